This design comes from an exercise in tuning for small area on the open sky130 flow, not from production work. Only simulation tests tie the RTL to the original design; equivalence was not proved. Order is by start time. A run may have started before the one above it ended, and the first run may already hold edits. Not every run is shown, and edits may drop behaviour that the tests do not exercise. No activity file was given, so power comes from the tool's default toggle rates. The flow treats the clock pin as an ideal source, which a real chip does not have.

[flow/design.v]
`timescale 1ns / 1ps
module packet_data #(
    parameter data_width = 8,
    parameter depth = 64
)(
    input wire clk,
    input wire rst,
    input wire [data_width-1:0] s_axis_data,
    input wire s_axis_valid,
    output reg s_axis_ready,
    input wire s_axis_last,
    input wire [data_width + data_width-1 :0] packet_config,
    output reg [data_width-1 : 0] m_axis_data,
    output reg m_axis_valid,
    input wire m_axis_ready,
    output reg m_axis_last,
    output  full,
    output  empty
);
    reg [data_width-1:0] mem_1 [depth-1:0];
    reg [data_width-1:0] mem_2 [depth-1:0];
    reg mem_3 [depth-1:0];
    reg [data_width-1:0] wr_ptr;
    reg [data_width-1:0] rd_ptr;
    reg [data_width:0] wr_ptr2;
    assign full = (wr_ptr == depth)?1:0;
    assign empty = (wr_ptr == 0)?1:0;
    wire [data_width-1:0] k;
    wire [data_width-1:0] len;
    assign {k, len} = packet_config;
    integer i;
     always@(posedge clk) begin
       if(rst) begin
         s_axis_ready <= 0;
       end else begin
         s_axis_ready <= 1;
       end
     end
    always @(posedge clk or posedge rst) begin
        if (rst) begin
            wr_ptr <= 0;
            wr_ptr2 <= 0;
            for (i = 0; i < depth; i = i + 1) begin
                mem_1[i] <= 0;
                mem_2[i] <= 0;
                mem_3[i] <= 0;
            end
        end else begin
            if (s_axis_valid && s_axis_ready && ~full) begin
                mem_1[wr_ptr] <= s_axis_data;
                mem_3[wr_ptr] <= s_axis_last;
                if (wr_ptr > len-1-k) begin
                    mem_2[wr_ptr2] <= s_axis_data;
                    wr_ptr2 <= wr_ptr2 + 1;
                end else begin
                wr_ptr2 <= 0;
                end
                wr_ptr <= wr_ptr + 1;
            end
            if (s_axis_last) begin
                wr_ptr <= 0;
            end
        end
    end
    wire [data_width-1:0] rd_1 = (rd_ptr < depth) ? mem_1[rd_ptr] : 0;
    wire [data_width-1:0] rd_2 = (rd_ptr < depth) ? mem_2[rd_ptr] : 0;
    wire                  rd_3 = (rd_ptr < depth) ? mem_3[rd_ptr] : 1'b0;
    always @(posedge clk or posedge rst) begin
        if (rst) begin
            m_axis_data <= 0;
            m_axis_valid <= 0;
            m_axis_last <= 0;
            rd_ptr <= 0;
        end else begin
            if (m_axis_ready && ~empty) begin
                m_axis_valid <= 1;
                m_axis_data <= rd_1 + rd_2;
                m_axis_last <= rd_3;
                rd_ptr <= rd_ptr + 1;
                if (rd_ptr == len - 1) begin
                    rd_ptr <= 0;
            end else begin
                m_axis_valid <= 0;
                m_axis_data  <= 0;
            end
        end
    end
 end
endmodule
[flow/run.sh]
#!/bin/bash
# synth_recipe.tcl (not shown) runs the flow's synth.tcl, then flattens the netlist and writes it again
# the make line also repeats each setting of config.mk as NAME=value (left out here)
make -C /OpenROAD-flow-scripts/flow DESIGN_CONFIG=/design/flow/config.mk WORK_HOME=/design/flow/orfs CLKGATE_MAP_FILE= SYNTH_SCRIPT=/design/flow/synth_recipe.tcl finish
[flow/config.mk]
export PLATFORM = sky130hd
export DESIGN_NAME = packet_data
export DESIGN_NICKNAME = packet_data
export VERILOG_FILES = /design/flow/design.v
export SDC_FILE = /design/flow/constraint.sdc
export NUM_CORES = 4
export LEC_CHECK = 0
export CAP_MARGIN = 20
export CORE_MARGIN = 2
export CORE_UTILIZATION = 45
export PLACE_DENSITY = 0.6
export SLEW_MARGIN = 20
[flow/constraint.sdc]
create_clock -name core_clock -period 6.5 [get_ports {clk}]
set_input_delay 1.3000 -clock core_clock [delete_from_list [all_inputs] [get_ports {clk}]]
set_output_delay 1.3000 -clock core_clock [all_outputs]
set_load 0.01 [all_outputs]
==> impl_metrics.tcl, run 1 <==
set metrics [dict create \
    period_minus_slack_ns 6.090 \
    synth_fa_ha_area_frac 0.01144 \
    combPwrFrac 0.105 \
    post_dp_cell_area_sq_mm 0.05560 \
    leakage_uw 0.02896 \
    hold_buffers 0 \
    synthArstFlopShare 0.9991 \
    die_h_um 342.7 \
    track_usage 0.3511 \
    routed_wl_mm 206.9 \
    grt_overflow 0 \
    post-route-period-util 0.9369 \
    drtIter0Drc 5166 \
    wl_met1_mm 85.47 \
    seqPwrFrac 0.460 \
    synthesis.nets 4079 \
    drtAntennaViolNets 0 \
    yosys-top-cells-area "dfrtp_1 (54%), mux2_2 (24%), a22oi_1 (4.8%)" \
    rsz0062_at_grt "no" \
    die_x_um 342.7 \
    firstDrtPassIters 6 \
    cpPeakStageDelay_ns 0.77 \
    clkTransAtPathRegs_ns 0.06 \
    ioPinCount 42 \
    fin_worst_skew_ns 0.02800 \
    utilization 0.5215 \
    hold_violations 0 \
    synth_compound_area_frac 0.08975 \
    min-delay-path-class "flip-flop to flip-flop" \
    drc 0 \
    drv_slew 0 \
    cp.arrival_ns 6.73 \
    pwr-share-clk 0.435 \
    vias 38230 \
    vias_per_cell 6.633 \
    synth_seq_cells 1121 \
    cts_tree "yes" \
    startpoint_type "flip-flop" \
    row_count 124 \
    yosys.area_share.simple 0.08410 \
    grt_pass1_vias 36800 \
    h-tree-depth 3 \
    grt_pass1_wl_mm 289.2 \
    synth_edf_count 0 \
    crit_chain "inv_1, ha_1, buf_4, nand3b_1, nor2_2, a22o_1, a221oi_1, nand4_1, or4_1, o21ai_0, inv_1, ha_1, a21o_1, a21oi_1, o21bai_1, a21oi_1, o21ai_0, or3b_2, o211ai_1" \
    drive_above_1_share 0.4066 \
    die_area_sq_mm 0.1175 \
    p_sw_frac 0.2682 \
    power.switching_uw 4143 \
    synth.distinct_cells 81 \
    post_cts_resized 0 \
    setup_violations 0 \
    tightest_slew_ns 1.258 \
    syn_inst 4004 \
    drv_cap 0 \
    wl_met2_mm 85.61 \
    grt_start_max_net_pins 177 \
    synth_top_family_by_area "multiplexers" \
    hpwl_mm 140.8 \
    seq_area_frac_synth 0.5433 \
    synth_area_sq_mm 0.05163 \
    worst_path_max_delay_cell "o21ai_0" \
    start_util 0.4527 \
    cp_max_fo 17 \
    internal_power_uw 11300 \
    syn_avg_cell_area_sq_um 12.89 \
    yosysWarningCount 4 \
    synthXorXnorAreaFrac 0.006204 \
    power.density_mw_per_mm2 259.7 \
    clkLatencyLatePin_ns 0.73 \
    clockBufferDepth 3 \
    layout.nets 4225 \
    cts_setup_buffers 0 \
    wl_per_cell_um 35.90 \
    final_area_sq_mm 0.05947 \
    max_freq_mhz 164.2 \
    path_class "flip-flop to flip-flop" \
    path_delay_family "compound AO/OA/AOI/OAI gates" \
    port_buffers 41 \
    cts_root_buf "clkbuf_16" \
    outcome "timing/DRC/antenna clean" \
    max_slew_margin 0.1604 \
    fin_setup_tns_ns 0 \
    routed.top_layer "met5" \
    cts.sink_count 1121 \
    critical_path_buf_inv_count 3 \
    required_ns 7.14 \
    synth_largest_area_cell "dfrtp_1" \
    cts_buffers 117 \
    peakVddDrop_v 0.0002214 \
    synth_top_area_frac 0.5429 \
    synthMuxAreaShare 0.2393 \
    core_region_area_sq_mm 0.1140 \
    setup.worst_path.end_class "flip-flop" \
    synth_flop_cell "dfrtp_1" \
    area_delta_synth_final_pct 15.20 \
    met3WireLength_mm 25.92 \
    antenna_found_initial 11 \
    gp_congestion 0.9871 \
]
[registers in the layout (all words and copies together), names as in the netlist]
| signal | count |
|---|---|
| mem_1 | 512 |
| mem_2 | 512 |
| mem_3 | 64 |
| m_axis_data | 8 |
| rd_ptr | 8 |
| wr_ptr | 8 |
| wr_ptr2 | 6 |
| m_axis_last | 1 |
| m_axis_valid | 1 |
| s_axis_ready | 1 |
[cell usage in the layout, fill, tap and decap left out, drive strengths merged, types with 38 or more instances in the layout]
cell type and instances:
inv 38, clkbuf 190, nand2 132, a22oi 333, a22o 64, nand3 155
buf 279, nand4 94, and3 53, ha 44, nor2 207, dfrtp 1120
nor3 38, mux2 1091, a221oi 59
[power by group through the flow]
stage / sequential [uW] / combinational [uW] / clock [uW]
2_1_floorplan: 7220 / 862 / 0
3_3_place_gp: 7230 / 1560 / 0
3_5_place_dp: 7230 / 1570 / 0
4_1_cts: 7100 / 1580 / 6760
5_1_grt: 7110 / 1690 / 7050
6_report: 7110 / 1620 / 6730
[worst paths after layout]
kind | cells past startpoint | end | slack (ns) | start
worst max-delay path | 19 | m_axis_data[7] | 0.41 | rd_ptr[0]
worst min-delay path | 1 | m_axis_valid | 0.48 | m_axis_valid
worst max register to register | 19 | m_axis_data[7] | 0.41 | rd_ptr[0]
worst min register to register | 1 | m_axis_valid | 0.48 | m_axis_valid
max in group asynchronous | 4 | mem_2[5][3] | 3.85 | rst
min in group asynchronous | 2 | mem_1[46][5] | 1.12 | rst
[metrics by stage]
step | setup WS, ns | cells | hold WS [ns] | power (uW)
after CTS | 0.6756 | 5753 | 0.4889 | 15440
after global routing | 0.2093 | 5755 | 0.5097 | 15850
after detailed placement | 0.02724 | 5541 | 0.4757 | 8801
after global placement | 0.04749 | 5541 | 0.4636 | 8788
after floorplan | -13.73 | 4004 | 0.4646 | 8082
final | 0.4098 | 5764 | 0.4806 | 15450
[worst register-to-register path, stage by stage, from the launching register on]
cell	delay, ns
dfrtp_1	0.51
inv_1	0.13
ha_1	0.21
buf_4	0.20
nand3b_1	0.40
nor2_2	0.08
a22o_1	0.23
a221oi_1	0.63
nand4_1	0.29
or4_1	0.62
o21ai_0	0.39
inv_1	0.09
ha_1	0.29
a21o_1	0.12
a21oi_1	0.10
o21bai_1	0.16
a21oi_1	0.12
o21ai_0	0.77
or3b_2	0.51
o211ai_1	0.16
[area by class of cell]
type | count | area (sq um)
Antenna cell | 9 | 22.52
Tap cell | 1512 | 1892
Clock inverter | 22 | 227.7
Timing Repair Buffer | 311 | 3049
Clock buffer | 190 | 3573
Sequential cell | 1121 | 28050
Multi-Input combinational cell | 2561 | 22510
Fill cell | 9876 | 54560
Inverter | 38 | 146.4
[synthesized netlist by cell type (all sizes together) (7+ instances only)]
library cell     n
clkbuf         238
buf             46
nand3b          13
and3            53
xnor2           17
nand2          132
a22oi          333
o21ai           23
dfrtp         1120
nand2b           7
xor2            17
o31ai            9
nor4            20
a222oi          11
nand3          155
and3b            7
nor3b            7
a221oi          59
a22o            64
nor2           207
a21o             8
nand4           94
a2111oi         14
nor3            38
nor2b           18
inv             38
a21oi           25
a31oi           12
ha              44
mux2          1091
[routing by layer]
metal | vias to the layer above | global-route usage
met5 | - | 0
met4 | 10 | 0.1549
met3 | 508 | 0.1195
met2 | 2247 | 0.4909
li1 | 15250 | -
met1 | 20220 | 0.4928
[logic make-up after synthesis]
logic type,after synthesis
simple gates,782
compound gates,603
buf+inv,322
fa+ha+maj,46
mux,1095
xor+xnor,35
flops,1121
==> inputs of run 2 (changes only) <==
==> flow/design.v (replaced) <==
`timescale 1ns / 1ps
module packet_data #(
    parameter data_width = 8,
    parameter depth = 64
)(
    input wire clk,
    input wire rst,
    input wire [data_width-1:0] s_axis_data,
    input wire s_axis_valid,
    output reg s_axis_ready,
    input wire s_axis_last,
    input wire [data_width + data_width-1 :0] packet_config,
    output reg [data_width-1 : 0] m_axis_data,
    output reg m_axis_valid,
    input wire m_axis_ready,
    output reg m_axis_last,
    output  full,
    output  empty
);
    reg [7:0] mem_1 [0:63];
    reg [7:0] mem_2 [0:62];
    reg       mem_3 [0:63];
    reg [6:0] wr_ptr;    
    reg [5:0] wr_ptr2;   
    reg [7:0] rd_ptr;
    reg [6:0] hwm1;      
    reg [5:0] hwm2;      
    assign full  = wr_ptr[6];
    assign empty = (wr_ptr == 7'd0);
    wire [7:0] k   = packet_config[15:8];
    wire [7:0] len = packet_config[7:0];
    always @(posedge clk) begin
        if (rst) s_axis_ready <= 1'b0;
        else     s_axis_ready <= 1'b1;
    end
    wire wr   = s_axis_valid & s_axis_ready & ~full;
    wire tail = (len > k) && ({2'b0, wr_ptr} + {1'b0, k} >= {1'b0, len});
    wire wr2  = wr & tail;
    always @(posedge clk) begin
        if (wr) begin
            mem_1[wr_ptr[5:0]] <= s_axis_data;
            mem_3[wr_ptr[5:0]] <= s_axis_last;
        end
        if (wr2)
            mem_2[wr_ptr2] <= s_axis_data;
    end
    always @(posedge clk or posedge rst) begin
        if (rst) begin
            wr_ptr  <= 7'd0;
            wr_ptr2 <= 6'd0;
            hwm1    <= 7'd0;
            hwm2    <= 6'd0;
        end else begin
            if (wr) begin
                if (wr_ptr == hwm1) hwm1 <= hwm1 + 7'd1;
                if (tail) begin
                    wr_ptr2 <= wr_ptr2 + 6'd1;
                    if (wr_ptr2 == hwm2) hwm2 <= hwm2 + 6'd1;
                end else begin
                    wr_ptr2 <= 6'd0;
                end
                wr_ptr <= wr_ptr + 7'd1;
            end
            if (s_axis_last)
                wr_ptr <= 7'd0;
        end
    end
    wire v1 = ({1'b0, rd_ptr} < {2'b0, hwm1});
    wire v2 = ({1'b0, rd_ptr} < {3'b0, hwm2});
    wire [5:0] ra = rd_ptr[5:0];
    reg [7:0] or_1, or_2;
    reg       or_3;
    integer i;
    always @* begin
        or_1 = 8'd0;
        or_2 = 8'd0;
        or_3 = 1'b0;
        for (i = 0; i < 64; i = i + 1) begin
            if (ra == i) begin
                or_1 = or_1 | mem_1[i];
                or_3 = or_3 | mem_3[i];
                if (i < 63) or_2 = or_2 | mem_2[i];
            end
        end
    end
    wire [7:0] rd_1 = v1 ? or_1 : 8'd0;
    wire [7:0] rd_2 = v2 ? or_2 : 8'd0;
    wire       rd_3 = v1 & or_3;
    wire [8:0] rd_inc = {1'b0, rd_ptr} + 9'd1;
    wire       hit    = (rd_inc == {1'b0, len});
    always @(posedge clk or posedge rst) begin
        if (rst) begin
            m_axis_data  <= 8'd0;
            m_axis_valid <= 1'b0;
            m_axis_last  <= 1'b0;
            rd_ptr       <= 8'd0;
        end else if (m_axis_ready && !empty) begin
            m_axis_last  <= rd_3;
            m_axis_valid <= hit;
            m_axis_data  <= hit ? rd_1 + rd_2 : 8'd0;
            rd_ptr       <= hit ? 8'd0 : rd_inc[7:0];
        end
    end
endmodule
==> run 2 against run 1 <==
Against the previous run: synthesized area is 15% lower; cell count is 24% lower; hold slack gained 0.0022 ns; maximum frequency down 0.30%; critical path depth decreased by 2; highest routed layer unchanged.
==> impl_metrics.tcl, run 2 <==
set metrics [dict create \
    fin_setup_tns_ns 0 \
    vias 30180 \
    multi_input_area_sq_mm 0.009978 \
    layout.nets 3086 \
    seqPwrFrac 0.478 \
    cts.sink_count 1125 \
    max_slew_margin 0.1287 \
    synthXorXnorAreaFrac 0.009828 \
    rr_startpoint "rd_ptr[0]" \
    largest_reg_flops 512 \
    cts_buffers 110 \
    clkLatencyLatePin_ns 0.71 \
    cp_max_fo 12 \
    clockBufferDepth 3 \
    leakage_uw 0.01703 \
    synthTopCellsByCount "edfxtp_1 (1080), a22oi_1 (482), nand2_1 (209), nor2_1 (169), clkbuf_1 (105)" \
    power.density_mw_per_mm2 332.0 \
    fillers 7882 \
    hp-start "m_axis_data[0]" \
    tightest_slew_ns 1.303 \
    drv_cap 0 \
    gp_congestion 1.052 \
    hpwl_mm 124.6 \
    cts_setup_buffers 0 \
    instances_no_fill 4373 \
    drive_above_1_share 0.1686 \
    setup_violations 0 \
    power.switching_uw 4779 \
    syn_inst 2766 \
    synth_flop_cell "edfxtp_1" \
    wl_per_cell_um 41.78 \
    required_ns 7.04 \
    post-route-period-util 0.9398 \
    synth.distinct_cells 70 \
    vias_per_cell 6.902 \
    utilization 0.5264 \
    drtAntennaViolNets 0 \
    die_x_um 315.5 \
    max_freq_mhz 163.7 \
    wl_met2_mm 75.62 \
    start_util 0.4529 \
    synth_area_sq_mm 0.04367 \
    yosysWarningCount 1 \
    synthArstFlopShare 0.03911 \
    grt_overflow 0 \
    routed.top_layer "met5" \
    synthMuxAreaShare 0.001519 \
    synth_largest_area_cell "edfxtp_1" \
    fin_worst_skew_ns 0.04253 \
    pwr-share-clk 0.365 \
    rsz0062_at_grt "no" \
    grt_pass1_vias 27760 \
    yosys.area_share.simple 0.08691 \
    setup.worst_path.start "rd_ptr[0]" \
    p_sw_frac 0.2836 \
    core_region_area_sq_mm 0.09642 \
    setup.worst_path.end_class "flip-flop" \
    synth_compound_area_frac 0.1019 \
    hold_violations 0 \
    die_area_sq_mm 0.09955 \
    routed_wl_mm 182.7 \
    track_usage 0.3651 \
    synthesis.nets 2847 \
    cts_root_buf "clkbuf_16" \
    grt_start_max_net_pins 78 \
    wl_met1_mm 68.01 \
    antenna_found_initial 12 \
    period_minus_slack_ns 6.108 \
    internal_power_uw 12070 \
    drv_slew 0 \
    synth_seq_cells 1125 \
    synth_top_family_by_area "compound AO/OA/AOI/OAI gates" \
    synth_top_area_frac 0.7427 \
    drc 0 \
    area_delta_synth_final_pct 16.24 \
    min-delay-path-class "flip-flop to flip-flop" \
    final_common_cell "edfxtp_1" \
    die_h_um 315.5 \
    post_cts_resized 0 \
    synth_fa_ha_area_frac 0.01524 \
    hold_buffers 0 \
    startpoint_type "flip-flop" \
    syn_avg_cell_area_sq_um 15.79 \
    synth_most_common_cell "edfxtp_1" \
    synth_edf_count 1080 \
    yosys-top-cells-area "edfxtp_1 (74%), a22oi_1 (8.3%), dfrtp_1 (2.5%)" \
    grt_pass1_wl_mm 243.4 \
    seq_area_frac_synth 0.7684 \
    path_class "flip-flop to flip-flop" \
    firstDrtPassIters 6 \
    drtIter0Drc 5965 \
    combPwrFrac 0.157 \
    outcome "timing/DRC/antenna clean" \
    ioPinCount 42 \
    port_buffers 41 \
    peakVddDrop_v 0.0002480 \
    cts_tree "yes" \
    final_cell_mix "edfxtp_1 (1080), a22oi_1 (482), buf_4 (216)" \
    cp.arrival_ns 6.65 \
    dp.cells 4169 \
    regArea_sq_mm 0.03355 \
    met3WireLength_mm 30.26 \
    clkTransAtPathRegs_ns 0.06 \
    row_count 114 \
    h-tree-depth 3 \
]
-- run 2: cell count changes after synthesis, moves of 77 or more --
| cell | delta |
|---|---|
| mux2_2 | -1081 |
| nand2_1 | +77 |
| a22oi_1 | +149 |
| edfxtp_1 | +1080 |
| dfrtp_1 | -1076 |
| clkbuf_1 | -131 |
-- run 2: logic make-up (layout without fill, tap and decap cells) --
logic type / Yosys count / in the layout
multiplexers: 6 / 6
buffers and inverters: 176 / 506
AND/OR/NAND/NOR: 761 / 761
adder cells (fa/ha/maj): 52 / 52
AO/OA/AOI/OAI: 597 / 597
other: 0 / 1
XOR/XNOR: 49 / 49
flip-flops: 1125 / 1125
-- run 2: routing by layer --
metal | track usage | vias up
met5 | 0 | -
met4 | 0.1476 | 24
met3 | 0.1477 | 458
met2 | 0.5088 | 2810
met1 | 0.5094 | 15320
li1 | - | 11570
-- run 2: critical path, stage by stage, from the launching register on --
cell	delay, ns
dfrtp_1	0.51
ha_1	0.48
or3b_2	0.58
nor2_2	0.89
buf_4	0.45
a22oi_1	0.28
nand4_1	0.18
nor3_1	0.11
and4_1	0.28
nor2_1	0.14
ha_1	0.28
a21oi_1	0.24
o21ai_0	0.18
o41a_1	0.40
o211a_1	0.16
mux2_4	0.27
o311ai_0	0.34
o211ai_1	0.14
-- run 2: path summary, 6_finish.rpt --
kind / end / slack, ns / cells past startpoint
max: m_axis_data[7] / 0.39 / 17
min: m_axis_data[0] / 0.48 / 2
max reg2reg: m_axis_data[7] / 0.39 / 17
min reg2reg: m_axis_data[0] / 0.48 / 2
max in group asynchronous: wr_ptr2[1] / 4.95 / 3
min in group asynchronous: rd_ptr[0] / 1.10 / 3
-- run 2: power by group through the flow --
stage               combinational (uW)  sequential, uW  clock, uW
global route                      2670            8070       6420
finish                            2650            8060       6150
CTS                               2510            8060       6140
detailed placement                2500            8210          0
global placement                  2490            8200          0
floorplan                         1160            8170          0
-- run 2: final cells by class --
class	instances	area share
diodes	1	0.00004930
clock buffers	140	0.05687
clock inverters	63	0.009885
inverters	48	0.003550
multi-input cells	1465	0.1966
flip-flops and latches	1125	0.6611
well taps	1276	0.03145
repair buffers	255	0.04055
-- run 2: metrics by stage --
| stage | cell area (sq um) | hold WS, ns | worst slack [ns] | power, uW |
|---|---|---|---|---|
| floorplan | 43670 | 0.4424 | 1.499 | 9330 |
| global placement | 47270 | 0.4669 | 0.4946 | 10690 |
| detailed placement | 47330 | 0.4805 | 0.7919 | 10710 |
| CTS | 50720 | 0.4944 | 0.7351 | 16700 |
| global route | 50750 | 0.5135 | 0.1669 | 17150 |
| finish | 50760 | 0.4828 | 0.3916 | 16850 |
==> inputs of run 3 (changes only) <==
--- a/flow/config.mk
+++ b/flow/config.mk
@@ -5,8 +5,9 @@
 export SDC_FILE = /design/flow/constraint.sdc
 export NUM_CORES = 4
 export LEC_CHECK = 0
-export CAP_MARGIN = 20
+export CAP_MARGIN = 0
 export CORE_MARGIN = 2
 export CORE_UTILIZATION = 45
+export CTS_BUF_LIST = sky130_fd_sc_hd__clkbuf_4 sky130_fd_sc_hd__clkbuf_8
 export PLACE_DENSITY = 0.6
-export SLEW_MARGIN = 20
+export SLEW_MARGIN = 0
==> run 3 against run 2 <==
Against the previous run: now fails the layout checks on capacitance limit, slew limit; maximum frequency fell by 2.9%; count of clock-buffer cells in the layout is 109 higher; synthesized area did not move; hold slack got worse by 0.0018 ns; critical endpoint unchanged; clock power shrank 3%; via count up 1.3%.
==> impl_metrics.tcl, run 3 <==
set metrics [dict create \
    outcome "failed layout checks" \
    failed_checks "capacitance limit, slew limit" \
    post_dp_cell_area_sq_mm 0.04729 \
    required_ns 7.24 \
    dp_slack_ns 0.4512 \
    synth_largest_area_cell "edfxtp_1" \
    synth_top_area_frac 0.7427 \
    syn_avg_cell_area_sq_um 15.79 \
    h-tree-depth 4 \
    drc 0 \
    clkLatencyLatePin_ns 0.93 \
    post_cts_resized 0 \
    seq_area_frac_synth 0.7684 \
    cpPeakStageDelay_ns 1.05 \
    leakage_uw 0.01723 \
    hold_violations 0 \
    clkTransAtPathRegs_ns 0.06 \
    antenna_found_initial 9 \
    period_minus_slack_ns 6.288 \
    worst_path_max_delay_cell "nor4_1" \
    die_h_um 315.5 \
    clockBufferDepth 3 \
    hold_buffers 0 \
    cp.arrival_ns 7.03 \
    drv_cap 1 \
    synth_area_sq_mm 0.04367 \
    crit_chain "inv_1, ha_1, nand2_1, nor2_2, buf_4, buf_4, a22oi_1, nand2_1, nor4_1, nand4_1, nor2b_1, ha_1, a21oi_1, o21ai_0, o41a_1, o211a_1, mux2_4, o311ai_0, o211ai_1" \
    final_area_sq_mm 0.05075 \
    core_region_area_sq_mm 0.09642 \
    fillers 7964 \
    yosys-top-cells-area "edfxtp_1 (74%), a22oi_1 (8.3%), dfrtp_1 (2.5%)" \
    cts_tree "yes" \
    synthMuxAreaShare 0.001519 \
    routed_wl_mm 184.1 \
    tightest_slew_ns 1.529 \
    die_x_um 315.5 \
    gp_congestion 1.052 \
    grt_pass1_vias 28290 \
    synth_edf_count 1080 \
    vias 30580 \
    wl_per_cell_um 41.01 \
    hpwl_mm 124.6 \
    track_usage 0.3679 \
    largest_reg_flops 512 \
    firstDrtPassIters 8 \
    synth_compound_area_frac 0.1019 \
    synth.distinct_cells 70 \
    cts.sink_count 1125 \
    grt_pass1_wl_mm 244.2 \
    setup_violations 0 \
    cts_root_buf "clkbuf_8" \
    startpoint_type "flip-flop" \
    max_slew_margin -0.02019 \
    setup.worst_path.end_class "flip-flop" \
    path_class "flip-flop to flip-flop" \
    port_buffers 41 \
    synth_seq_cells 1125 \
    synthArstFlopShare 0.03911 \
    min-delay-path-class "flip-flop to flip-flop" \
    drtAntennaViolNets 0 \
    cts_buffers 178 \
    drive_above_1_share 0.2004 \
    synthTopCellsByCount "edfxtp_1 (1080), a22oi_1 (482), nand2_1 (209), nor2_1 (169), clkbuf_1 (105)" \
    fin_ws_ns 0.2121 \
    start_util 0.4529 \
    utilization 0.5264 \
    synth_most_common_cell "edfxtp_1" \
    max_freq_mhz 159.0 \
    yosys.area_share.simple 0.08691 \
    peakVddDrop_v 0.0001833 \
    synth_top_family_by_area "compound AO/OA/AOI/OAI gates" \
    post-route-period-util 0.9674 \
    vias_per_cell 6.813 \
    critical_path_buf_inv_count 3 \
    hold-worst-slack_ns 0.4810 \
    grt_start_max_net_pins 78 \
    synth_fa_ha_area_frac 0.01524 \
    path_delay_family "simple AND/OR/NAND/NOR gates" \
    fin_setup_tns_ns 0 \
    rsz0062_at_grt "no" \
    syn_inst 2766 \
    yosysWarningCount 1 \
    layout.nets 3154 \
    row_count 114 \
    synth_flop_cell "edfxtp_1" \
    fin_worst_skew_ns 0.06365 \
    synthesis.nets 2847 \
    drv_slew 17 \
    synthXorXnorAreaFrac 0.009828 \
    drtIter0Drc 5718 \
    power.density_mw_per_mm2 329.0 \
    cp_max_fo 8 \
    grt_overflow 0 \
    cts_setup_buffers 0 \
    die_area_sq_mm 0.09955 \
    multi_input_area_sq_mm 0.009897 \
    regArea_sq_mm 0.03355 \
    final_common_cell "edfxtp_1" \
    final_cell_mix "edfxtp_1 (1080), a22oi_1 (482), buf_4 (216)" \
    area_delta_synth_final_pct 16.23 \
    ioPinCount 42 \
]
-- run 3: cell counts after synthesis --
Identical to the previous run, type by type.
-- run 3: final timing paths --
check	to	slack (ns)	from	cells past startpoint
max	m_axis_data[7]	0.21	rd_ptr[1]	19
min	m_axis_last	0.48	m_axis_last	2
max reg2reg	m_axis_data[7]	0.21	rd_ptr[1]	19
min reg2reg	m_axis_last	0.48	m_axis_last	2
max in group asynchronous	wr_ptr2[1]	5.16	rst	3
min in group asynchronous	hwm2[1]	0.91	rst	3
-- run 3: layout make-up --
cell class,count,area share
Antenna cell,4,0.0001972
Clock buffer,249,0.05877
Clock inverter,66,0.009294
Inverter,48,0.003550
Multi-Input combinational cell,1465,0.1950
Sequential cell,1125,0.6611
Tap cell,1276,0.03146
Timing Repair Buffer,255,0.04063
-- run 3: metal layers --
metal	up-vias	part of all wire	global-route usage
met5	-	0.00052	0
li1	11750	-	-
met3	485	0.17	0.1480
met1	15370	0.37	0.5113
met4	14	0.049	0.1631
met2	2961	0.41	0.5088
-- run 3: where the power goes --
| part | switching [uW] | total [uW] | internal, uW |
|---|---|---|---|
| Sequential | 84.1 | 8060 | 7980 |
| Clock | 2910 | 5990 | 3080 |
| Combinational | 1920 | 2650 | 723 |
| Total | 4920 | 16700 | 11800 |
-- run 3: metrics by stage --
stage / std cells / power (uW)
final: 4488 / 16700
after global routing: 4485 / 17030
after CTS: 4484 / 16550
after detailed placement: 4169 / 10700
after global placement: 4168 / 10690
after floorplan: 2766 / 9330
-- run 3: worst reg2reg max path, cell delays in order (launching register included) --
cell      delay, ns
dfrtp_1        0.49
inv_1          0.11
ha_1           0.30
nand2_1        0.35
nor2_2         0.16
buf_4          0.23
buf_4          0.20
a22oi_1        0.15
nand2_1        0.07
nor4_1         1.05
nand4_1        0.64
nor2b_1        0.32
ha_1           0.32
a21oi_1        0.24
o21ai_0        0.18
o41a_1         0.40
o211a_1        0.17
mux2_4         0.27
o311ai_0       0.34
o211ai_1       0.14
-- run 3: cell families after synthesis --
group                      after synthesis
AOI/OAI and AO/OA                      597
xor gates and xnor gates                49
adders and majority gates               52
buffers and inverters                  176
DFF                                   1125
muxes                                    6
and+or+nand+nor                        761
==> inputs of run 4 (changes only) <==
--- a/flow/config.mk
+++ b/flow/config.mk
@@ -7,7 +7,7 @@
 export LEC_CHECK = 0
 export CAP_MARGIN = 0
 export CORE_MARGIN = 2
-export CORE_UTILIZATION = 45
+export CORE_UTILIZATION = 65
 export CTS_BUF_LIST = sky130_fd_sc_hd__clkbuf_4 sky130_fd_sc_hd__clkbuf_8
-export PLACE_DENSITY = 0.6
+export PLACE_DENSITY = 0.75
 export SLEW_MARGIN = 0
==> run 4 against run 3 <==
Against the previous run: still fails the layout checks on capacitance limit, slew limit; largest power group unchanged; die area shrank 30%; critical endpoint unchanged; setup slack gained 0.29 ns; total power shrank 1.1%; count of clock-buffer cells in the layout shrank 24; synthesized cell count is the same; flip-flop and latch count is the same; maximum frequency grew 4.8%; combinational power shrank 3%; global-route usage grew 15 points; first-iteration DRC count grew 35%.
==> impl_metrics.tcl, run 4 <==
set metrics [dict create \
    vias 31870 \
    failed_checks "capacitance limit, slew limit" \
    ioPinCount 42 \
    drc 0 \
    power.density_mw_per_mm2 330.2 \
    cts.sink_count 1125 \
    yosysWarningCount 1 \
    peakVddDrop_v 0.0003042 \
    cp.arrival_ns 6.80 \
    synthArstFlopShare 0.03911 \
    r2r_cells 20 \
    seq_area_frac_synth 0.7684 \
    gp_congestion 1.058 \
    clkTransAtPathRegs_ns 0.07 \
    path_delay_family "simple AND/OR/NAND/NOR gates" \
    synth_edf_count 1080 \
    period_minus_slack_ns 5.999 \
    power.total_uw 16510 \
    drtAntennaViolNets 0 \
    setup_violations 0 \
    setup.worst_path.start "rd_ptr[1]" \
    largest_reg_flops 512 \
    fin_setup_tns_ns 0 \
    hpwl_mm 116.2 \
    synth_flop_cell "edfxtp_1" \
    synthTopCellsByCount "edfxtp_1 (1080), a22oi_1 (482), nand2_1 (209), nor2_1 (169), clkbuf_1 (105)" \
    synth.distinct_cells 70 \
    layout.nets 3136 \
    fin_worst_skew_ns 0.03915 \
    grt_overflow 0 \
    die_x_um 263.2 \
    reg2reg_slack_ns 0.50 \
    synth_most_common_cell "edfxtp_1" \
    area_delta_synth_final_pct 14.50 \
    final_cell_mix "edfxtp_1 (1080), a22oi_1 (482), buf_4 (210)" \
    antenna_found_initial 12 \
    grt_pass1_wl_mm 237.7 \
    wl_per_cell_um 43.75 \
    instances_no_fill 4071 \
    rr_startpoint "rd_ptr[1]" \
    syn_avg_cell_area_sq_um 15.79 \
    firstDrtPassIters 9 \
    row_count 95 \
    crit_chain "inv_1, ha_1, buf_4, nand2b_1, nor2_1, buf_4, a22oi_1, nand2_1, nor4_1, nand4_1, nor2b_1, ha_1, a21o_1, a21oi_1, o21ai_0, o41a_1, o211a_1, mux2_4, or3_1, o211ai_1" \
    grt_pass1_vias 29510 \
    hold-worst-slack_ns 0.4946 \
    max_freq_mhz 166.7 \
    cpPeakStageDelay_ns 0.96 \
    path_class "flip-flop to flip-flop" \
    hold_violations 0 \
    drtIter0Drc 7693 \
    startpoint_type "flip-flop" \
    cp_max_fo 14 \
    rsz0062_at_grt "no" \
    clockBufferDepth 3 \
    r2r-end "m_axis_data[7]" \
    cts_tree "yes" \
    required_ns 7.30 \
    synth_largest_area_cell "edfxtp_1" \
    post_cts_resized 0 \
    cts_buffers 169 \
    leakage_uw 0.01711 \
    synth_top_area_frac 0.7427 \
    vias_per_cell 7.828 \
    outcome "failed layout checks" \
    routed_wl_mm 178.1 \
    syn_inst 2766 \
    track_usage 0.5160 \
    worst_path_max_delay_cell "nor4_1" \
    core_region_area_sq_mm 0.06680 \
    hp-start "m_axis_valid" \
    setup.worst_path.end_class "flip-flop" \
    cts_setup_buffers 0 \
    drv_slew 21 \
    final_common_cell "edfxtp_1" \
    fillers 3856 \
    yosys-top-cells-area "edfxtp_1 (74%), a22oi_1 (8.3%), dfrtp_1 (2.5%)" \
    min-delay-path-class "flip-flop to flip-flop" \
    post-route-period-util 0.9230 \
    port_buffers 41 \
    cts_root_buf "clkbuf_8" \
    worstSetupPathDepth 20 \
    synthesis.nets 2847 \
    die_area_sq_mm 0.06927 \
    die_h_um 263.2 \
    max_slew_margin -0.03023 \
    clkLatencyLatePin_ns 0.88 \
    synth_area_sq_mm 0.04367 \
    drive_above_1_share 0.1862 \
    tightest_slew_ns 1.545 \
    critical_path_buf_inv_count 3 \
    dp.cells 3756 \
    hold_buffers 0 \
    critPathCapture "m_axis_data[7]" \
    drv_cap 3 \
    h-tree-depth 4 \
    synth_seq_cells 1125 \
    grt_start_max_net_pins 89 \
    start_util 0.6537 \
]
-- run 4: cell counts after synthesis --
No cell type changed its count.
-- run 4: cell type report --
cell class	count	area (sq um)	share of cell area
well taps	873	1092	0.02185
multi-input cells	1465	9827	0.1966
clock buffers	225	2746	0.05493
repair buffers	246	1969	0.03939
diodes	8	20.02	0.0004004
flip-flops and latches	1125	33550	0.6711
clock inverters	81	609.3	0.01219
inverters	48	180.2	0.003604
-- run 4: how the worst min path moves through the flow --
stage	slack (ns)	depth (start not counted)	endpoint
after floorplan	0.44	2	hwm1[6]
after global placement	0.47	1	m_axis_valid
after detailed placement	0.48	2	m_axis_data[0]
after CTS	0.50	2	m_axis_data[0]
after global routing	0.53	2	m_axis_last
final	0.49	1	m_axis_valid
-- run 4: metal layers --
layer,wire (um),GRT usage,vias up
met5,506,0.01455,-
met1,55820,0.6597,15230
met2,68690,0.6675,3971
met4,13650,0.2749,25
met3,39440,0.3339,926
li1,-,-,11720
-- run 4: metrics by stage --
step                      setup WS [ns]  instance area [sq um]    util
after CTS                        0.8678                  49950  0.7477
after global routing             0.4484                  49980  0.7482
after detailed placement         0.5479                  46590  0.6975
after floorplan                   1.499                  43670       -
after global placement           0.6243                  46590  0.6975
final                            0.5008                  50000  0.7484
-- run 4: cell families (layout without fill, tap and decap cells) --
group	Yosys count	after routing	share of synthesized area
AND/OR/NAND/NOR	761	761	0.08691
flip-flops	1125	1125	0.7684
other	0	8	0
XOR/XNOR	49	49	0.009828
buffers and inverters	176	600	0.01619
AO/OA/AOI/OAI	597	597	0.1019
multiplexers	6	6	0.001519
adder cells (fa/ha/maj)	52	52	0.01524
-- run 4: power breakdown --
group          internal (uW)  switching (uW)  leakage (uW)
Sequential              7980            94.8        0.0103
Combinational            713            1860       0.00504
Clock                   3000            2870       0.00177
==> inputs of run 5 (changes only) <==
==> flow/config.mk (replaced) <==
export PLATFORM = sky130hd
export DESIGN_NAME = packet_data
export DESIGN_NICKNAME = packet_data
export VERILOG_FILES = /design/flow/design.v
export SDC_FILE = /design/flow/constraint.sdc
export NUM_CORES = 4
export LEC_CHECK = 0
export CAP_MARGIN = 20
export CORE_MARGIN = 2
export CORE_UTILIZATION = 45
export CTS_BUF_LIST = sky130_fd_sc_hd__clkbuf_8 sky130_fd_sc_hd__clkbuf_16
export CTS_CLUSTER_DIAMETER = 100
export CTS_CLUSTER_SIZE = 20
export PLACE_DENSITY = 0.6
export SLEW_MARGIN = 20
==> run 5 against run 4 <==
Against the previous run: the run now finishes clean; die area is 44% higher; sequential power barely moved; wire length rose by 2.1%; largest cell class unchanged; clock power fell by 27%; critical endpoint unchanged.
==> impl_metrics.tcl, run 5 <==
set metrics [dict create \
    synth_edf_count 1080 \
    fin_setup_tns_ns 0 \
    startpoint_type "flip-flop" \
    path_class "flip-flop to flip-flop" \
    final_area_sq_mm 0.04924 \
    antenna_found_initial 9 \
    hold_violations 0 \
    setup_violations 0 \
    post-route-period-util 0.9281 \
    power.total_uw 14980 \
    yosys.area_share.simple 0.08691 \
    seq_area_frac_synth 0.7684 \
    core_region_area_sq_mm 0.09642 \
    max_slew_margin 0.1188 \
    grt_pass1_wl_mm 242.0 \
    rsz0062_at_grt "no" \
    layout.nets 3043 \
    hold_end "m_axis_data[0]" \
    tightest_slew_ns 1.310 \
    grt_pass1_vias 27330 \
    post_cts_resized 0 \
    start_util 0.4529 \
    wl_met2_mm 75.47 \
    syn_avg_cell_area_sq_um 15.79 \
    cts_tree "yes" \
    synth_seq_cells 1125 \
    synth_top_area_frac 0.7427 \
    hp-start "m_axis_data[0]" \
    power.density_mw_per_mm2 304.2 \
    r2r-end "m_axis_data[7]" \
    gp_congestion 1.052 \
    grt_overflow 0 \
    synth_largest_area_cell "edfxtp_1" \
    wl_per_cell_um 42.65 \
    fin_ws_ns 0.4673 \
    outcome "timing/DRC/antenna clean" \
    period_minus_slack_ns 6.033 \
    cts_setup_buffers 0 \
    synthXorXnorAreaFrac 0.009828 \
    reg2reg_slack_ns 0.47 \
    synth_flop_cell "edfxtp_1" \
    cts_buffers 66 \
    synth_top_family_by_area "compound AO/OA/AOI/OAI gates" \
    hold_buffers 0 \
    firstDrtPassIters 8 \
    drtIter0Drc 5794 \
    peakVddDrop_v 0.0002009 \
    synth_most_common_cell "edfxtp_1" \
    row_count 114 \
    setup.worst_path.end_class "flip-flop" \
    clockBufferDepth 3 \
    final_common_cell "edfxtp_1" \
    yosysWarningCount 1 \
    synthMuxAreaShare 0.001519 \
    routed.top_layer "met5" \
    die_h_um 315.5 \
    area_delta_synth_final_pct 12.75 \
    syn_inst 2766 \
    synth_compound_area_frac 0.1019 \
    rr_startpoint "rd_ptr[0]" \
    fin_worst_skew_ns 0.01791 \
    clkTransAtPathRegs_ns 0.09 \
    min-delay-path-class "flip-flop to flip-flop" \
    r2r_cells 17 \
    hpwl_mm 124.6 \
    synthesis.nets 2847 \
    synthArstFlopShare 0.03911 \
    die_x_um 315.5 \
    vias_per_cell 6.997 \
    required_ns 7.07 \
    drc 0 \
    synth.distinct_cells 70 \
    track_usage 0.3638 \
    drv_slew 0 \
    synth_area_sq_mm 0.04367 \
    drtAntennaViolNets 0 \
    ioPinCount 42 \
    post_dp_cell_area_sq_mm 0.04733 \
    wl_met1_mm 67.46 \
    cts.sink_count 1125 \
    synth_fa_ha_area_frac 0.01524 \
    routed_wl_mm 181.8 \
    drv_cap 0 \
    cts_root_buf "clkbuf_16" \
    cp_max_fo 12 \
    grt_start_max_net_pins 78 \
    yosys-top-cells-area "edfxtp_1 (74%), a22oi_1 (8.3%), dfrtp_1 (2.5%)" \
    final_cell_mix "edfxtp_1 (1080), a22oi_1 (482), buf_4 (216)" \
    dp_slack_ns 0.7919 \
    holdPathStages 2 \
    leakage_uw 0.01637 \
    clkLatencyLatePin_ns 0.66 \
    met3WireLength_mm 30.22 \
    synthTopCellsByCount "edfxtp_1 (1080), a22oi_1 (482), nand2_1 (209), nor2_1 (169), clkbuf_1 (105)" \
    port_buffers 41 \
    largest_reg_flops 512 \
    max_freq_mhz 165.8 \
    vias 29820 \
    cp.arrival_ns 6.60 \
    h-tree-depth 3 \
    drive_above_1_share 0.1521 \
    die_area_sq_mm 0.09955 \
]
==> run 5: cell counts after synthesis <==
No cell type changed its count.
==> run 5: per-layer routing <==
| layer | vias to the layer above | global-route usage |
|---|---|---|
| met5 | - | 0 |
| met4 | 14 | 0.1455 |
| met3 | 414 | 0.1492 |
| met2 | 2814 | 0.5064 |
| met1 | 15160 | 0.5073 |
| li1 | 11420 | - |
==> run 5: cell families (layout without fill, tap and decap cells) <==
| logic type | after synthesis | in the layout |
|---|---|---|
| flip-flops | 1125 | 1125 |
| AND/OR/NAND/NOR | 761 | 761 |
| AO/OA/AOI/OAI | 597 | 597 |
| buffers and inverters | 176 | 394 |
| adder cells (fa/ha/maj) | 52 | 52 |
| XOR/XNOR | 49 | 49 |
| multiplexers | 6 | 6 |
| other | 0 | 2 |
==> run 5: where the power goes <==
group | switching [uW] | total [uW] | internal (uW)
clock network | 2390 | 4290 | 1910
logic | 1910 | 2640 | 724
registers | 85.5 | 8050 | 7960
==> run 5: layout make-up <==
cell class / count / area (sq um)
fillers: 8004 / 47190
clock inverters: 22 / 140.1
inverters: 48 / 180.2
well taps: 1276 / 1597
diodes: 2 / 5.005
clock buffers: 68 / 1702
multi-input cells: 1465 / 9973
flip-flops and latches: 1125 / 33550
repair buffers: 256 / 2086
==> run 5: how the worst max path moves through the flow <==
| stage | startpoint | slack, ns | end | cells past startpoint |
|---|---|---|---|---|
| 2_1_floorplan | packet_config[8] | 1.50 | mem_2[32][0] | 15 |
| 3_3_place_gp | rd_ptr[1] | 0.49 | m_axis_data[7] | 19 |
| 3_5_place_dp | rd_ptr[0] | 0.79 | m_axis_data[7] | 17 |
| 4_1_cts | rd_ptr[0] | 0.75 | m_axis_data[7] | 17 |
| 5_1_grt | rd_ptr[0] | 0.20 | m_axis_data[7] | 17 |
| 6_report | rd_ptr[0] | 0.47 | m_axis_data[7] | 17 |
==> run 5: stage by stage <==
stage          utilization  cells  hold slack, ns
2_1_floorplan            -   2766          0.4424
3_3_place_gp        0.4903   4168          0.4669
3_5_place_dp        0.4909   4169          0.4805
4_1_cts             0.5100   4259          0.5012
5_1_grt             0.5106   4260          0.5222
6_report            0.5106   4262          0.4899
==> run 5: worst max-delay path, cell delays in order (launching register included) <==
cell      delay [ns]
dfrtp_1         0.52
ha_1            0.49
or3b_2          0.58
nor2_2          0.88
buf_4           0.45
a22oi_1         0.27
nand4_1         0.17
nor3_1          0.10
and4_1          0.26
nor2_1          0.13
ha_1            0.28
a21oi_1         0.24
o21ai_0         0.19
o41a_1          0.40
o211a_1         0.16
mux2_4          0.27
or3_1           0.36
o211ai_1        0.17
==> inputs of run 6 (changes only) <==
--- a/flow/design.v
+++ b/flow/design.v
@@ -34,7 +34,8 @@
         else     s_axis_ready <= 1'b1;
     end
     wire wr   = s_axis_valid & s_axis_ready & ~full;
-    wire tail = (len > k) && ({2'b0, wr_ptr} + {1'b0, k} >= {1'b0, len});
+    wire [8:0] dlk = {1'b0, len} - {1'b0, k};
+    wire tail = !dlk[8] && (dlk != 9'd0) && ({2'b0, wr_ptr} >= dlk);
     wire wr2  = wr & tail;
     always @(posedge clk) begin
         if (wr) begin
@@ -68,18 +69,22 @@
     wire v1 = ({1'b0, rd_ptr} < {2'b0, hwm1});
     wire v2 = ({1'b0, rd_ptr} < {3'b0, hwm2});
     wire [5:0] ra = rd_ptr[5:0];
-    reg [7:0] or_1, or_2;
-    reg       or_3;
-    integer i;
+    reg [7:0] or_1, or_2, g_1, g_2;
+    reg       or_3, g_3;
+    integer i, j;
     always @* begin
-        or_1 = 8'd0;
-        or_2 = 8'd0;
-        or_3 = 1'b0;
-        for (i = 0; i < 64; i = i + 1) begin
-            if (ra == i) begin
-                or_1 = or_1 | mem_1[i];
-                or_3 = or_3 | mem_3[i];
-                if (i < 63) or_2 = or_2 | mem_2[i];
+        or_1 = 8'd0; or_2 = 8'd0; or_3 = 1'b0;
+        for (i = 0; i < 8; i = i + 1) begin
+            g_1 = 8'd0; g_2 = 8'd0; g_3 = 1'b0;
+            for (j = 0; j < 8; j = j + 1) begin
+                if (ra[2:0] == j) begin
+                    g_1 = g_1 | mem_1[i*8+j];
+                    g_3 = g_3 | mem_3[i*8+j];
+                    if (i*8+j < 63) g_2 = g_2 | mem_2[i*8+j];
+                end
+            end
+            if (ra[5:3] == i) begin
+                or_1 = or_1 | g_1; or_2 = or_2 | g_2; or_3 = or_3 | g_3;
             end
         end
     end
==> flow/flow/run.sh (new file) <==
#!/bin/bash
# The standard layout (standard.sh) with these changes:
#  - synthesis: the same script, but its abc step maps with an area-oriented
#    ABC script (flow/area.abc); see flow/my_synth.tcl. Registers are mapped
#    before abc, so they keep the standard synthesis's names and cell types.
#  - CTS: no dummy balancing loads, leaf clusters sized for clkbuf_16.
#  - port buffers: sky130_fd_sc_hd__buf_1.
# make's output goes to flow.log; each ORFS step logs under orfs/logs/.
set -euo pipefail
HERE=$(pwd)
export MY_ABC_SCRIPT=$HERE/flow/area.abc
export FLOW_SYNTH_TCL=$HERE/synth_recipe.tcl
export CTS_ARGS="-sink_clustering_enable -repair_clock_nets -dont_use_dummy_load -buf_list sky130_fd_sc_hd__clkbuf_16 -sink_clustering_size 22 -sink_clustering_max_diameter 110"
export BUFFER_PORTS_ARGS="-buffer_cell sky130_fd_sc_hd__buf_1"
sed "s#SYNTH_SCRIPT=[^ ]*#SYNTH_SCRIPT=$HERE/flow/my_synth.tcl#" standard.sh > my_standard.sh
bash my_standard.sh > flow.log 2>&1
==> flow/flow/area.abc (new file) <==
strash
&get -n
&st
&dc2
&dch
&nf -R 1000
&put
topo
==> flow/flow/my_synth.tcl (new file) <==
# The standard flow's synthesis (synth_recipe.tcl) with one change: the technology mapping
# step (abc) runs an area-oriented ABC script instead of ORFS's speed script.
# Everything before abc, including dfflibmap, is unchanged, so the registers
# keep the standard synthesis's names and cell types.
proc abc {args} {
  set i [lsearch -exact $args -script]
  if { $i >= 0 } {
    lset args [expr { $i + 1 }] $::env(MY_ABC_SCRIPT)
  }
  # drop the delay target: the script maps for area
  set j [lsearch -exact $args -D]
  if { $j >= 0 } {
    set args [lreplace $args $j [expr { $j + 1 }]]
  }
  yosys abc {*}$args
}
source $::env(FLOW_SYNTH_TCL)
==> flow/standard.sh (new file) <==
#!/bin/bash
# synth_recipe.tcl (not shown) runs the flow's synth.tcl, then flattens the netlist and writes it again
# the make line also repeats each setting of config.mk as NAME=value (left out here)
make -C /OpenROAD-flow-scripts/flow DESIGN_CONFIG=/design/flow/config.mk WORK_HOME=/design/flow/orfs CLKGATE_MAP_FILE= SYNTH_SCRIPT=/design/flow/synth_recipe.tcl "${@:-finish}"
--- a/flow/config.mk
+++ b/flow/config.mk
@@ -8,8 +8,5 @@
 export CAP_MARGIN = 20
 export CORE_MARGIN = 2
 export CORE_UTILIZATION = 45
-export CTS_BUF_LIST = sky130_fd_sc_hd__clkbuf_8 sky130_fd_sc_hd__clkbuf_16
-export CTS_CLUSTER_DIAMETER = 100
-export CTS_CLUSTER_SIZE = 20
 export PLACE_DENSITY = 0.6
 export SLEW_MARGIN = 20
removed: flow/run.sh
==> run 6 against run 5 <==
Against the previous run: clock power shrank 14%; maximum frequency is 16% higher; synthesized area is 5.3% lower; flip-flop and latch count is the same; via count is 19% lower; register-to-register slack improved by 0.82 ns; highest routed layer unchanged; hold slack improved by 0.0098 ns; first-iteration DRC count fell by 18%; cell area decreased by 8.5%; setup slack improved by 0.82 ns; sequential power is 0.5% lower.
==> impl_metrics.tcl, run 6 <==
set metrics [dict create \
    wl_per_cell_um 32.61 \
    fin_worst_skew_ns 0.07437 \
    synth_seq_cells 1125 \
    die_area_sq_mm 0.09429 \
    synth.distinct_cells 46 \
    yosys-top-cells-area "edfxtp_1 (78%), a222oi_1 (6.4%), dfrtp_1 (2.7%)" \
    drive_above_1_share 0.05964 \
    post_dp_cell_area_sq_mm 0.04358 \
    final_area_sq_mm 0.04504 \
    grt_overflow 0 \
    drtAntennaViolNets 0 \
    cp_max_fo 38 \
    die_h_um 307.1 \
    final_cell_mix "edfxtp_1 (1080), a222oi_1 (265), nor2_1 (152)" \
    synthTopCellsByCount "edfxtp_1 (1080), a222oi_1 (265), nor2_1 (153), a22oi_1 (140), a31oi_1 (130)" \
    fin_setup_tns_ns 0 \
    seq_area_frac_synth 0.8118 \
    startpoint_type "flip-flop" \
    rsz0062_at_grt "no" \
    core_region_area_sq_mm 0.09139 \
    port_buffers 41 \
    outcome "timing/DRC/antenna clean" \
    cts_root_buf "clkbuf_16" \
    clockBufferDepth 3 \
    worst_path_max_delay_cell "dfrtp_1" \
    hold_buffers 0 \
    synth_largest_area_cell "edfxtp_1" \
    synthArstFlopShare 0.03911 \
    hold_violations 0 \
    synth_area_sq_mm 0.04133 \
    hold-worst-slack_ns 0.4997 \
    post-route-period-util 0.8022 \
    power.density_mw_per_mm2 338.0 \
    vias_per_cell 6.791 \
    synth_top_area_frac 0.7846 \
    die_x_um 307.1 \
    fillers 7425 \
    ioPinCount 42 \
    period_minus_slack_ns 5.215 \
    required_ns 7.04 \
    use_met2 0.3688 \
    cts_buffers 57 \
    max_slew_margin 0.2157 \
    utilization 0.4929 \
    cts_setup_buffers 0 \
    drv_cap 0 \
    setup_violations 0 \
    use_met1 0.3592 \
    firstDrtPassIters 8 \
    grtUsageMet3 0.04686 \
    cpPeakStageDelay_ns 0.76 \
    clkLatencyLatePin_ns 0.66 \
    layout.nets 2458 \
    cp.arrival_ns 5.75 \
    syn_avg_cell_area_sq_um 18.62 \
    h-tree-depth 2 \
    critical_path.most_common_cell "a21oi_1" \
    track_usage 0.2427 \
    hpwl_mm 70.24 \
    path_class "flip-flop to flip-flop" \
    antenna_found_initial 4 \
    grt_start_max_net_pins 84 \
    yosysWarningCount 1 \
    leakage_uw 0.01339 \
    min-delay-path-class "flip-flop to flip-flop" \
    largest_reg_flops 512 \
    final_common_cell "edfxtp_1" \
    post_cts_resized 0 \
    row_count 111 \
    syn_inst 2220 \
    clkTransAtPathRegs_ns 0.09 \
    crit_chain "clkinv_1, ha_4, a222oi_1, a31oi_1, or4_1, o41ai_1, clkinv_1, ha_1, a21o_1, a21oi_1, o21bai_1, a21oi_1, o21bai_1, a21oi_1, nand2_1, nand2_1, o21ai_0" \
    setup.worst_path.end_class "flip-flop" \
    tightest_slew_ns 1.173 \
    drv_slew 0 \
    area_delta_synth_final_pct 8.969 \
    start_util 0.4523 \
    synth_edf_count 1080 \
    max_freq_mhz 191.8 \
    gp_congestion 0.8937 \
    grt_pass1_wl_mm 166.2 \
    cts_tree "yes" \
    grt.busiest_layer "met2" \
    synthesis.nets 2295 \
    synth_flop_cell "edfxtp_1" \
    cts.sink_count 1125 \
    vias 24230 \
    drtIter0Drc 4766 \
    antenna-diode-count 0 \
    routed_wl_mm 116.3 \
    peakVddDrop_v 0.0002137 \
    drc 0 \
    synth_most_common_cell "edfxtp_1" \
    grt_pass1_vias 23240 \
]
-- run 6: cell type report --
cell class / instances / area [sq um] / area share
clock buffer: 57 / 1426 / 0.03167
inverter: 47 / 176.4 / 0.003917
multi-input combinational: 1048 / 7692 / 0.1708
sequential: 1125 / 33550 / 0.7450
tap: 1186 / 1484 / 0.03295
timing repair buffer: 104 / 708.2 / 0.01572
-- run 6: logic make-up after synthesis --
group / share of synthesized area
AOI/OAI and AO/OA: 0.1261
adders and majority gates: 0.01429
buffers and inverters: 0.004268
and+or+nand+nor: 0.03633
xor gates and xnor gates: 0.007205
DFF: 0.8118
-- run 6: where the power goes --
part	switching (uW)	leakage, uW	internal, uW
Sequential	54.3	0.0103	7950
Combinational	2350	0.00239	1200
Clock	2120	0.000702	1560
-- run 6: path summary, 6_finish.rpt --
kind | end | depth (start not counted) | slack (ns) | startpoint
worst max-delay path | m_axis_data[7] | 17 | 1.29 | rd_ptr[2]
worst min-delay path | hwm1[4] | 1 | 0.50 | hwm1[4]
worst max register to register | m_axis_data[7] | 17 | 1.29 | rd_ptr[2]
worst min register to register | hwm1[4] | 1 | 0.50 | hwm1[4]
max in group asynchronous | m_axis_data[2] | 3 | 5.23 | rst
min in group asynchronous | wr_ptr[4] | 3 | 0.79 | rst
-- run 6: metal layers --
metal / vias up / wire (um)
met1: 12350 / 47090
met2: 1661 / 52570
met4: 2 / 3229
li1: 10010 / -
met5: - / 13
met3: 197 / 13420
-- run 6: through the flow --
stage / std cells / total power, uW / setup slack [ns]
after global placement: 3508 / 11600 / 0.8345
final: 3567 / 15220 / 1.285
after floorplan: 2220 / 10190 / 0.09092
after global routing: 3567 / 15700 / 0.9909
after CTS: 3565 / 15210 / 1.263
after detailed placement: 3508 / 11650 / 0.8272
-- run 6: worst max-delay path, delay by kind of cell (launching register included) --
| family | cells | cell delay, ns |
|---|---|---|
| AO/OA/AOI/OAI | 10 | 2.57 |
| flip-flops | 1 | 0.76 |
| adder cells (fa/ha/maj) | 2 | 0.72 |
| AND/OR/NAND/NOR | 3 | 0.64 |
| buffers and inverters | 2 | 0.41 |
==> inputs of run 7 (changes only) <==
--- a/flow/flow/run.sh
+++ b/flow/flow/run.sh
@@ -10,7 +10,7 @@
 HERE=$(pwd)
 export MY_ABC_SCRIPT=$HERE/flow/area.abc
 export FLOW_SYNTH_TCL=$HERE/synth_recipe.tcl
-export CTS_ARGS="-sink_clustering_enable -repair_clock_nets -dont_use_dummy_load -buf_list sky130_fd_sc_hd__clkbuf_16 -sink_clustering_size 22 -sink_clustering_max_diameter 110"
+export CTS_ARGS="-sink_clustering_enable -repair_clock_nets -dont_use_dummy_load -buf_list sky130_fd_sc_hd__clkbuf_16 -sink_clustering_size 28 -sink_clustering_max_diameter 100"
 export BUFFER_PORTS_ARGS="-buffer_cell sky130_fd_sc_hd__buf_1"
 sed "s#SYNTH_SCRIPT=[^ ]*#SYNTH_SCRIPT=$HERE/flow/my_synth.tcl#" standard.sh > my_standard.sh
 bash my_standard.sh > flow.log 2>&1
==> run 7 against run 6 <==
Against the previous run: still clean; global-route usage decreased by 0.069 points; via count down 0.37%; sequential share of layout area increased by 0.45 points; maximum frequency is 0.21% higher; flip-flop and latch count did not move; first-iteration DRC count rose by 0.67%; clock power is 9.8% lower; total power is 2.4% lower; core utilization down 0.30 points; cell count decreased by 0.25%; synthesized area unchanged; largest cell class unchanged; largest power group unchanged.
==> impl_metrics.tcl, run 7 <==
set metrics [dict create \
    outcome "timing/DRC/antenna clean" \
    rsz0062_at_grt "no" \
    hold_end "hwm1[4]" \
    required_ns 7.01 \
    power.density_mw_per_mm2 332.0 \
    setup_violations 0 \
    start_util 0.4523 \
    synth_largest_area_cell "edfxtp_1" \
    hold_buffers 0 \
    hp-start "hwm1[4]" \
    h-tree-depth 2 \
    track_usage 0.2420 \
    peakVddDrop_v 0.0002047 \
    core_region_area_sq_mm 0.09139 \
    antenna_found_initial 6 \
    cp_max_fo 38 \
    setup.worst_path.end_class "flip-flop" \
    synth_top_area_frac 0.7846 \
    synthTopCellsByCount "edfxtp_1 (1080), a222oi_1 (265), nor2_1 (153), a22oi_1 (140), a31oi_1 (130)" \
    grt_pass1_vias 23150 \
    final_common_cell "edfxtp_1" \
    min-delay-path-class "flip-flop to flip-flop" \
    die_h_um 307.1 \
    die_x_um 307.1 \
    critical_path.most_common_cell "a21oi_1" \
    cts_tree "yes" \
    fin_worst_skew_ns 0.06160 \
    period_minus_slack_ns 5.203 \
    cpPeakStageDelay_ns 0.76 \
    post-route-period-util 0.8005 \
    synth_seq_cells 1125 \
    worst_path_max_delay_cell "dfrtp_1" \
    grt_start_max_net_pins 84 \
    grt_overflow 0 \
    cts.sink_count 1125 \
    layout.nets 2447 \
    synth_area_sq_mm 0.04133 \
    vias_per_cell 6.784 \
    syn_inst 2220 \
    max_slew_margin 0.2249 \
    row_count 111 \
    cts_root_buf "clkbuf_16" \
    largest_reg_flops 512 \
    port_buffers 41 \
    r2r-end "m_axis_data[7]" \
    leakage_uw 0.01326 \
    rr_startpoint "rd_ptr[2]" \
    firstDrtPassIters 10 \
    crit_chain "clkinv_1, ha_4, a222oi_1, a31oi_1, or4_1, o41ai_1, clkinv_1, ha_1, a21o_1, a21oi_1, o21bai_1, a21oi_1, o21bai_1, a21oi_1, nand2_1, nand2_1, o21ai_0" \
    path_class "flip-flop to flip-flop" \
    cts_setup_buffers 0 \
    hpwl_mm 70.24 \
    drv_cap 0 \
    utilization 0.4899 \
    holdPathStages 1 \
    grt_pass1_wl_mm 165.6 \
    drc 0 \
    drtAntennaViolNets 0 \
    drv_slew 0 \
    reg2reg_slack_ns 1.30 \
    syn_avg_cell_area_sq_um 18.62 \
    startpoint_type "flip-flop" \
    area_delta_synth_final_pct 8.316 \
    wl_per_cell_um 32.60 \
    cts_buffers 46 \
    yosys-top-cells-area "edfxtp_1 (78%), a222oi_1 (6.4%), dfrtp_1 (2.7%)" \
    max_freq_mhz 192.2 \
    ioPinCount 42 \
    drive_above_1_share 0.05527 \
    post_cts_resized 0 \
    r2r_cells 17 \
    drtIter0Drc 4798 \
    tightest_slew_ns 1.158 \
    synth_flop_cell "edfxtp_1" \
    synth.distinct_cells 46 \
    vias 24140 \
    fin_setup_tns_ns 0 \
    clkTransAtPathRegs_ns 0.11 \
    yosysWarningCount 1 \
    clockBufferDepth 3 \
    gp_congestion 0.8937 \
    routed_wl_mm 116.0 \
    synth_most_common_cell "edfxtp_1" \
    die_area_sq_mm 0.09429 \
    final_cell_mix "edfxtp_1 (1080), a222oi_1 (265), nor2_1 (152)" \
    synthArstFlopShare 0.03911 \
    cp.arrival_ns 5.71 \
    synth_edf_count 1080 \
    hold_violations 0 \
    synthesis.nets 2295 \
    seq_area_frac_synth 0.8118 \
    clkLatencyLatePin_ns 0.64 \
]
## run 7: logic make-up after synthesis
group,synth area share
fa+ha+maj,0.01429
flops,0.8118
buf+inv,0.004268
simple gates,0.03633
compound gates,0.1261
xor+xnor,0.007205
## run 7: per-layer routing
metal / track usage / wire (um)
met5: 0 / 13
met4: 0.06909 / 3199
met3: 0.04680 / 13440
met2: 0.3677 / 52540
met1: 0.3577 / 46810
## run 7: cell type report
type                            instances  area, sq um
Inverter                               47        176.4
Tap cell                             1186         1484
Sequential cell                      1125        33550
Multi-Input combinational cell       1048         7692
Fill cell                            7450        46620
Antenna cell                            2        5.005
Timing Repair Buffer                  104        708.2
Clock buffer                           46         1151
## run 7: worst max-delay path by stage
stage                                 from        endpoint  slack, ns  depth (start not counted)
after floorplan                  rd_ptr[0]  m_axis_data[6]       0.09                         17
after CTS                        rd_ptr[2]  m_axis_data[7]       1.26                         18
after global placement    packet_config[0]    mem_2[54][3]       0.83                         19
final                            rd_ptr[2]  m_axis_data[7]       1.30                         17
after global routing             rd_ptr[2]  m_axis_data[7]       0.99                         17
after detailed placement  packet_config[0]    mem_2[52][2]       0.83                         19
## run 7: critical path, delay by kind of cell (launching register included)
family                     cells  cell delay (ns)
AOI/OAI and AO/OA             10             2.55
DFF                            1             0.76
adders and majority gates      2             0.71
and+or+nand+nor                3             0.63
buffers and inverters          2             0.41
## run 7: through the flow
step	std cells	cell area [sq um]	total power, uW	hold slack, ns	worst slack, ns
3_5_place_dp	3508	43580	11650	0.4832	0.8272
2_1_floorplan	2220	41340	10190	0.4541	0.09092
6_report	3558	44770	14860	0.5019	1.297
3_3_place_gp	3508	43580	11600	0.4695	0.8345
5_1_grt	3556	44760	15340	0.5440	0.9888
4_1_cts	3554	44730	14860	0.5024	1.258
## run 7: where the power goes
| group | leakage, uW | total (uW) | switching (uW) | internal [uW] |
|---|---|---|---|---|
| sequential | 0.0103 | 8010 | 54.8 | 7950 |
| clock | 0.000567 | 3310 | 2040 | 1280 |
| combinational | 0.00239 | 3540 | 2340 | 1200 |
| total | 0.0133 | 14900 | 4430 | 10400 |
==> inputs of run 8 (changes only) <==
--- a/flow/flow/run.sh
+++ b/flow/flow/run.sh
@@ -10,7 +10,7 @@
 HERE=$(pwd)
 export MY_ABC_SCRIPT=$HERE/flow/area.abc
 export FLOW_SYNTH_TCL=$HERE/synth_recipe.tcl
-export CTS_ARGS="-sink_clustering_enable -repair_clock_nets -dont_use_dummy_load -buf_list sky130_fd_sc_hd__clkbuf_16 -sink_clustering_size 28 -sink_clustering_max_diameter 100"
+export CTS_ARGS="-sink_clustering_enable -repair_clock_nets -dont_use_dummy_load -buf_list sky130_fd_sc_hd__clkbuf_16 -sink_clustering_size 22 -sink_clustering_max_diameter 110"
 export BUFFER_PORTS_ARGS="-buffer_cell sky130_fd_sc_hd__buf_1"
 sed "s#SYNTH_SCRIPT=[^ ]*#SYNTH_SCRIPT=$HERE/flow/my_synth.tcl#" standard.sh > my_standard.sh
 bash my_standard.sh > flow.log 2>&1
--- a/flow/config.mk
+++ b/flow/config.mk
@@ -7,6 +7,6 @@
 export LEC_CHECK = 0
 export CAP_MARGIN = 20
 export CORE_MARGIN = 2
-export CORE_UTILIZATION = 45
-export PLACE_DENSITY = 0.6
+export CORE_UTILIZATION = 60
+export PLACE_DENSITY = 0.72
 export SLEW_MARGIN = 20
==> run 8 against run 7 <==
Against the previous run: still clean; maximum frequency shrank 6.7%; first-iteration DRC count grew 16%; cell count is 8.5% lower; via count up 0.86%; sequential power about the same; sequential share of layout area up 0.25 points; combinational power fell by 2%; register-to-register slack worse by 0.30 ns; hold slack worse by 0.012 ns; total power rose by 1.5%; largest power group unchanged.
==> impl_metrics.tcl, run 8 <==
set metrics [dict create \
    outcome "timing/DRC/antenna clean" \
    power.density_mw_per_mm2 338.2 \
    synthArstFlopShare 0.03911 \
    hp-start "hwm1[4]" \
    peakVddDrop_v 0.0002468 \
    synth_edf_count 1080 \
    die_area_sq_mm 0.07100 \
    die_h_um 266.5 \
    yosys-top-cells-area "edfxtp_1 (78%), a222oi_1 (6.4%), dfrtp_1 (2.7%)" \
    required_ns 6.77 \
    row_count 96 \
    setup.worst_path.start "packet_config[0]" \
    rr_startpoint "rd_ptr[2]" \
    syn_inst 2220 \
    cts_setup_buffers 0 \
    die_x_um 266.5 \
    cp.arrival_ns 5.85 \
    seq_area_frac_synth 0.8118 \
    tightest_slew_ns 1.144 \
    cts_root_buf "clkbuf_16" \
    clkTransAtPathRegs_ns 0.09 \
    firstDrtPassIters 10 \
    port_buffers 41 \
    cp_max_fo 8 \
    grt_pass1_vias 22860 \
    largest_reg_flops 512 \
    critical_path.most_common_cell "a21oi_1" \
    drive_above_1_share 0.05563 \
    hold_violations 0 \
    ioPinCount 42 \
    hpwl_mm 65.95 \
    period_minus_slack_ns 5.579 \
    post-route-period-util 0.8583 \
    path_class "input port to flip-flop" \
    rsz0062_at_grt "no" \
    post_cts_resized 0 \
    routed_wl_mm 109.3 \
    h-tree-depth 2 \
    gp_congestion 0.9541 \
    synthesis.nets 2295 \
    setup_violations 0 \
    startpoint_type "input port" \
    crit_chain "buf_1, clkinv_1, ha_1, clkinv_1, fa_1, a21o_1, a21oi_1, o21bai_1, a21oi_1, xor2_1, ha_1, a21oi_1, a21oi_1, o21ai_0, a21oi_1, o311ai_2, nor2_1, nand3_1, nor2_1" \
    cpPeakStageDelay_ns 0.73 \
    synth_largest_area_cell "edfxtp_1" \
    layout.nets 2450 \
    vias 24340 \
    clkLatencyLatePin_ns 0.65 \
    cts_tree "yes" \
    met3WireLength_mm 15.52 \
    drv_cap 0 \
    holdPathStages 1 \
    antenna_found_initial 2 \
    clockBufferDepth 3 \
    yosysWarningCount 1 \
    max_freq_mhz 179.3 \
    r2r_cells 17 \
    synth_top_area_frac 0.7846 \
    worst_path_max_delay_cell "nor2_1" \
    synth_area_sq_mm 0.04133 \
    drtIter0Drc 5554 \
    core_region_area_sq_mm 0.06835 \
    fin_worst_skew_ns 0.05209 \
    setup.worst_path.end_class "flip-flop" \
    wl_met2_mm 49.48 \
    syn_avg_cell_area_sq_um 18.62 \
    cts.sink_count 1125 \
    synth_flop_cell "edfxtp_1" \
    cts_buffers 57 \
    synthTopCellsByCount "edfxtp_1 (1080), a222oi_1 (265), nor2_1 (153), a22oi_1 (140), a31oi_1 (130)" \
    max_slew_margin 0.2372 \
    min-delay-path-class "flip-flop to flip-flop" \
    drc 0 \
    synth_seq_cells 1125 \
    track_usage 0.3081 \
    fin_setup_tns_ns 0 \
    grt_pass1_wl_mm 158.4 \
    area_delta_synth_final_pct 7.955 \
    final_cell_mix "edfxtp_1 (1080), a222oi_1 (265), nor2_1 (153)" \
    wl_per_cell_um 33.56 \
    start_util 0.6048 \
    final_common_cell "edfxtp_1" \
    wl_met1_mm 41.32 \
    power.total_uw 15090 \
    synth.distinct_cells 46 \
    drv_slew 0 \
    utilization 0.6529 \
    grt_start_max_net_pins 97 \
    synth_most_common_cell "edfxtp_1" \
    hold_buffers 0 \
    vias_per_cell 7.476 \
    drtAntennaViolNets 0 \
    leakage_uw 0.01335 \
    grt_overflow 0 \
    routed.top_layer "met4" \
]
[run 8: cell counts after synthesis]
No cell type changed its count.
[run 8: worst max-delay path: cells and delay by family]
kind	cells	cell delay, ns
buf+inv	3	0.23
fa+ha+maj	3	0.86
compound gates	9	1.40
xor+xnor	1	0.13
simple gates	3	1.90
[run 8: final timing paths]
| kind | endpoint | slack [ns] |
|---|---|---|
| max in group asynchronous | m_axis_data[2] | 5.13 |
| setup reg to reg | m_axis_data[7] | 1.00 |
| min in group asynchronous | hwm1[0] | 0.81 |
| hold / removal | hwm1[4] | 0.49 |
| hold reg to reg | hwm1[4] | 0.49 |
| setup / recovery | mem_2[55][2] | 0.92 |
[run 8: power by group]
| part | internal (uW) | switching, uW |
|---|---|---|
| Combinational | 1190 | 2270 |
| Sequential | 7950 | 57.7 |
| Clock | 1560 | 2060 |
[run 8: area by class of cell]
class / instances / area, sq um
Clock buffer: 57 / 1426
Timing Repair Buffer: 96 / 685.7
Multi-Input combinational cell: 1048 / 7672
Inverter: 47 / 177.7
Antenna cell: 1 / 2.502
Tap cell: 882 / 1104
Fill cell: 4441 / 23730
Sequential cell: 1125 / 33550
[run 8: kinds of logic (layout without fill, tap and decap cells)]
group	count (synthesis)	after routing	synth area share
flops	1125	1125	0.8118
simple gates	327	327	0.03633
other cells	0	1	0
fa+ha+maj	46	46	0.01429
compound gates	641	641	0.1261
xor+xnor	34	34	0.007205
buf+inv	47	200	0.004268
[run 8: stage by stage]
stage	cells	instance area (sq um)	hold WS, ns	setup slack [ns]
CTS	3255	44620	0.4896	1.140
finish	3256	44620	0.4902	0.9213
floorplan	2220	41340	0.4541	0.09092
global route	3255	44620	0.5279	0.7127
detailed placement	3198	43190	0.4724	0.5277
global placement	3197	43180	0.4676	0.6342
[run 8: layer usage]
layer / GRT usage / vias to the layer above
met5: 0 / -
met4: 0.07835 / 0
met3: 0.06587 / 198
met2: 0.4612 / 1997
met1: 0.4686 / 12150
li1: - / 9995
==> inputs of run 9 (changes only) <==
--- a/flow/flow/run.sh
+++ b/flow/flow/run.sh
@@ -10,7 +10,7 @@
 HERE=$(pwd)
 export MY_ABC_SCRIPT=$HERE/flow/area.abc
 export FLOW_SYNTH_TCL=$HERE/synth_recipe.tcl
-export CTS_ARGS="-sink_clustering_enable -repair_clock_nets -dont_use_dummy_load -buf_list sky130_fd_sc_hd__clkbuf_16 -sink_clustering_size 22 -sink_clustering_max_diameter 110"
+export CTS_ARGS="-sink_clustering_enable -repair_clock_nets -dont_use_dummy_load -buf_list sky130_fd_sc_hd__clkbuf_16 -sink_clustering_size 34 -sink_clustering_max_diameter 90"
 export BUFFER_PORTS_ARGS="-buffer_cell sky130_fd_sc_hd__buf_1"
 sed "s#SYNTH_SCRIPT=[^ ]*#SYNTH_SCRIPT=$HERE/flow/my_synth.tcl#" standard.sh > my_standard.sh
 bash my_standard.sh > flow.log 2>&1
==> run 9 against run 8 <==
Against the previous run: still clean; critical path depth shrank 2; clock power shrank 16%; via count down 0.83%; global-route usage down 0.16 points; core utilization decreased by 0.65 points; sequential share of layout area is 0.76 points higher; die area is the same; count of clock-buffer cells in the layout is 18 lower; register-to-register slack got worse by 0.04 ns; flip-flop and latch count stayed put; synthesized area did not move; critical path type is now flip-flop to flip-flop; highest routed layer is now met5.
==> impl_metrics.tcl, run 9 <==
set metrics [dict create \
    min-delay-path-class "flip-flop to flip-flop" \
    row_count 96 \
    synth_top_area_frac 0.7846 \
    wl_per_cell_um 33.58 \
    rsz0062_at_grt "no" \
    final_cell_mix "edfxtp_1 (1080), a222oi_1 (265), nor2_1 (153)" \
    cts_setup_buffers 0 \
    outcome "timing/DRC/antenna clean" \
    drtAntennaViolNets 0 \
    grt_pass1_wl_mm 156.7 \
    internal_power_uw 10240 \
    gp_congestion 0.9541 \
    track_usage 0.3065 \
    drv_slew 0 \
    clkTransAtPathRegs_ns 0.11 \
    area_delta_synth_final_pct 6.878 \
    yosysWarningCount 1 \
    peakVddDrop_v 0.0002119 \
    routed_wl_mm 108.8 \
    hold_buffers 0 \
    fin_setup_tns_ns 0 \
    firstDrtPassIters 10 \
    power.density_mw_per_mm2 328.9 \
    hpwl_mm 65.95 \
    path_class "flip-flop to flip-flop" \
    drive_above_1_share 0.04841 \
    required_ns 7.00 \
    synth_largest_area_cell "edfxtp_1" \
    cts_tree "yes" \
    max_slew_margin 0.2556 \
    power.switching_uw 4287 \
    synth_area_sq_mm 0.04133 \
    final_common_cell "edfxtp_1" \
    cp.arrival_ns 6.04 \
    worst_path_max_delay_cell "o41ai_1" \
    leakage_uw 0.01313 \
    seq_area_frac_synth 0.8118 \
    antenna_found_initial 4 \
    core_region_area_sq_mm 0.06835 \
    crit_chain "clkinv_1, ha_4, a222oi_1, a31oi_1, or4_1, o41ai_1, clkinv_1, ha_1, a21o_1, a21oi_1, o21bai_1, a21oi_1, o21bai_1, a21oi_1, nand2_1, nand2_1, o21ai_0" \
    synthTopCellsByCount "edfxtp_1 (1080), a222oi_1 (265), nor2_1 (153), a22oi_1 (140), a31oi_1 (130)" \
    ioPinCount 42 \
    cts_root_buf "clkbuf_16" \
    synth_seq_cells 1125 \
    post-route-period-util 0.8523 \
    p_sw_frac 0.2951 \
    setup.worst_path.end_class "flip-flop" \
    die_x_um 266.5 \
    fin_worst_skew_ns 0.05436 \
    synth.distinct_cells 46 \
    synthesis.nets 2295 \
    drc 0 \
    cp_max_fo 41 \
    die_area_sq_mm 0.07100 \
    synth_edf_count 1080 \
    largest_reg_flops 512 \
    synthArstFlopShare 0.03911 \
    syn_avg_cell_area_sq_um 18.62 \
    clockBufferDepth 3 \
    yosys-top-cells-area "edfxtp_1 (78%), a222oi_1 (6.4%), dfrtp_1 (2.7%)" \
    die_h_um 266.5 \
    setup_violations 0 \
    critical_path_buf_inv_count 2 \
    syn_inst 2220 \
    grt_overflow 0 \
    grt_start_max_net_pins 97 \
    vias 24140 \
    utilization 0.6463 \
    combPwrFrac 0.239 \
    layout.nets 2432 \
    startpoint_type "flip-flop" \
    max_freq_mhz 180.5 \
    vias_per_cell 7.451 \
    drv_cap 0 \
    clkLatencyLatePin_ns 0.64 \
    grt_pass1_vias 22590 \
    drtIter0Drc 5314 \
    h-tree-depth 2 \
    seqPwrFrac 0.551 \
    cts_buffers 39 \
    fillers 4510 \
    port_buffers 41 \
    start_util 0.6048 \
    post_cts_resized 0 \
    path_delay_family "compound AO/OA/AOI/OAI gates" \
    hold_violations 0 \
    cts.sink_count 1125 \
    synth_most_common_cell "edfxtp_1" \
    tightest_slew_ns 1.117 \
    synth_flop_cell "edfxtp_1" \
    cpPeakStageDelay_ns 0.79 \
    pwr-share-clk 0.210 \
    critical_path.most_common_cell "a21oi_1" \
    period_minus_slack_ns 5.540 \
]
==> run 9: cell counts after synthesis <==
Identical to the previous run, type by type.
==> run 9: through the flow <==
stage	power [uW]	cells	area, sq um	hold slack, ns	setup WS [ns]
2_1_floorplan	10190	2220	41340	0.4541	0.09092
3_3_place_gp	11500	3197	43180	0.4676	0.6342
3_5_place_dp	11570	3198	43190	0.4724	0.5277
4_1_cts	14460	3237	44170	0.4935	1.124
5_1_grt	14980	3237	44170	0.5314	0.6909
6_report	14530	3240	44170	0.5007	0.9602
==> run 9: final timing paths <==
path	slack (ns)	end	cells after the start	startpoint
worst max-delay path	0.96	m_axis_data[7]	17	rd_ptr[2]
worst min-delay path	0.50	hwm1[4]	1	hwm1[4]
worst max register to register	0.96	m_axis_data[7]	17	rd_ptr[2]
worst min register to register	0.50	hwm1[4]	1	hwm1[4]
max in group asynchronous	5.09	rd_ptr[6]	2	rst
min in group asynchronous	0.81	wr_ptr[4]	2	rst
==> run 9: cell type report <==
class                           count  area [sq um]  area share
Timing Repair Buffer               96         685.7     0.01552
Antenna cell                        3         7.507   0.0001699
Tap cell                          882          1104     0.02498
Multi-Input combinational cell   1048          7672      0.1737
Clock buffer                       39         975.9     0.02209
Inverter                           47         177.7    0.004022
Sequential cell                  1125         33550      0.7595
==> run 9: kinds of logic (layout without fill, tap and decap cells) <==
logic type	after synthesis	count (layout)	synth area share
DFF	1125	1125	0.8118
adders and majority gates	46	46	0.01429
other	0	3	0
AOI/OAI and AO/OA	641	641	0.1261
xor gates and xnor gates	34	34	0.007205
and+or+nand+nor	327	327	0.03633
buffers and inverters	47	182	0.004268
==> run 9: power by group through the flow <==
stage / combinational (uW) / sequential [uW] / clock [uW]
floorplan: 2040 / 8150 / 0
global placement: 3330 / 8170 / 0
detailed placement: 3390 / 8170 / 0
CTS: 3400 / 8010 / 3050
global route: 3690 / 8020 / 3270
finish: 3470 / 8010 / 3040
==> run 9: routing by layer <==
layer / up-vias / GRT usage / share of wire
li1: 9956 / - / -
met1: 12050 / 0.4566 / 0.37
met2: 1954 / 0.4609 / 0.46
met3: 179 / 0.07934 / 0.15
met4: 2 / 0.07273 / 0.023
met5: - / 0 / 0.00012
==> inputs of run 10 (changes only) <==
--- a/flow/flow/run.sh
+++ b/flow/flow/run.sh
@@ -10,7 +10,7 @@
 HERE=$(pwd)
 export MY_ABC_SCRIPT=$HERE/flow/area.abc
 export FLOW_SYNTH_TCL=$HERE/synth_recipe.tcl
-export CTS_ARGS="-sink_clustering_enable -repair_clock_nets -dont_use_dummy_load -buf_list sky130_fd_sc_hd__clkbuf_16 -sink_clustering_size 34 -sink_clustering_max_diameter 90"
+export CTS_ARGS="-sink_clustering_enable -repair_clock_nets -dont_use_dummy_load -buf_list sky130_fd_sc_hd__clkbuf_16 -sink_clustering_size 32 -sink_clustering_max_diameter 100"
 export BUFFER_PORTS_ARGS="-buffer_cell sky130_fd_sc_hd__buf_1"
 sed "s#SYNTH_SCRIPT=[^ ]*#SYNTH_SCRIPT=$HERE/flow/my_synth.tcl#" standard.sh > my_standard.sh
 bash my_standard.sh > flow.log 2>&1
==> flow/flow/area.abc (replaced) <==
strash
dc2
dch
amap -m
topo
--- a/flow/config.mk
+++ b/flow/config.mk
@@ -7,6 +7,6 @@
 export LEC_CHECK = 0
 export CAP_MARGIN = 20
 export CORE_MARGIN = 2
-export CORE_UTILIZATION = 60
-export PLACE_DENSITY = 0.72
+export CORE_UTILIZATION = 45
+export PLACE_DENSITY = 0.6
 export SLEW_MARGIN = 20
==> run 10 against run 9 <==
Against the previous run: setup slack got worse by 0.32 ns; hold slack improved by 0.016 ns; combinational power rose by 16%; core utilization fell by 16 points; largest cell class unchanged; largest power group unchanged; highest routed layer unchanged.
==> impl_metrics.tcl, run 10 <==
set metrics [dict create \
    period_minus_slack_ns 5.864 \
    path_class "flip-flop to flip-flop" \
    gp_congestion 0.8897 \
    hold_buffers 0 \
    grt_pass1_vias 23540 \
    utilization 0.4911 \
    setup.worst_path.end_class "flip-flop" \
    die_x_um 306.8 \
    drtAntennaViolNets 0 \
    critical_path.most_common_cell "a21oi_1" \
    reg2reg_slack_ns 0.64 \
    drv_cap 0 \
    die_area_sq_mm 0.09410 \
    synthesis.nets 2312 \
    seq_area_frac_synth 0.8134 \
    grt_overflow 0 \
    cts_setup_buffers 0 \
    fin_setup_tns_ns 0 \
    vias_per_cell 6.817 \
    die_h_um 306.8 \
    h-tree-depth 2 \
    post_cts_resized 0 \
    fillers 7309 \
    fin_worst_skew_ns 0.05279 \
    cp_max_fo 52 \
    clkTransAtPathRegs_ns 0.12 \
    syn_avg_cell_area_sq_um 18.44 \
    hold_violations 0 \
    max_freq_mhz 170.5 \
    worst_path_max_delay_cell "a2111oi_0" \
    antenna-diode-count 0 \
    leakage_uw 0.01321 \
    ioPinCount 42 \
    post-route-period-util 0.9022 \
    path_delay_family "compound AO/OA/AOI/OAI gates" \
    row_count 111 \
    min-delay-path-class "flip-flop to flip-flop" \
    synth_edf_count 1080 \
    cpPeakStageDelay_ns 0.91 \
    grt_pass1_wl_mm 167.5 \
    tightest_slew_ns 1.206 \
    drc 0 \
    yosysWarningCount 1 \
    grt_start_max_net_pins 87 \
    syn_inst 2237 \
    routed_wl_mm 116.1 \
    crit_chain "clkinv_1, ha_4, buf_4, a222oi_1, a31oi_1, a2111oi_0, a21oi_1, ha_1, a21oi_1, o21bai_1, nand2_1, clkinv_1, o21a_1, or2_0, a21oi_1, o21bai_1, o21ai_0, nor2_1, a21oi_1, o21ai_0" \
    required_ns 7.01 \
    firstDrtPassIters 14 \
    yosys-top-cells-area "edfxtp_1 (79%), a222oi_1 (6.5%), dfrtp_1 (2.7%)" \
    area_delta_synth_final_pct 8.645 \
    vias 24470 \
    peakVddDrop_v 0.0002459 \
    synth.distinct_cells 40 \
    synth_area_sq_mm 0.04125 \
    final_common_cell "edfxtp_1" \
    track_usage 0.2436 \
    clockBufferDepth 3 \
    cts_buffers 41 \
    max_slew_margin 0.1943 \
    startpoint_type "flip-flop" \
    hold-worst-slack_ns 0.5163 \
    cts_root_buf "clkbuf_16" \
    port_buffers 41 \
    cts_tree "yes" \
    critical_path_buf_inv_count 3 \
    setup_violations 0 \
    clkLatencyLatePin_ns 0.63 \
    wl_per_cell_um 32.35 \
    final_cell_mix "edfxtp_1 (1080), a222oi_1 (266), nor2_1 (155)" \
    synth_most_common_cell "edfxtp_1" \
    layout.nets 2480 \
    rsz0062_at_grt "no" \
    hpwl_mm 71.22 \
    outcome "timing/DRC/antenna clean" \
    synth_largest_area_cell "edfxtp_1" \
    core_region_area_sq_mm 0.09125 \
    largest_reg_flops 512 \
    cts.sink_count 1125 \
    cp.arrival_ns 6.38 \
    power.density_mw_per_mm2 338.9 \
    drive_above_1_share 0.06076 \
    synth_seq_cells 1125 \
    drv_slew 0 \
    synth_flop_cell "edfxtp_1" \
    synth_top_area_frac 0.7862 \
    synthTopCellsByCount "edfxtp_1 (1080), a222oi_1 (266), nor2_1 (162), a22oi_1 (145), a31oi_1 (127)" \
    start_util 0.4521 \
    drtIter0Drc 4821 \
    synthArstFlopShare 0.03911 \
    antenna_found_initial 2 \
]
## run 10: cell count changes after synthesis, sizes merged, moves of 11 or more
| cell | delta |
|---|---|
| clkinv | +27 |
| a21boi | -13 |
| xnor2 | -23 |
| o21a | +21 |
| nand3 | +16 |
| nand2 | -11 |
| a21oi | +13 |
## run 10: stage by stage
step	cells	setup WS [ns]	area, sq um	total power, uW
after global routing	3589	0.2917	44810	15690
after detailed placement	3548	0.2430	43780	12110
after floorplan	2237	0.4536	41260	10230
after CTS	3589	0.7944	44810	15150
after global placement	3548	0.3065	43780	12080
final	3589	0.6358	44810	15190
## run 10: cell families (layout without fill, tap and decap cells)
kind of cell | Yosys count | in the layout | synth area share
AO/OA/AOI/OAI | 672 | 672 | 0.1310
XOR/XNOR | 2 | 2 | 0.0004247
adder cells (fa/ha/maj) | 46 | 46 | 0.01432
buffers and inverters | 74 | 240 | 0.006734
flip-flops | 1125 | 1125 | 0.8134
AND/OR/NAND/NOR | 318 | 318 | 0.03412
## run 10: layout make-up
type	count	area (sq um)	share of cell area
multi-input cells	1038	7496	0.1673
well taps	1186	1484	0.03311
clock buffers	41	1026	0.02289
flip-flops and latches	1125	33550	0.7487
repair buffers	125	978.4	0.02183
inverters	74	277.8	0.006198
## run 10: final timing paths
check                          start              to  cells after the start
hold / removal               hwm2[4]         hwm2[4]                      1
hold reg to reg              hwm2[4]         hwm2[4]                      1
setup reg to reg           rd_ptr[2]  m_axis_data[7]                     20
min in group asynchronous        rst      wr_ptr2[1]                      3
setup / recovery           rd_ptr[2]  m_axis_data[7]                     20
max in group asynchronous        rst       wr_ptr[4]                      3
## run 10: where the power goes
group	internal [uW]	switching, uW
combinational	1300	2710
clock	1150	2010
sequential	7960	59.3
## run 10: metal layers
layer	wire length, um	global-route usage
met1	47580	0.3658
met2	52650	0.3716
met3	13330	0.04631
met4	2530	0.05426
met5	24	0
## run 10: worst register-to-register path: cells and delay by family, from the launching register on
family | cells | cell delay (ns)
adders and majority gates | 2 | 0.95
AOI/OAI and AO/OA | 12 | 2.82
and+or+nand+nor | 3 | 0.38
buffers and inverters | 3 | 0.90
DFF | 1 | 0.67
==> inputs of run 11 (changes only) <==
==> flow/flow/area.abc (replaced) <==
strash
&get -n
&st
&dc2
&dch
&nf -R 1000
&put
topo
==> run 11 against run 10 <==
Against the previous run: critical endpoint unchanged; still clean; via count down 1.4%; cell area down 0.41%; largest cell class unchanged; core utilization down 0.27 points.
==> impl_metrics.tcl, run 11 <==
set metrics [dict create \
    startpoint_type "flip-flop" \
    port_buffers 41 \
    firstDrtPassIters 10 \
    worst_path_max_delay_cell "dfrtp_1" \
    drv_slew 0 \
    cts_buffers 41 \
    path_delay_family "compound AO/OA/AOI/OAI gates" \
    setup.worst_path.end_class "flip-flop" \
    start_util 0.4523 \
    synthArstFlopShare 0.03911 \
    vias 24130 \
    track_usage 0.2415 \
    crit_chain "clkinv_1, ha_4, buf_4, a222oi_1, a31oi_1, or2_0, o41ai_1, clkinv_1, ha_1, a21o_1, a21oi_1, o21bai_1, a21oi_1, o21bai_1, a21oi_1, nand2_1, nand2_1, o21ai_0" \
    setup_violations 0 \
    clockBufferDepth 3 \
    gp_congestion 0.8937 \
    synth_edf_count 1080 \
    cts_setup_buffers 0 \
    synthTopCellsByCount "edfxtp_1 (1080), a222oi_1 (265), nor2_1 (153), a22oi_1 (140), a31oi_1 (130)" \
    syn_avg_cell_area_sq_um 18.62 \
    synth_most_common_cell "edfxtp_1" \
    rr_startpoint "rd_ptr[2]" \
    ioPinCount 42 \
    grt_start_max_net_pins 84 \
    final_cell_mix "edfxtp_1 (1080), a222oi_1 (265), nor2_1 (152)" \
    hold-worst-slack_ns 0.5031 \
    combPwrFrac 0.241 \
    die_area_sq_mm 0.09429 \
    rsz0062_at_grt "no" \
    fin_worst_skew_ns 0.07299 \
    syn_inst 2220 \
    fin_setup_tns_ns 0 \
    h-tree-depth 2 \
    drc 0 \
    vias_per_cell 6.798 \
    hold_buffers 0 \
    period_minus_slack_ns 5.225 \
    required_ns 7.01 \
    hold_violations 0 \
    die_x_um 307.1 \
    yosys-top-cells-area "edfxtp_1 (78%), a222oi_1 (6.4%), dfrtp_1 (2.7%)" \
    die_h_um 307.1 \
    hpwl_mm 70.24 \
    internal_power_uw 10300 \
    seqPwrFrac 0.544 \
    cp.arrival_ns 5.74 \
    drive_above_1_share 0.05288 \
    post_cts_resized 0 \
    power.switching_uw 4415 \
    setup.worst_path.start "rd_ptr[2]" \
    reg2reg_slack_ns 1.27 \
    routed_wl_mm 115.9 \
    cts.sink_count 1125 \
    peakVddDrop_v 0.0002197 \
    drv_cap 0 \
    core_region_area_sq_mm 0.09139 \
    clkTransAtPathRegs_ns 0.12 \
    synth_area_sq_mm 0.04133 \
    synth.distinct_cells 46 \
    grt_overflow 0 \
    synthesis.nets 2295 \
    final_common_cell "edfxtp_1" \
    outcome "timing/DRC/antenna clean" \
    max_slew_margin 0.2357 \
    leakage_uw 0.01319 \
    min-delay-path-class "flip-flop to flip-flop" \
    cp_max_fo 38 \
    synth_largest_area_cell "edfxtp_1" \
    critical_path_buf_inv_count 3 \
    path_class "flip-flop to flip-flop" \
    largest_reg_flops 512 \
    clkLatencyLatePin_ns 0.63 \
    power.density_mw_per_mm2 329.7 \
    cts_tree "yes" \
    fillers 7457 \
    drtAntennaViolNets 0 \
    grt_pass1_vias 23050 \
    synth_flop_cell "edfxtp_1" \
    cpPeakStageDelay_ns 0.77 \
    antenna_found_initial 2 \
    layout.nets 2441 \
    max_freq_mhz 191.4 \
    synth_seq_cells 1125 \
    cts_root_buf "clkbuf_16" \
    wl_per_cell_um 32.65 \
    synth_top_area_frac 0.7846 \
    area_delta_synth_final_pct 7.983 \
    hp-start "hwm1[4]" \
    tightest_slew_ns 1.143 \
    grt_pass1_wl_mm 165.5 \
    post-route-period-util 0.8039 \
    seq_area_frac_synth 0.8118 \
    yosysWarningCount 1 \
    antenna-diode-count 0 \
    p_sw_frac 0.3000 \
    drtIter0Drc 4953 \
    row_count 111 \
    critical_path.most_common_cell "a21oi_1" \
    pwr-share-clk 0.215 \
]
==> run 11: cell count changes in the layout (fill, tap and decap cells not counted), moves of 8 or more <==
cell,change
nand2_1,+11
clkinv_1,-27
xor2_1,+9
buf_12,-9
a21oi_1,-13
o22ai_1,-9
nand3_1,-16
nand4_1,-8
buf_4,-14
o21a_1,-21
a21boi_0,+13
xnor2_1,+23
==> run 11: worst paths after layout <==
path / cells after the start / endpoint
max in group asynchronous: 3 / m_axis_data[3]
hold / removal: 1 / hwm1[4]
setup reg to reg: 18 / m_axis_data[7]
min in group asynchronous: 3 / wr_ptr[4]
hold reg to reg: 1 / hwm1[4]
setup / recovery: 18 / m_axis_data[7]
==> run 11: routing by layer <==
layer	up-vias	wire length (um)	GRT usage	part of all wire
met5	-	13	0	0.00011
met4	2	3007	0.06103	0.026
met3	187	13290	0.04611	0.11
met2	1618	52540	0.3697	0.45
met1	12350	47050	0.3583	0.41
li1	9975	-	-	-
==> run 11: power groups by stage <==
| stage | Sequential, uW | Combinational [uW] | Clock, uW |
|---|---|---|---|
| after CTS | 8010 | 3490 | 3190 |
| after detailed placement | 8170 | 3480 | 0 |
| after global routing | 8020 | 3750 | 3400 |
| final | 8010 | 3540 | 3170 |
| after global placement | 8170 | 3430 | 0 |
| after floorplan | 8150 | 2040 | 0 |
==> run 11: kinds of logic after synthesis <==
logic type               synth area share
buffers and inverters            0.004268
flip-flops                         0.8118
AO/OA/AOI/OAI                      0.1261
XOR/XNOR                         0.007205
adder cells (fa/ha/maj)           0.01429
AND/OR/NAND/NOR                   0.03633
==> run 11: final cells by class <==
class | count | area, sq um | area share
multi-input cells | 1048 | 7692 | 0.1724
inverters | 47 | 176.4 | 0.003953
well taps | 1186 | 1484 | 0.03325
flip-flops and latches | 1125 | 33550 | 0.7518
repair buffers | 103 | 700.7 | 0.01570
clock buffers | 41 | 1026 | 0.02299
==> run 11: stage by stage <==
step | total power [uW] | worst slack (ns) | instance area [sq um] | cells | util
after global routing | 15170 | 1.003 | 44630 | 3550 | 0.4884
after global placement | 11600 | 0.8345 | 43580 | 3508 | 0.4769
final | 14710 | 1.275 | 44630 | 3550 | 0.4884
after CTS | 14690 | 1.277 | 44610 | 3549 | 0.4881
after floorplan | 10190 | 0.09092 | 41340 | 2220 | -
after detailed placement | 11650 | 0.8272 | 43580 | 3508 | 0.4769
==> inputs of run 12 (changes only) <==
--- a/flow/flow/run.sh
+++ b/flow/flow/run.sh
@@ -10,7 +10,7 @@
 HERE=$(pwd)
 export MY_ABC_SCRIPT=$HERE/flow/area.abc
 export FLOW_SYNTH_TCL=$HERE/synth_recipe.tcl
-export CTS_ARGS="-sink_clustering_enable -repair_clock_nets -dont_use_dummy_load -buf_list sky130_fd_sc_hd__clkbuf_16 -sink_clustering_size 32 -sink_clustering_max_diameter 100"
+export CTS_ARGS="-sink_clustering_enable -repair_clock_nets -dont_use_dummy_load -buf_list sky130_fd_sc_hd__clkbuf_16 -sink_clustering_size 32 -sink_clustering_max_diameter 80"
 export BUFFER_PORTS_ARGS="-buffer_cell sky130_fd_sc_hd__buf_1"
 sed "s#SYNTH_SCRIPT=[^ ]*#SYNTH_SCRIPT=$HERE/flow/my_synth.tcl#" standard.sh > my_standard.sh
 bash my_standard.sh > flow.log 2>&1
==> run 12 against run 11 <==
Against the previous run: clock power up 3%; total power up 0.67%; first-iteration DRC count up 3.4%; maximum frequency up 1.8%; critical path depth down 1; non-clock buffer count unchanged; cell count about the same; flip-flop and latch count unchanged; wire length up 0.11%; highest routed layer unchanged.
==> impl_metrics.tcl, run 12 <==
set metrics [dict create \
    outcome "timing/DRC/antenna clean" \
    power.density_mw_per_mm2 331.3 \
    drc 0 \
    max_freq_mhz 194.8 \
    clkTransAtPathRegs_ns 0.10 \
    synthArstFlopShare 0.03911 \
    firstDrtPassIters 12 \
    hold-worst-slack_ns 0.4992 \
    fillers 7452 \
    cpPeakStageDelay_ns 0.75 \
    cp_max_fo 38 \
    combPwrFrac 0.239 \
    routed.top_layer "met5" \
    wl_met1_mm 47.07 \
    leakage_uw 0.01323 \
    final_common_cell "edfxtp_1" \
    min-delay-path-class "flip-flop to flip-flop" \
    vias 23990 \
    rsz0062_at_grt "no" \
    die_h_um 307.1 \
    synth_top_area_frac 0.7846 \
    synth_top_family_by_area "compound AO/OA/AOI/OAI gates" \
    yosysWarningCount 1 \
    fin_setup_tns_ns 0 \
    core_region_area_sq_mm 0.09139 \
    fin_worst_skew_ns 0.07540 \
    h-tree-depth 2 \
    crit_chain "clkinv_1, ha_4, a222oi_1, a31oi_1, or4_1, o41ai_1, clkinv_1, ha_1, a21o_1, a21oi_1, o21bai_1, a21oi_1, o21bai_1, a21oi_1, nand2_1, nand2_1, o21ai_0" \
    synth_area_sq_mm 0.04133 \
    antenna-diode-count 0 \
    grt_overflow 0 \
    synth_most_common_cell "edfxtp_1" \
    synth_fa_ha_area_frac 0.01429 \
    synth_largest_area_cell "edfxtp_1" \
    wl_per_cell_um 32.66 \
    seqPwrFrac 0.541 \
    max_slew_margin 0.2308 \
    port_buffers 41 \
    cp.arrival_ns 5.65 \
    power.switching_uw 4437 \
    internal_power_uw 10380 \
    die_x_um 307.1 \
    drtAntennaViolNets 0 \
    synth_edf_count 1080 \
    gp_congestion 0.8937 \
    period_minus_slack_ns 5.132 \
    critical_path.most_common_cell "a21oi_1" \
    post_cts_resized 0 \
    start_util 0.4523 \
    cts_buffers 44 \
    drtIter0Drc 5122 \
    area_delta_synth_final_pct 8.164 \
    layout.nets 2444 \
    synth_flop_cell "edfxtp_1" \
    die_area_sq_mm 0.09429 \
    post_dp_cell_area_sq_mm 0.04358 \
    row_count 111 \
    tightest_slew_ns 1.151 \
    cts.sink_count 1125 \
    setup_violations 0 \
    path_class "flip-flop to flip-flop" \
    clockBufferDepth 3 \
    yosys-top-cells-area "edfxtp_1 (78%), a222oi_1 (6.4%), dfrtp_1 (2.7%)" \
    antenna_found_initial 7 \
    p_sw_frac 0.2995 \
    drv_slew 0 \
    cts_root_buf "clkbuf_16" \
    grt_start_max_net_pins 84 \
    setup.worst_path.end_class "flip-flop" \
    synthMuxAreaShare 0 \
    clkLatencyLatePin_ns 0.63 \
    largest_reg_flops 512 \
    wl_met2_mm 52.50 \
    fin_ws_ns 1.368 \
    hpwl_mm 70.24 \
    synthTopCellsByCount "edfxtp_1 (1080), a222oi_1 (265), nor2_1 (153), a22oi_1 (140), a31oi_1 (130)" \
    hold_violations 0 \
    dp_slack_ns 0.8272 \
    pwr-share-clk 0.220 \
    drive_above_1_share 0.05408 \
    final_area_sq_mm 0.04471 \
    synth.distinct_cells 46 \
    vias_per_cell 6.752 \
    hold_buffers 0 \
    synthXorXnorAreaFrac 0.007205 \
    synthesis.nets 2295 \
    startpoint_type "flip-flop" \
    seq_area_frac_synth 0.8118 \
    routed_wl_mm 116.0 \
    peakVddDrop_v 0.0001895 \
    grt_pass1_vias 23100 \
    final_cell_mix "edfxtp_1 (1080), a222oi_1 (265), nor2_1 (152)" \
    synth_compound_area_frac 0.1261 \
    cts_tree "yes" \
    track_usage 0.2420 \
    worst_path_max_delay_cell "dfrtp_1" \
    drv_cap 0 \
    cts_setup_buffers 0 \
    ioPinCount 42 \
    syn_avg_cell_area_sq_um 18.62 \
    yosys.area_share.simple 0.03633 \
    synth_seq_cells 1125 \
    syn_inst 2220 \
    met3WireLength_mm 13.07 \
    grt_pass1_wl_mm 165.7 \
    required_ns 7.02 \
    post-route-period-util 0.7896 \
]
==> run 12: path summary, 6_finish.rpt <==
check	from	endpoint	slack (ns)	cells after the start
setup / recovery	rd_ptr[2]	m_axis_data[7]	1.37	17
hold / removal	hwm1[4]	hwm1[4]	0.50	1
setup reg to reg	rd_ptr[2]	m_axis_data[7]	1.37	17
hold reg to reg	hwm1[4]	hwm1[4]	0.50	1
max in group asynchronous	rst	rd_ptr[4]	5.19	3
min in group asynchronous	rst	m_axis_data[2]	0.84	3
==> run 12: critical path: cells and delay by family (launching register included) <==
kind	cells	cell delay [ns]
flip-flops	1	0.75
adder cells (fa/ha/maj)	2	0.72
AND/OR/NAND/NOR	3	0.63
buffers and inverters	2	0.41
AO/OA/AOI/OAI	10	2.53
==> run 12: per-stage QoR <==
stage	instances	total power, uW	util
after global routing	3553	15280	0.4892
after global placement	3508	11600	0.4769
final	3553	14810	0.4892
after CTS	3552	14800	0.4890
after floorplan	2220	10190	-
after detailed placement	3508	11650	0.4769
==> run 12: layer usage <==
layer,up-vias,track usage
met2,1542,0.3662
met3,200,0.04886
met1,12260,0.3582
li1,9987,-
met4,6,0.06818
met5,-,0
==> run 12: cell type report <==
type | count | area [sq um] | area share
tap | 1186 | 1484 | 0.03319
clock buffer | 44 | 1101 | 0.02463
inverter | 47 | 176.4 | 0.003946
sequential | 1125 | 33550 | 0.7505
multi-input combinational | 1048 | 7692 | 0.1721
timing repair buffer | 103 | 700.7 | 0.01567
==> run 12: power by group through the flow <==
stage	combinational (uW)	sequential [uW]	clock, uW
6_report	3540	8010	3270
5_1_grt	3750	8010	3510
4_1_cts	3490	8010	3300
3_5_place_dp	3480	8170	0
3_3_place_gp	3430	8170	0
2_1_floorplan	2040	8150	0
==> run 12: kinds of logic (layout without fill, tap and decap cells) <==
logic type / count (synthesis) / in the layout
AND/OR/NAND/NOR: 327 / 327
buffers and inverters: 47 / 194
adder cells (fa/ha/maj): 46 / 46
XOR/XNOR: 34 / 34
flip-flops: 1125 / 1125
AO/OA/AOI/OAI: 641 / 641
==> inputs of run 13 (changes only) <==
--- a/flow/flow/run.sh
+++ b/flow/flow/run.sh
@@ -10,7 +10,7 @@
 HERE=$(pwd)
 export MY_ABC_SCRIPT=$HERE/flow/area.abc
 export FLOW_SYNTH_TCL=$HERE/synth_recipe.tcl
-export CTS_ARGS="-sink_clustering_enable -repair_clock_nets -dont_use_dummy_load -buf_list sky130_fd_sc_hd__clkbuf_16 -sink_clustering_size 32 -sink_clustering_max_diameter 80"
+export CTS_ARGS="-sink_clustering_enable -repair_clock_nets -dont_use_dummy_load -buf_list sky130_fd_sc_hd__clkbuf_16 -sink_clustering_size 32 -sink_clustering_max_diameter 100"
 export BUFFER_PORTS_ARGS="-buffer_cell sky130_fd_sc_hd__buf_1"
 sed "s#SYNTH_SCRIPT=[^ ]*#SYNTH_SCRIPT=$HERE/flow/my_synth.tcl#" standard.sh > my_standard.sh
 bash my_standard.sh > flow.log 2>&1
--- a/flow/config.mk
+++ b/flow/config.mk
@@ -5,8 +5,8 @@
 export SDC_FILE = /design/flow/constraint.sdc
 export NUM_CORES = 4
 export LEC_CHECK = 0
-export CAP_MARGIN = 20
+export CAP_MARGIN = 10
 export CORE_MARGIN = 2
 export CORE_UTILIZATION = 45
 export PLACE_DENSITY = 0.6
-export SLEW_MARGIN = 20
+export SLEW_MARGIN = 10
==> run 13 against run 12 <==
Against the previous run: still clean on timing, DRC and antenna; combinational power barely moved; clock power decreased by 3%; global-route usage about the same; wire length shrank 0.37%; maximum frequency shrank 0.53%; core utilization is 0.11 points lower; hold slack better by 0.0042 ns; cell count is 0.11% lower; critical path type unchanged; critical endpoint unchanged; largest cell class unchanged; largest power group unchanged.
==> impl_metrics.tcl, run 13 <==
set metrics [dict create \
    outcome "timing/DRC/antenna clean" \
    setup.worst_path.end_class "flip-flop" \
    synth_compound_area_frac 0.1261 \
    p_sw_frac 0.2993 \
    final_cell_mix "edfxtp_1 (1080), a222oi_1 (265), nor2_1 (153)" \
    synth_flop_cell "edfxtp_1" \
    reg2reg_slack_ns 1.34 \
    port_buffers 41 \
    power.switching_uw 4399 \
    synth_fa_ha_area_frac 0.01429 \
    h-tree-depth 2 \
    synthTopCellsByCount "edfxtp_1 (1080), a222oi_1 (265), nor2_1 (153), a22oi_1 (140), a31oi_1 (130)" \
    final_area_sq_mm 0.04461 \
    clkTransAtPathRegs_ns 0.12 \
    r2r_cells 17 \
    max_slew_margin 0.1572 \
    synthXorXnorAreaFrac 0.007205 \
    power.density_mw_per_mm2 329.5 \
    tightest_slew_ns 1.262 \
    peakVddDrop_v 0.0002170 \
    antenna_found_initial 2 \
    setup_violations 0 \
    combPwrFrac 0.240 \
    synth_edf_count 1080 \
    drv_slew 0 \
    clockBufferDepth 3 \
    pwr-share-clk 0.215 \
    min-delay-path-class "flip-flop to flip-flop" \
    fin_worst_skew_ns 0.07539 \
    path_class "flip-flop to flip-flop" \
    layout.nets 2440 \
    setup.worst_path.start "rd_ptr[2]" \
    drv_cap 0 \
    fin_setup_tns_ns 0 \
    grt_pass1_wl_mm 165.5 \
    die_area_sq_mm 0.09429 \
    grt_start_max_net_pins 84 \
    hold_violations 0 \
    synth_top_family_by_area "compound AO/OA/AOI/OAI gates" \
    hpwl_mm 70.24 \
    synthArstFlopShare 0.03911 \
    cts_root_buf "clkbuf_16" \
    drtIter0Drc 4660 \
    firstDrtPassIters 10 \
    area_delta_synth_final_pct 7.928 \
    seqPwrFrac 0.545 \
    drive_above_1_share 0.05205 \
    cts_buffers 41 \
    final_common_cell "edfxtp_1" \
    yosys.area_share.simple 0.03633 \
    synth_area_sq_mm 0.04133 \
    required_ns 7.01 \
    synth_top_area_frac 0.7846 \
    syn_inst 2220 \
    clkLatencyLatePin_ns 0.64 \
    synthMuxAreaShare 0 \
    cp.arrival_ns 5.67 \
    wl_per_cell_um 32.57 \
    syn_avg_cell_area_sq_um 18.62 \
    cts_setup_buffers 0 \
    startpoint_type "flip-flop" \
    yosys-top-cells-area "edfxtp_1 (78%), a222oi_1 (6.4%), dfrtp_1 (2.7%)" \
    max_freq_mhz 193.8 \
    synthesis.nets 2295 \
    fillers 7459 \
    yosysWarningCount 1 \
    drtAntennaViolNets 0 \
    post_cts_resized 0 \
    seq_area_frac_synth 0.8118 \
    holdPathStages 1 \
    drc 0 \
    rr_startpoint "rd_ptr[2]" \
    track_usage 0.2415 \
    cts_tree "yes" \
    ioPinCount 42 \
    gp_congestion 0.8937 \
    vias_per_cell 6.759 \
    grt_pass1_vias 23050 \
    die_h_um 307.1 \
    die_x_um 307.1 \
    r2r-end "m_axis_data[7]" \
    internal_power_uw 10300 \
    core_region_area_sq_mm 0.09139 \
    antenna-diode-count 0 \
    synth.distinct_cells 46 \
    synth_seq_cells 1125 \
    critPathCapture "m_axis_data[7]" \
    row_count 111 \
    largest_reg_flops 512 \
    post_dp_cell_area_sq_mm 0.04358 \
    hold_buffers 0 \
    cts.sink_count 1125 \
    grt_overflow 0 \
    rsz0062_at_grt "no" \
    routed_wl_mm 115.6 \
    post-route-period-util 0.7938 \
    period_minus_slack_ns 5.160 \
    start_util 0.4523 \
    synth_most_common_cell "edfxtp_1" \
    vias 23990 \
    cp_max_fo 38 \
    synth_largest_area_cell "edfxtp_1" \
    leakage_uw 0.01318 \
]
## run 13: cell counts after synthesis
No cell type changed its count.
## run 13: worst min path at each step
| stage | startpoint | endpoint |
|---|---|---|
| floorplan | hwm1[4] | hwm1[4] |
| global placement | hwm1[4] | hwm1[4] |
| detailed placement | hwm1[4] | hwm1[4] |
| CTS | hwm1[4] | hwm1[4] |
| global route | hwm1[4] | hwm1[4] |
| finish | hwm1[4] | hwm1[4] |
## run 13: area by class of cell
class                      instances  area (sq um)  area share
sequential                      1125         33550      0.7521
clock buffer                      41          1026     0.02300
multi-input combinational       1048          7677      0.1721
tap                             1186          1484     0.03327
inverter                          47         176.4    0.003955
timing repair buffer             102         693.2     0.01554
## run 13: power by group through the flow
stage / Sequential, uW / Combinational (uW) / Clock, uW
final: 8010 / 3530 / 3160
after global routing: 8020 / 3750 / 3400
after CTS: 8010 / 3490 / 3190
after detailed placement: 8170 / 3480 / 0
after global placement: 8170 / 3430 / 0
after floorplan: 8150 / 2040 / 0
## run 13: logic make-up after synthesis
| kind of cell | Yosys count |
|---|---|
| compound gates | 641 |
| xor+xnor | 34 |
| fa+ha+maj | 46 |
| buf+inv | 47 |
| flops | 1125 |
| simple gates | 327 |
## run 13: stage by stage
stage / cells / utilization / setup WS (ns) / hold WS [ns] / total power [uW]
2_1_floorplan: 2220 / - / 0.09092 / 0.4541 / 10190
4_1_cts: 3549 / 0.4881 / 1.277 / 0.5037 / 14690
3_5_place_dp: 3508 / 0.4769 / 0.8272 / 0.4832 / 11650
5_1_grt: 3549 / 0.4881 / 1.003 / 0.5453 / 15170
6_report: 3549 / 0.4881 / 1.340 / 0.5035 / 14700
3_3_place_gp: 3508 / 0.4769 / 0.8345 / 0.4695 / 11600
## run 13: critical path, cell delays in order, from the launching register on
cell and delay (ns):
dfrtp_1 0.76, clkinv_1 0.24, ha_4 0.38, a222oi_1 0.51, a31oi_1 0.21, or4_1 0.50
o41ai_1 0.69, clkinv_1 0.17, ha_1 0.33, a21o_1 0.18, a21oi_1 0.22, o21bai_1 0.10
a21oi_1 0.24, o21bai_1 0.10, a21oi_1 0.18, nand2_1 0.07, nand2_1 0.06, o21ai_0 0.08
## run 13: routing by layer
| metal | track usage | part of all wire |
|---|---|---|
| met1 | 0.3583 | 0.40 |
| met2 | 0.3697 | 0.45 |
| met3 | 0.04611 | 0.12 |
| met4 | 0.06103 | 0.026 |
| met5 | 0 | 0.00011 |
==> inputs of run 14 (changes only) <==
--- a/flow/design.v
+++ b/flow/design.v
@@ -45,21 +45,19 @@
         if (wr2)
             mem_2[wr_ptr2] <= s_axis_data;
     end
+    always @(posedge clk) begin
+        if (wr)
+            wr_ptr2 <= tail ? wr_ptr2 + 6'd1 : 6'd0;
+    end
     always @(posedge clk or posedge rst) begin
         if (rst) begin
             wr_ptr  <= 7'd0;
-            wr_ptr2 <= 6'd0;
             hwm1    <= 7'd0;
             hwm2    <= 6'd0;
         end else begin
             if (wr) begin
                 if (wr_ptr == hwm1) hwm1 <= hwm1 + 7'd1;
-                if (tail) begin
-                    wr_ptr2 <= wr_ptr2 + 6'd1;
-                    if (wr_ptr2 == hwm2) hwm2 <= hwm2 + 6'd1;
-                end else begin
-                    wr_ptr2 <= 6'd0;
-                end
+                if (tail && wr_ptr2 == hwm2) hwm2 <= hwm2 + 6'd1;
                 wr_ptr <= wr_ptr + 7'd1;
             end
             if (s_axis_last)
--- a/flow/flow/run.sh
+++ b/flow/flow/run.sh
@@ -5,6 +5,8 @@
 #    before abc, so they keep the standard synthesis's names and cell types.
 #  - CTS: no dummy balancing loads, leaf clusters sized for clkbuf_16.
 #  - port buffers: sky130_fd_sc_hd__buf_1.
+#  - no adder-cell mapping before abc (ADDER_MAP_FILE empty): abc maps the
+#    adders with the rest of the logic.
 # make's output goes to flow.log; each ORFS step logs under orfs/logs/.
 set -euo pipefail
 HERE=$(pwd)
@@ -13,4 +15,4 @@
 export CTS_ARGS="-sink_clustering_enable -repair_clock_nets -dont_use_dummy_load -buf_list sky130_fd_sc_hd__clkbuf_16 -sink_clustering_size 32 -sink_clustering_max_diameter 100"
 export BUFFER_PORTS_ARGS="-buffer_cell sky130_fd_sc_hd__buf_1"
 sed "s#SYNTH_SCRIPT=[^ ]*#SYNTH_SCRIPT=$HERE/flow/my_synth.tcl#" standard.sh > my_standard.sh
-bash my_standard.sh > flow.log 2>&1
+bash my_standard.sh ADDER_MAP_FILE= finish > flow.log 2>&1
--- a/flow/config.mk
+++ b/flow/config.mk
@@ -5,8 +5,8 @@
 export SDC_FILE = /design/flow/constraint.sdc
 export NUM_CORES = 4
 export LEC_CHECK = 0
-export CAP_MARGIN = 10
+export CAP_MARGIN = 20
 export CORE_MARGIN = 2
 export CORE_UTILIZATION = 45
 export PLACE_DENSITY = 0.6
-export SLEW_MARGIN = 10
+export SLEW_MARGIN = 20
==> run 14 against run 13 <==
Against the previous run: total power up 1.9%; via count up 0.51%; count of clock-buffer cells in the layout unchanged; cell area up 0.43%; first-iteration DRC count down 8.5%; synthesized cell count up 2.3%; non-clock buffer count up 19; combinational power up 7.4%; hold slack better by 0.016 ns; flip-flop and latch count unchanged; critical path depth down 1; critical endpoint is now mem_2[48][7].
==> impl_metrics.tcl, run 14 <==
set metrics [dict create \
    outcome "timing/DRC/antenna clean" \
    synth_most_common_cell "edfxtp_1" \
    setup_violations 0 \
    required_ns 6.76 \
    setup.worst_path.end_class "flip-flop" \
    cts_tree "yes" \
    post-route-period-util 0.8435 \
    grt_overflow 0 \
    period_minus_slack_ns 5.483 \
    synth_largest_area_cell "edfxtp_1" \
    pwr-share-clk 0.211 \
    h-tree-depth 2 \
    synth_top_area_frac 0.7925 \
    gp_congestion 0.8746 \
    fillers 7305 \
    wl_per_cell_um 31.72 \
    cp_max_fo 8 \
    synth_edf_count 1086 \
    ioPinCount 42 \
    synth_seq_cells 1125 \
    power.density_mw_per_mm2 334.3 \
    yosys-top-cells-area "edfxtp_1 (79%), a222oi_1 (4.2%), a22oi_1 (3.3%)" \
    drc 0 \
    synthesis.nets 2301 \
    startpoint_type "input port" \
    post_cts_resized 0 \
    dp.cells 3568 \
    path_delay_family "simple AND/OR/NAND/NOR gates" \
    final_common_cell "edfxtp_1" \
    yosysWarningCount 1 \
    die_h_um 306.4 \
    track_usage 0.2402 \
    fin_setup_tns_ns 0 \
    port_buffers 41 \
    hold_violations 0 \
    peakVddDrop_v 0.0003254 \
    synthArstFlopShare 0.03378 \
    grt_pass1_wl_mm 165.7 \
    final_cell_mix "edfxtp_1 (1086), a22oi_1 (181), a222oi_1 (174)" \
    instances_no_fill 3610 \
    cts_buffers 41 \
    power.total_uw 14980 \
    syn_inst 2272 \
    core_region_area_sq_mm 0.09029 \
    drtAntennaViolNets 0 \
    synthTopCellsByCount "edfxtp_1 (1086), a22oi_1 (181), a222oi_1 (174), nor2_1 (168), a31oi_1 (82)" \
    synth.distinct_cells 44 \
    cts.sink_count 1125 \
    die_x_um 306.4 \
    internal_power_uw 10380 \
    start_util 0.4558 \
    firstDrtPassIters 7 \
    hold_buffers 0 \
    drtIter0Drc 4266 \
    hpwl_mm 69.24 \
    row_count 110 \
    drv_cap 0 \
    final_area_sq_mm 0.04480 \
    min-delay-path-class "flip-flop to flip-flop" \
    post_dp_cell_area_sq_mm 0.04376 \
    clockBufferDepth 3 \
    p_sw_frac 0.3071 \
    grt_pass1_vias 23050 \
    antenna-diode-count 0 \
    synth_area_sq_mm 0.04115 \
    path_class "input port to flip-flop" \
    vias 24110 \
    cp.arrival_ns 5.74 \
    synth_flop_cell "edfxtp_1" \
    cts_root_buf "clkbuf_16" \
    cpPeakStageDelay_ns 0.81 \
    cts_setup_buffers 0 \
    power.switching_uw 4600 \
    crit_chain "buf_1, xnor2_1, a21oi_1, nor2_1, a21oi_1, maj3_1, nor2_1, a21oi_1, maj3_1, maj3_1, a221oi_1, o21ai_0, clkinv_1, nand2_1, or4_1, nor2_1" \
    seqPwrFrac 0.536 \
    tightest_slew_ns 1.180 \
    worst_path_max_delay_cell "or4_1" \
    critical_path_buf_inv_count 2 \
    vias_per_cell 6.678 \
    clkLatencyLatePin_ns 0.63 \
    max_freq_mhz 182.4 \
    max_slew_margin 0.2105 \
    drive_above_1_share 0.05957 \
    area_delta_synth_final_pct 8.876 \
    rsz0062_at_grt "no" \
    die_area_sq_mm 0.09387 \
    routed_wl_mm 114.5 \
    layout.nets 2465 \
    syn_avg_cell_area_sq_um 18.11 \
    combPwrFrac 0.253 \
    drv_slew 0 \
    utilization 0.4962 \
    leakage_uw 0.01313 \
    clkTransAtPathRegs_ns 0.12 \
    antenna_found_initial 2 \
    seq_area_frac_synth 0.8161 \
    fin_worst_skew_ns 0.05176 \
    grt_start_max_net_pins 105 \
    largest_reg_flops 512 \
]
## run 14: cell count changes after synthesis, moves of 13 or more
cell,delta
a222oi_1,-91
a31oi_1,-48
ha_1,-44
a21oi_1,+41
a22oi_1,+41
a221oi_1,+36
nand3_1,+35
a22o_1,+24
nand2_1,+23
o22ai_1,+21
clkinv_1,-19
nor2_1,+15
a21boi_0,-13
## run 14: worst reg2reg max path, delay by kind of cell (launching register included)
family                 cells  cell delay, ns
and+or+nand+nor            8            2.11
AOI/OAI and AO/OA          6            1.33
buffers and inverters      2            0.83
DFF                        1            0.70
## run 14: cells by family (layout without fill, tap and decap cells)
kind of cell,after synthesis,count (layout),share of synthesized area
DFF,1125,1125,0.8161
AOI/OAI and AO/OA,660,660,0.1250
buffers and inverters,28,190,0.002554
adders and majority gates,6,6,0.001460
and+or+nand+nor,412,412,0.04616
xor gates and xnor gates,41,41,0.008727
## run 14: path summary, 6_finish.rpt
kind | cells past startpoint | to | start | slack, ns
max in group asynchronous | 3 | rd_ptr[2] | rst | 5.24
worst max register to register | 16 | m_axis_data[6] | rd_ptr[2] | 1.48
min in group asynchronous | 3 | m_axis_data[0] | rst | 0.82
worst min register to register | 2 | m_axis_data[6] | m_axis_data[6] | 0.52
worst min-delay path | 2 | m_axis_data[6] | m_axis_data[6] | 0.52
worst max-delay path | 16 | mem_2[48][7] | packet_config[1] | 1.02
## run 14: final cells by class
cell class,count,area [sq um],area share
multi-input cells,1119,7564,0.1688
repair buffers,121,1052,0.02349
flip-flops and latches,1125,33580,0.7496
inverters,28,105.1,0.002346
clock buffers,41,1026,0.02290
well taps,1176,1471,0.03284
## run 14: through the flow
stage / setup slack, ns / hold slack, ns
4_1_cts: 1.052 / 0.5237
6_report: 1.017 / 0.5199
3_3_place_gp: 0.5379 / 0.4683
2_1_floorplan: 0.6975 / 0.4851
5_1_grt: 0.6829 / 0.5563
3_5_place_dp: 0.3724 / 0.4964
## run 14: power by group through the flow
stage	Clock [uW]	Sequential (uW)	Combinational [uW]
global route	3410	8030	4020
CTS	3180	8030	3750
floorplan	0	8170	2130
global placement	0	8190	3710
finish	3160	8030	3790
detailed placement	0	8190	3730
## run 14: per-layer routing
layer / routed length, um / global-route usage
met5: 12 / 0
met2: 54680 / 0.3927
met3: 11000 / 0.03567
met4: 3131 / 0.05974
met1: 45670 / 0.3409
==> inputs of run 15 (changes only) <==
--- a/flow/design.v
+++ b/flow/design.v
@@ -45,19 +45,21 @@
         if (wr2)
             mem_2[wr_ptr2] <= s_axis_data;
     end
-    always @(posedge clk) begin
-        if (wr)
-            wr_ptr2 <= tail ? wr_ptr2 + 6'd1 : 6'd0;
-    end
     always @(posedge clk or posedge rst) begin
         if (rst) begin
             wr_ptr  <= 7'd0;
+            wr_ptr2 <= 6'd0;
             hwm1    <= 7'd0;
             hwm2    <= 6'd0;
         end else begin
             if (wr) begin
                 if (wr_ptr == hwm1) hwm1 <= hwm1 + 7'd1;
-                if (tail && wr_ptr2 == hwm2) hwm2 <= hwm2 + 6'd1;
+                if (tail) begin
+                    wr_ptr2 <= wr_ptr2 + 6'd1;
+                    if (wr_ptr2 == hwm2) hwm2 <= hwm2 + 6'd1;
+                end else begin
+                    wr_ptr2 <= 6'd0;
+                end
                 wr_ptr <= wr_ptr + 7'd1;
             end
             if (s_axis_last)
==> run 15 against run 14 <==
Against the previous run: still clean on timing, DRC and antenna; sequential share of layout area fell by 0.37 points; non-clock buffer count rose by 28; critical path depth did not move; cell count rose by 1.6%; global-route usage rose by 0.86 points; first-iteration DRC count fell by 6.0%; cell area rose by 0.40%; highest routed layer is now met4.
==> impl_metrics.tcl, run 15 <==
set metrics [dict create \
    layout.nets 2509 \
    seq_area_frac_synth 0.8137 \
    path_class "input port to flip-flop" \
    yosysWarningCount 1 \
    cts_tree "yes" \
    fin_worst_skew_ns 0.04504 \
    port_buffers 41 \
    final_area_sq_mm 0.04498 \
    tightest_slew_ns 1.188 \
    synth_area_sq_mm 0.04123 \
    area_delta_synth_final_pct 9.095 \
    post-route-period-util 0.8487 \
    period_minus_slack_ns 5.517 \
    cp.arrival_ns 5.76 \
    post_dp_cell_area_sq_mm 0.04393 \
    synthXorXnorAreaFrac 0.009559 \
    clkLatencyLatePin_ns 0.63 \
    gp_congestion 0.9049 \
    synth_most_common_cell "edfxtp_1" \
    hpwl_mm 75.03 \
    vias_per_cell 6.620 \
    drv_slew 0 \
    cts.sink_count 1125 \
    final_common_cell "edfxtp_1" \
    cts_setup_buffers 0 \
    yosys.area_share.simple 0.04543 \
    syn_avg_cell_area_sq_um 18.02 \
    cts_root_buf "clkbuf_16" \
    syn_inst 2288 \
    hold_violations 0 \
    routed_wl_mm 118.9 \
    r2r_cells 17 \
    h-tree-depth 2 \
    grt_overflow 0 \
    drtIter0Drc 4012 \
    grt_pass1_vias 23470 \
    clkTransAtPathRegs_ns 0.12 \
    required_ns 6.75 \
    dp.cells 3621 \
    hp-start "hwm1[5]" \
    rr_startpoint "rd_ptr[2]" \
    utilization 0.4930 \
    track_usage 0.2488 \
    synthTopCellsByCount "edfxtp_1 (1080), a22oi_1 (188), a222oi_1 (172), nor2_1 (168), nand2_1 (89)" \
    drv_cap 0 \
    start_util 0.4519 \
    synth_top_area_frac 0.7866 \
    vias 24280 \
    row_count 111 \
    drc 0 \
    peakVddDrop_v 0.0002282 \
    largest_reg_flops 512 \
    synth_largest_area_cell "edfxtp_1" \
    firstDrtPassIters 10 \
    instances_no_fill 3667 \
    die_x_um 306.7 \
    yosys-top-cells-area "edfxtp_1 (79%), a222oi_1 (4.2%), a22oi_1 (3.4%)" \
    clockBufferDepth 3 \
    post_cts_resized 0 \
    synth.distinct_cells 48 \
    die_area_sq_mm 0.09406 \
    reg2reg_slack_ns 1.08 \
    power.density_mw_per_mm2 340.2 \
    synth_top_family_by_area "compound AO/OA/AOI/OAI gates" \
    synthesis.nets 2317 \
    max_slew_margin 0.2057 \
    synthMuxAreaShare 0 \
    wl_per_cell_um 32.44 \
    holdPathStages 1 \
    ioPinCount 42 \
    synthArstFlopShare 0.03911 \
    outcome "timing/DRC/antenna clean" \
    setup.worst_path.end_class "flip-flop" \
    grt_start_max_net_pins 82 \
    cp_max_fo 8 \
    min-delay-path-class "flip-flop to flip-flop" \
    grt_pass1_wl_mm 169.7 \
    leakage_uw 0.01332 \
    drtAntennaViolNets 0 \
    drive_above_1_share 0.06901 \
    synth_compound_area_frac 0.1269 \
    fin_setup_tns_ns 0 \
    rsz0062_at_grt "no" \
    cts_buffers 41 \
    startpoint_type "input port" \
    synth_seq_cells 1125 \
    synth_fa_ha_area_frac 0.001942 \
    synth_flop_cell "edfxtp_1" \
    setup_violations 0 \
    antenna_found_initial 5 \
    final_cell_mix "edfxtp_1 (1080), a22oi_1 (188), a222oi_1 (172)" \
    synth_edf_count 1080 \
    max_freq_mhz 181.3 \
    core_region_area_sq_mm 0.09125 \
    die_h_um 306.7 \
    hold_end "hwm1[5]" \
    r2r-end "m_axis_data[7]" \
    hold_buffers 0 \
]
run 15: cell types whose count changed after synthesis, moves of 6 or more:
cell      change
a21oi_1       -7
a22oi_1       +7
dfrtp_1       +6
edfxtp_1      -6
nand2_1       +9
nor3b_1       -6
nor4_1        -8
o21ai_0      +10
or2_0         +7
run 15: kinds of logic (layout without fill, tap and decap cells):
| family | count (synthesis) | in the layout |
|---|---|---|
| other cells | 0 | 3 |
| flops | 1125 | 1125 |
| fa+ha+maj | 8 | 8 |
| simple gates | 413 | 413 |
| xor+xnor | 45 | 45 |
| buf+inv | 27 | 217 |
| compound gates | 670 | 670 |
run 15: how the worst max path moves through the flow:
stage                     startpoint        endpoint  depth (start not counted)  slack [ns]
detailed placement  packet_config[1]    mem_2[50][3]                         16        0.36
CTS                 packet_config[1]    mem_2[48][7]                         16        0.98
global route        packet_config[1]    mem_2[49][0]                         16        0.54
floorplan                  rd_ptr[0]  m_axis_data[7]                         17        0.70
global placement    packet_config[1]    mem_2[50][4]                         16        0.34
finish              packet_config[1]    mem_2[48][7]                         16        0.98
run 15: power by group:
| group | switching, uW | total [uW] | internal [uW] |
|---|---|---|---|
| logic | 2770 | 4100 | 1330 |
| clock network | 2010 | 3160 | 1150 |
| registers | 75.3 | 8040 | 7960 |
run 15: per-layer routing:
metal  vias up  wire [um]  track usage
met4         0       4025      0.07923
met2      1507      56770       0.4013
li1      10180          -            -
met3       185      11820      0.03846
met5         -          0            0
met1     12410      46320       0.3498
run 15: layout make-up:
class	instances	area, sq um
Multi-Input combinational cell	1136	7665
Timing Repair Buffer	149	1146
Clock buffer	41	1026
Sequential cell	1125	33550
Inverter	27	101.3
Fill cell	7478	46260
Antenna cell	3	7.507
Tap cell	1186	1484
run 15: metrics by stage:
stage	setup slack, ns	hold WS (ns)	total power, uW
3_5_place_dp	0.3600	0.4754	12240
4_1_cts	0.9821	0.4963	15290
6_report	0.9833	0.4899	15300
2_1_floorplan	0.6964	0.4541	10360
5_1_grt	0.5436	0.5178	15780
3_3_place_gp	0.3437	0.4726	12210
run 15: worst max-delay path: stages:
cell and delay, ns:
buf_1 0.12, xnor2_1 0.28, a21oi_1 0.16, maj3_1 0.42, maj3_1 0.41, maj3_1 0.40, o21ai_0 0.08, a21boi_0 0.36
xnor2_1 0.22, a22oi_1 0.13, a21oi_1 0.18, nand4b_1 0.30, nor2_1 0.23, buf_4 0.16, nand3_1 0.34, nor2_1 0.66
==> inputs of run 16 (changes only) <==
--- a/flow/design.v
+++ b/flow/design.v
@@ -45,21 +45,19 @@
         if (wr2)
             mem_2[wr_ptr2] <= s_axis_data;
     end
+    always @(posedge clk) begin
+        if (wr)
+            wr_ptr2 <= tail ? wr_ptr2 + 6'd1 : 6'd0;
+    end
     always @(posedge clk or posedge rst) begin
         if (rst) begin
             wr_ptr  <= 7'd0;
-            wr_ptr2 <= 6'd0;
             hwm1    <= 7'd0;
             hwm2    <= 6'd0;
         end else begin
             if (wr) begin
                 if (wr_ptr == hwm1) hwm1 <= hwm1 + 7'd1;
-                if (tail) begin
-                    wr_ptr2 <= wr_ptr2 + 6'd1;
-                    if (wr_ptr2 == hwm2) hwm2 <= hwm2 + 6'd1;
-                end else begin
-                    wr_ptr2 <= 6'd0;
-                end
+                if (tail && wr_ptr2 == hwm2) hwm2 <= hwm2 + 6'd1;
                 wr_ptr <= wr_ptr + 7'd1;
             end
             if (s_axis_last)
--- a/flow/flow/run.sh
+++ b/flow/flow/run.sh
@@ -5,8 +5,6 @@
 #    before abc, so they keep the standard synthesis's names and cell types.
 #  - CTS: no dummy balancing loads, leaf clusters sized for clkbuf_16.
 #  - port buffers: sky130_fd_sc_hd__buf_1.
-#  - no adder-cell mapping before abc (ADDER_MAP_FILE empty): abc maps the
-#    adders with the rest of the logic.
 # make's output goes to flow.log; each ORFS step logs under orfs/logs/.
 set -euo pipefail
 HERE=$(pwd)
@@ -15,4 +13,4 @@
 export CTS_ARGS="-sink_clustering_enable -repair_clock_nets -dont_use_dummy_load -buf_list sky130_fd_sc_hd__clkbuf_16 -sink_clustering_size 32 -sink_clustering_max_diameter 100"
 export BUFFER_PORTS_ARGS="-buffer_cell sky130_fd_sc_hd__buf_1"
 sed "s#SYNTH_SCRIPT=[^ ]*#SYNTH_SCRIPT=$HERE/flow/my_synth.tcl#" standard.sh > my_standard.sh
-bash my_standard.sh ADDER_MAP_FILE= finish > flow.log 2>&1
+bash my_standard.sh finish > flow.log 2>&1
==> run 16 against run 15 <==
Against the previous run: synthesized cell count shrank 3.5%; cell count down 3.1%; total power decreased by 3.2%; via count shrank 0.81%; critical path depth is 1 higher; still clean on timing, DRC and antenna; sequential share of layout area increased by 0.38 points.
==> impl_metrics.tcl, run 16 <==
set metrics [dict create \
    outcome "timing/DRC/antenna clean" \
    critical_path_buf_inv_count 2 \
    leakage_uw 0.01336 \
    routed_wl_mm 116.8 \
    worst_path_max_delay_cell "nor4_1" \
    cp.arrival_ns 5.79 \
    synth_edf_count 1086 \
    drc 0 \
    r2r-end "m_axis_data[7]" \
    path_class "flip-flop to flip-flop" \
    required_ns 7.01 \
    r2r_cells 17 \
    fin_worst_skew_ns 0.03507 \
    clkLatencyLatePin_ns 0.63 \
    synth_top_area_frac 0.7886 \
    cts_buffers 41 \
    drtAntennaViolNets 0 \
    setup_violations 0 \
    cts_tree "yes" \
    setup.worst_path.end_class "flip-flop" \
    synth.distinct_cells 49 \
    use_met1 0.3545 \
    crit_chain "clkinv_1, ha_1, nor2b_4, buf_12, a222oi_1, a31oi_1, nor4_1, a21boi_0, ha_1, a21oi_1, o21bai_1, a21oi_1, o21bai_1, a21oi_1, nand2_1, nand2_1, o21ai_0" \
    rr_startpoint "rd_ptr[0]" \
    start_util 0.4525 \
    drive_above_1_share 0.05790 \
    cts_setup_buffers 0 \
    synth_seq_cells 1125 \
    max_freq_mhz 189.2 \
    post_cts_resized 0 \
    startpoint_type "flip-flop" \
    final_common_cell "edfxtp_1" \
    track_usage 0.2435 \
    max_slew_margin 0.2490 \
    wl_per_cell_um 32.87 \
    antenna_found_initial 2 \
    area_delta_synth_final_pct 8.318 \
    synth_largest_area_cell "edfxtp_1" \
    critPathCapture "m_axis_data[7]" \
    syn_inst 2209 \
    h-tree-depth 2 \
    combPwrFrac 0.245 \
    synth_area_sq_mm 0.04135 \
    die_h_um 307.1 \
    min-delay-path-class "flip-flop to flip-flop" \
    cts_root_buf "clkbuf_16" \
    reg2reg_slack_ns 1.21 \
    grt_overflow 0 \
    tightest_slew_ns 1.122 \
    utilization 0.4902 \
    cts.sink_count 1125 \
    largest_reg_flops 512 \
    die_area_sq_mm 0.09434 \
    synthesis.nets 2284 \
    seq_area_frac_synth 0.8121 \
    seqPwrFrac 0.542 \
    grt_start_max_net_pins 89 \
    cpPeakStageDelay_ns 0.91 \
    final_cell_mix "edfxtp_1 (1086), a222oi_1 (265), nor2_1 (152)" \
    die_x_um 307.1 \
    use_met2 0.3736 \
    firstDrtPassIters 13 \
    internal_power_uw 10300 \
    grt_pass1_vias 23050 \
    ioPinCount 42 \
    critical_path.most_common_cell "a21oi_1" \
    drv_slew 0 \
    grt_pass1_wl_mm 166.5 \
    hpwl_mm 70.72 \
    core_region_area_sq_mm 0.09139 \
    layout.nets 2443 \
    yosysWarningCount 1 \
    yosys-top-cells-area "edfxtp_1 (79%), a222oi_1 (6.4%), a22oi_1 (2.5%)" \
    hold_violations 0 \
    rsz0062_at_grt "no" \
    drtIter0Drc 4912 \
    cp_max_fo 64 \
    synthTopCellsByCount "edfxtp_1 (1086), a222oi_1 (265), nor2_1 (154), a22oi_1 (140), a31oi_1 (112)" \
    vias 24080 \
    worstSetupPathDepth 17 \
    clockBufferDepth 3 \
    drv_cap 0 \
    power.density_mw_per_mm2 330.8 \
    syn_avg_cell_area_sq_um 18.72 \
    final_area_sq_mm 0.04479 \
    path_delay_family "compound AO/OA/AOI/OAI gates" \
    post_dp_cell_area_sq_mm 0.04373 \
    port_buffers 41 \
    grt.busiest_layer "met2" \
    hold-worst-slack_ns 0.5041 \
    clkTransAtPathRegs_ns 0.11 \
    post-route-period-util 0.8131 \
    gp_congestion 0.9087 \
    row_count 111 \
    peakVddDrop_v 0.0002114 \
    setup.worst_path.start "rd_ptr[0]" \
    p_sw_frac 0.3049 \
    vias_per_cell 6.777 \
    synth_most_common_cell "edfxtp_1" \
    power.switching_uw 4517 \
    period_minus_slack_ns 5.285 \
    grtUsageMet3 0.05010 \
    synthArstFlopShare 0.03378 \
    pwr-share-clk 0.213 \
    hold_buffers 0 \
    synth_flop_cell "edfxtp_1" \
]
[run 16: cell count changes in the layout (fill, tap and decap cells not counted), sizes merged, moves of 23 or more]
cell	delta
a221oi	-38
clkinv	+23
a31oi	+35
ha	+44
nand2	-46
a22o	-26
a21oi	-36
buf	-32
a22oi	-48
a222oi	+93
[run 16: worst min-delay path by stage]
stage / depth (start not counted) / slack, ns / endpoint / start
after floorplan: 1 / 0.45 / hwm1[5] / hwm1[5]
after detailed placement: 2 / 0.48 / m_axis_data[6] / m_axis_data[6]
after CTS: 1 / 0.51 / hwm1[5] / hwm1[5]
after global routing: 2 / 0.52 / m_axis_data[5] / m_axis_data[5]
final: 1 / 0.50 / hwm1[5] / hwm1[5]
after global placement: 1 / 0.47 / hwm1[5] / hwm1[5]
[run 16: through the flow]
stage / std cells / setup TNS [ns] / worst slack, ns / total power [uW]
after floorplan: 2209 / -0.07111 / -0.07111 / 10180
after global placement: 3509 / 0 / 0.7053 / 11690
after detailed placement: 3509 / 0 / 0.6302 / 11730
after CTS: 3550 / 0 / 1.245 / 14770
after global routing: 3552 / 0 / 0.8528 / 15250
final: 3553 / 0 / 1.215 / 14820
[run 16: per-layer routing]
layer | up-vias | routed length (um)
met4 | 4 | 3465
met1 | 12220 | 46450
met3 | 213 | 13540
li1 | 9969 | -
met2 | 1676 | 53300
met5 | - | 22
[run 16: cell families after synthesis]
family          Yosys count  share of synthesized area
simple gates            319                    0.03558
flops                  1125                     0.8121
buf+inv                  50                   0.004538
xor+xnor                 39                   0.008260
compound gates          629                     0.1250
mux                       1                  0.0002723
fa+ha+maj                46                    0.01428
[run 16: power groups by stage]
stage	clock (uW)	sequential, uW	combinational, uW
after global routing	3400	8030	3820
after floorplan	0	8160	2030
final	3160	8030	3630
after detailed placement	0	8190	3540
after global placement	0	8190	3510
after CTS	3190	8020	3560
[run 16: final cells by class]
type | instances | area, sq um
Fill cell | 7478 | 46590
Sequential cell | 1125 | 33580
Multi-Input combinational cell | 1034 | 7662
Tap cell | 1186 | 1484
Clock buffer | 41 | 1026
Timing Repair Buffer | 116 | 848.3
Inverter | 50 | 187.7
Antenna cell | 1 | 2.502
[run 16: worst reg2reg max path, stage by stage (launching register included)]
cell	delay, ns
dfrtp_1	0.50
clkinv_1	0.30
ha_1	0.31
nor2b_4	0.17
buf_12	0.27
a222oi_1	0.47
a31oi_1	0.40
nor4_1	0.91
a21boi_0	0.38
ha_1	0.41
a21oi_1	0.22
o21bai_1	0.09
a21oi_1	0.23
o21bai_1	0.10
a21oi_1	0.19
nand2_1	0.07
nand2_1	0.06
o21ai_0	0.08

## separate check: timing with driven ports
Ports are ideal in the flow. The routed layouts listed here were re-timed in OpenROAD.
Step 1, drivers: a clkbuf_16 drives clk and a buf_2 each remaining input, both assumed.
Step 2 also shifts input and output timing later by t, the mid clock arrival at the registers, as if the neighbouring blocks saw the same clock.
Three values: ideal, step 1, step 2; two values: the first two.
| run | t (ns) | setup WS [ns] | hold WS [ns] | clock arrival spread, ns |
|---|---|---|---|---|
| run 1 | 0.792 | 0.410 / 0.410 / -0.050 | 0.481 / 0.481 / 0.481 | 0.032 / 0.032 |
| run 2 | 0.754 | 0.392 / 0.392 / 0.392 | 0.483 / 0.483 / 0.483 | 0.044 / 0.044 |
| run 3 | 0.958 | 0.212 / 0.212 / 0.212 | 0.481 / 0.481 / 0.481 | 0.081 / 0.081 |
| run 4 | 0.928 | 0.501 / 0.501 / 0.462 | 0.495 / 0.495 / 0.495 | 0.043 / 0.043 |
| run 5 | 0.715 | 0.467 / 0.467 / 0.467 | 0.490 / 0.490 / 0.490 | 0.024 / 0.024 |
| run 6 | 0.696 | 1.285 / 1.285 / 0.741 | 0.500 / 0.500 / 0.500 | 0.077 / 0.077 |
| run 7 | 0.679 | 1.297 / 1.297 / 0.798 | 0.502 / 0.502 / 0.502 | 0.061 / 0.062 |
| run 8 | 0.694 | 0.921 / 0.965 / 0.272 | 0.490 / 0.490 / 0.490 | 0.058 / 0.057 |
| run 9 | 0.678 | 0.960 / 0.960 / 0.483 | 0.501 / 0.501 / 0.501 | 0.054 / 0.054 |
| run 10 | 0.679 | 0.636 / 0.636 / 0.198 | 0.516 / 0.516 / 0.516 | 0.055 / 0.055 |
| run 11 | 0.668 | 1.275 / 1.275 / 0.747 | 0.503 / 0.503 / 0.503 | 0.073 / 0.073 |
| run 12 | 0.676 | 1.368 / 1.368 / 0.812 | 0.499 / 0.499 / 0.499 | 0.089 / 0.089 |
| run 13 | 0.668 | 1.340 / 1.340 / 0.761 | 0.503 / 0.503 / 0.503 | 0.075 / 0.075 |
| run 14 | 0.667 | 1.017 / 1.055 / 0.388 | 0.520 / 0.520 / 0.520 | 0.054 / 0.054 |
| run 15 | 0.669 | 0.983 / 1.023 / 0.354 | 0.490 / 0.490 / 0.490 | 0.050 / 0.050 |
| run 16 | 0.682 | 1.215 / 1.215 / 0.617 | 0.504 / 0.504 / 0.504 | 0.036 / 0.036 |
Met with ideal ports but missed after step 2: setup timing in run 1. For run 8, which loses most, drivers alone change the setup slack by +0.044 ns; drivers and shift together by -0.649 ns.
